From an optimization exercise on the open Yosys and OpenROAD flow, aimed at small area; shortcuts taken in it are not production practice. RTL that was checked went through simulation tests only; none was proved equivalent to the original. Runs are listed by start time; runs that overlapped did not see each other's results, and the first one shown may already differ from the original design. Not every run is shown, and edits may drop behaviour that the tests do not exercise. Only the layout flow was run in run 3; the RTL was not checked for function there. The flow treats the clock pin as an ideal source. Dropping or thinning the clock tree relies on that and would not hold on a real chip. Power figures rest on the tool's default switching activity, not on a simulated workload.

--- flow/design.v ---
`timescale 1ns / 1ps
module time_count(count, s0, s1, m0, m1, h0, h1);
	input[16:0] count;
	output[3:0] s0, s1, m0, m1, h0, h1;
	reg[3:0] s0, s1, m0, m1, h0, h1;
	always@(*)
		begin
			s0 = (count%60)%10;
			s1 = (count%60-((count%60)%10))/10;
			m0 = (((count-count%60)/60)%60)%10;
			m1 = ((((count-count%60)/60)-((count-count%60)/60)%10)%60)/10;
			h0 = ((count-count%3600)/3600)%10;
			h1 = (((count-count%3600)/3600)-((count-count%3600)/3600)%10)/10;
		end
endmodule
`timescale 1ns / 1ps
module digital_clock(clk, rst, tick_sec, tick_scan, select, y);
	input clk, rst, tick_sec, tick_scan;
	output[7:0] y;
	output[7:0] select;
	reg[16:0] count;
	reg[7:0] select, y;
	wire[3:0] s0, s1, m0, m1, h0, h1;
	always@(posedge clk)
		begin
			if(rst)
				count <= 0;
			else if(tick_sec)
				begin
					if(count != 17'd86399)
						count <= count + 1;
					else count <= 0;
				end
		end
	time_count t(count, s0, s1, m0, m1, h0, h1);
	wire[7:0] y0, y1, y2, y3, y4, y5;
	decoder4_8 d1(s0, y0);
	decoder4_8 d2(s1, y1);
	decoder4_8 d3(m0, y2);
	decoder4_8 d4(m1, y3);
	decoder4_8 d5(h0, y4);
	decoder4_8 d6(h1, y5);
	reg[2:0] flag;
	always@(posedge clk)
		begin
			if(rst)
				flag <= 0;
			else if(tick_scan)
				flag <= (flag+1)%6;
		end
	always@(*)
		begin
			select = 8'b1111_1110;
			y = y0;
			if(flag == 3'd1)
				begin
					select = 8'b1111_1101;
					y = y1;
				end
			if(flag == 3'd2)
				begin
					select = 8'b1111_1011;
					y = y2;
				end
			if(flag == 3'd3)
				begin
					select = 8'b1111_0111;
					y = y3;
				end
			if(flag == 3'd4)
				begin
					select = 8'b1110_1111;
					y = y4;
				end
			if(flag == 3'd5)
				begin
					select = 8'b1101_1111;
					y = y5;
				end
		end
endmodule
module decoder4_8(x, y);
	input[3:0] x;
	output[7:0] y;
	reg[7:0] y;
	always@(*)
		case(x)
			4'd0: y = 8'h03;
			4'd1: y = 8'h9f;
			4'd2: y = 8'h25;
			4'd3: y = 8'h0d;
			4'd4: y = 8'h99;
			4'd5: y = 8'h49;
			4'd6: y = 8'h41;
			4'd7: y = 8'h1f;
			4'd8: y = 8'h01;
			4'd9: y = 8'h09;
			default: y = 8'hff;
		endcase
endmodule
--- flow/run.sh ---
#!/bin/bash
# synth_recipe.tcl (not shown) runs the flow's synth.tcl, then flattens the netlist and writes it again
# the make line also repeats each setting of config.mk as NAME=value (left out here)
make -C /OpenROAD-flow-scripts/flow DESIGN_CONFIG=/design/flow/config.mk WORK_HOME=/design/flow/orfs CLKGATE_MAP_FILE= SYNTH_SCRIPT=/design/flow/synth_recipe.tcl finish
--- flow/config.mk ---
export PLATFORM = sky130hd
export DESIGN_NAME = digital_clock
export DESIGN_NICKNAME = digital_clock
export VERILOG_FILES = /design/flow/design.v
export SDC_FILE = /design/flow/constraint.sdc
export NUM_CORES = 4
export LEC_CHECK = 0
export ABC_AREA = 1
export CAP_MARGIN = 20
export CORE_MARGIN = 2
export CORE_UTILIZATION = 40
export SLEW_MARGIN = 20
--- flow/constraint.sdc ---
create_clock -name core_clock -period 50.0 [get_ports {clk}]
set_input_delay 10.0000 -clock core_clock [delete_from_list [all_inputs] [get_ports {clk}]]
set_output_delay 10.0000 -clock core_clock [all_outputs]
set_load 0.01 [all_outputs]
==> results of run 1 <==
==> metrics by stage <==
step,utilization,hold WS (ns),cell area (sq um),worst slack (ns),cells
2_1_floorplan,-,0.499,21100,12.12,3650
3_3_place_gp,0.424,0.559,21800,7.94,4324
3_5_place_dp,0.424,0.557,21800,7.20,4324
4_1_cts,0.426,0.573,21900,6.80,4328
5_1_grt,0.426,0.604,21900,1.66,4328
6_report,0.426,0.564,21900,6.61,4328
==> flip-flops by register name, indices dropped and copies added, names as in the netlist <==
register / cells
flag: 3
count: 17
==> final timing paths <==
kind | endpoint | start | slack [ns] | depth (start not counted)
max | y[4] | count[12] | 6.61 | 260
min | flag[1] | flag[1] | 0.56 | 2
max reg2reg | count[15] | count[1] | 47.18 | 10
min reg2reg | flag[1] | flag[1] | 0.56 | 2
==> layout make-up <==
type	count	area share
multi-input combinational	2995	0.821
inverter	613	0.110
tap	680	0.0388
sequential	20	0.0183
timing repair buffer	16	0.00730
clock buffer	3	0.00342
clock inverter	1	0.00137
==> kinds of logic after synthesis <==
kind of cell             after synthesis  share of synthesized area
AND/OR/NAND/NOR                     2073                      0.514
XOR/XNOR                             191                     0.0843
other                                  2                   0.000359
buffers and inverters                635                      0.128
AO/OA/AOI/OAI                        548                      0.171
flip-flops                            20                     0.0191
adder cells (fa/ha/maj)              139                     0.0831
==> layer usage <==
metal,GRT usage,vias to the layer above,wire [um]
li1,-,11700,-
met1,0.244,9064,24600
met2,0.318,183,22300
met3,0.00662,22,897
met4,0.0139,0,393
met5,0,-,0
==> layout by cell type, fill, tap and decap left out, types with 8 or more instances in the layout <==
cell | synthesis | layout
or2_2 | 13 | 13
o21ai_1 | 77 | 77
nand4_4 | 8 | 8
o211ai_1 | 10 | 10
nand3b_1 | 10 | 10
ha_1 | 139 | 139
nor3_1 | 26 | 26
a21o_1 | 8 | 8
nand4_1 | 71 | 71
clkinv_1 | 16 | 16
a21oi_2 | 16 | 16
nor2_1 | 261 | 261
a21oi_1 | 153 | 153
o21bai_1 | 21 | 21
a31oi_1 | 12 | 12
xnor2_1 | 46 | 46
o21bai_2 | 13 | 13
nor4_1 | 8 | 8
xor2_1 | 138 | 138
nor2_2 | 54 | 54
nor2_4 | 16 | 16
nand2_2 | 300 | 300
a211oi_1 | 8 | 8
nand3_1 | 290 | 290
nand2_1 | 845 | 845
inv_2 | 99 | 99
inv_1 | 475 | 475
nand2_4 | 74 | 74
clkdlybuf4s50_1 | 0 | 16
clkinv_2 | 11 | 11
dfxtp_1 | 20 | 20
conb_1 | 2 | 44
nand3_2 | 63 | 63
o21ai_0 | 125 | 125
o21ai_2 | 48 | 48
==> critical path: cells and delay by family, from the launching register on <==
family                     cells  cell delay [ns]
and+or+nand+nor              164            17.21
AOI/OAI and AO/OA             46             8.79
buffers and inverters         38             3.52
xor gates and xnor gates       9             1.81
adders and majority gates      3             1.03
DFF                            1             0.71
==> reports/qor.csv, run 1 <==
stage,metric,value,unit
min_path,hold_path_class,flop to flop,
timing,slew_violations,0,
timing,tightest_slew,0.661,ns
routing,viasPerCell,4.83,
critical_path,slowest_stage,dfxtp_1,
logic_synthesis,synth_ff_type,dfxtp_1,
global_routing,grt-ovfl-total,0,
logic_synthesis,synth_cell_types,80,
routing,firstDrtPassIters,5,
die,dieArea,0.0542,sq mm
die,io_pins,20,
routing,routed_wl,48200,um
logic_synthesis,yosys-top-cells-area,"nand2_1, nand2_2, inv_1",
logic_synthesis,async_reset_ff_frac,0,
clocking,insertion_delay,0.26,ns
logic_synthesis,synth_largest_area_cell,nand2_1,
critical_path,crit_path_end_kind,primary output,
logic_synthesis,yosys_register_bits,20,
cells_and_area,syn_to_final_growth,4.77,%
routing,routedWlPerCell,11.1,um
place,portBuffers,16,
die,die_w,233,um
cells_and_area,n_fill_cell,5779,
routing,drc,0,
timing,final_period_minus_worst_setup_slack,43.39,ns
clocking,post_cts_buffers,0,
routing,drt-initial-drc-count,937,
die,initial_core_util,0.406,
cells_and_area,multi_input_area,0.0180,sq mm
clocking,clockBufferDepth,2,
cells_and_area,drive_above_1_share,0.216,
routing,drtAntennaViolNets,0,
clocking,cts_hold_buf,0,
critical_path,arrival,33.39,ns
logic_synthesis,synthesis.area,0.0209,sq mm
timing,hold_viol_final,0,
clocking,cts_buffers,3,
clocking,htree_levels,1,
critical_path,required,40.00,ns
timing,slew_headroom,0.555,
logic_synthesis,yosysSeqAreaShare,0.0191,
logic_synthesis,synth_edf_count,0,
global_routing,antenna_found_initial,0,
global_routing,grt_pass1_vias,18900,
critical_path,start_kind,flop,
logic_synthesis,yosysMostFrequentCell,nand2_1,
timing,rsz0062_at_grt,no,
status,status,timing/DRC/antenna clean,
clocking,cts_num_sinks,20,
die,rows,83,
logic_synthesis,yosys_warnings,3,
timing,min_period_over_period,0.868,
logic_synthesis,synthCells,3608,
critical_path,crit_path_frequent_cell,nand2_1,
logic_synthesis,synth_top_cell_area_share,0.151,
die,coreArea,0.0515,sq mm
timing,fin_tns_setup,0,ns
place,place.gp.congestion,0.898,
timing,finalSetupViolCount,0,
timing,skew,0.00931,ns
clocking,clk_pin_slew_worst_paths,0.07,ns
timing,timing.fmax,0.0230,GHz
logic_synthesis,avgSynthCellArea,5.80,sq um
global_routing,grt_first_pass_wirelength,84400,um
cells_and_area,final_nets,3792,
clocking,cts_resized,0,
critical_path,crit_fanout,14,
routing,vias,20900,
clocking,cts_root_buf,clkbuf_16,
critical_path,max_stage_delay,0.71,ns
cells_and_area,seq_area,400,sq um
job,drv_cap,0,
clocking,cts_tree,yes,
logic_synthesis,synth_commonest_cells,"nand2_1, inv_1, nand2_2",
global_routing,track_usage,0.178,
cells_and_area,diodes,0,
place,hpwl,41800,um
global_routing,grt_max_degree,23,
die,fp.dieH,233,um
critical_path,crit_type,flop to primary output,
Power of run 1 is left out: the tool's default activity adds up to more than one toggle a clock period on the data nets, which glitch-free logic cannot reach.
==> inputs of run 2 (changes only) <==
==> flow/design.v (replaced) <==
module seg_dec(x, y);
	input [3:0] x;
	output reg [7:0] y;
	always @(*)
		case (x)
			4'd0: y = 8'h03;
			4'd1: y = 8'h9f;
			4'd2: y = 8'h25;
			4'd3: y = 8'h0d;
			4'd4: y = 8'h99;
			4'd5: y = 8'h49;
			4'd6: y = 8'h41;
			4'd7: y = 8'h1f;
			4'd8: y = 8'h01;
			default: y = 8'h09;
		endcase
endmodule
module digital_clock(clk, rst, tick_sec, tick_scan, select, y);
	input clk, rst, tick_sec, tick_scan;
	output [7:0] select;
	output [7:0] y;
	reg [3:0] s0, m0, h0;
	reg [2:0] s1, m1;
	reg [1:0] h1;
	reg [2:0] flag;
	wire s0w = s0[3] & s0[0];             
	wire s1w = s1[2] & s1[0];             
	wire m0w = m0[3] & m0[0];
	wire m1w = m1[2] & m1[0];
	wire h0w = h0[3] & h0[0];
	wire dw  = h1[1] & h0[1] & h0[0];     
	wire c1 = tick_sec & s0w;
	wire c2 = c1 & s1w;
	wire c3 = c2 & m0w;
	wire c4 = c3 & m1w;
	always @(posedge clk) begin
		if (rst) begin
			s0 <= 0; s1 <= 0; m0 <= 0; m1 <= 0; h0 <= 0; h1 <= 0;
		end else begin
			if (tick_sec) s0 <= s0w ? 4'd0 : s0 + 4'd1;
			if (c1) s1 <= s1w ? 3'd0 : s1 + 3'd1;
			if (c2) m0 <= m0w ? 4'd0 : m0 + 4'd1;
			if (c3) m1 <= m1w ? 3'd0 : m1 + 3'd1;
			if (c4) begin
				h0 <= (h0w | dw) ? 4'd0 : h0 + 4'd1;
				h1 <= dw ? 2'd0 : h0w ? h1 + 2'd1 : h1;
			end
		end
	end
	always @(posedge clk) begin
		if (rst) flag <= 0;
		else if (tick_scan) flag <= (flag[2] & flag[0]) ? 3'd0 : flag + 3'd1;
	end
	reg [3:0] d;
	reg [7:0] sel;
	always @(*) begin
		case (flag)
			3'd0: begin d = s0; sel = 8'b1111_1110; end
			3'd1: begin d = {1'b0, s1}; sel = 8'b1111_1101; end
			3'd2: begin d = m0; sel = 8'b1111_1011; end
			3'd3: begin d = {1'b0, m1}; sel = 8'b1111_0111; end
			3'd4: begin d = h0; sel = 8'b1110_1111; end
			default: begin d = {2'b0, h1}; sel = 8'b1101_1111; end
		endcase
	end
	assign select = sel;
	seg_dec u(d, y);
endmodule
==> run 2 against run 1 <==
Setup slack improved by 31 ns. Wire length is 93% lower. Non-clock buffer count unchanged. Critical path depth shrank 247. Sequential share of layout area rose by 24 points. Flip-flop and latch count increased by 3. Hold slack worse by 0.088 ns. Global-route usage fell by 1.2 points. Still clean on timing, DRC and antenna. Register-to-register slack improved by 1.4 ns. Fmax grew to 3.4 times the previous value. Clock skew shrank 0.0054 ns.
==> reports/qor.csv, run 2 <==
stage,metric,value,unit,change
status,status,timing/DRC/antenna clean,,
routing,routed_wl,3160,um,-93%
critical_path,crit_path_end_kind,primary output,,
place,placed_area,0.00175,sq mm,-92%
routing,viasPerCell,4.72,,-2.4%
logic_synthesis,synth_largest_area_cell,dfxtp_1,,
die,fp.dieH,66.3,um,-72%
clocking,cts_hold_buf,0,,unchanged
clocking,cts_buffers,3,,unchanged
logic_synthesis,yosys_register_bits,23,,+15%
cells_and_area,final_nets,264,,-93%
cells_and_area,diodes,0,,unchanged
logic_synthesis,synthCells,227,,-94%
global_routing,track_usage,0.166,,-0.0120
cells_and_area,mostFrequentLayoutCell,nand2_1,,
timing,timing.hold.ws,0.476,ns,-0.0883 ns
place,portBuffers,16,,unchanged
power_and_ir_drop,powerDensity,22.1,mW/mm^2,
global_routing,grt_first_pass_wirelength,5670,um,-93%
clocking,insertion_delay,0.26,ns,about the same
logic_synthesis,synth_commonest_cells,"nand2_1, inv_1, dfxtp_1",,
logic_synthesis,yosys-top-cells-area,"dfxtp_1, nand2_1, ha_1",,
critical_path,required,40.00,ns,about the same
routing,firstDrtPassIters,4,,-1
logic_synthesis,synth_ff_type,dfxtp_1,,
cells_and_area,drive_above_1_share,0.0492,,-0.167
cells_and_area,syn_to_final_growth,15.4,%,
critical_path,cp-startpoint,flag[0],,
routing,drc,0,,unchanged
critical_path,reg2reg_from,s0[0],,
timing,fin_tns_setup,0,ns,unchanged
timing,hold_viol_final,0,,unchanged
timing,min_period_over_period,0.256,,-0.611
min_path,min_from,m0[3],,
global_routing,antenna_found_initial,0,,unchanged
routing,routedWlPerCell,10.8,um,-2.6%
die,io_pins,20,,unchanged
die,die_w,66.3,um,-72%
timing,skew,0.00392,ns,-0.00539 ns
global_routing,grt_max_degree,14,,-39%
timing,final_period_minus_worst_setup_slack,12.82,ns,-30.57 ns
timing,timing.fmax,0.0780,GHz,+240%
cells_and_area,mostFrequentLayoutCells,"nand2_1, inv_1, dfxtp_1",,
clocking,cts_num_sinks,23,,+15%
clocking,cts_tree,yes,,
logic_synthesis,synth_cell_types,27,,-66%
clocking,clk_pin_slew_worst_paths,0.08,ns,about the same
cells_and_area,postLayoutCellArea,0.00179,sq mm,-92%
die,coreArea,0.00369,sq mm,-93%
logic_synthesis,avgSynthCellArea,6.85,sq um,+18%
logic_synthesis,async_reset_ff_frac,0,,unchanged
routing,drt-initial-drc-count,67,,-93%
critical_path,arrival,2.82,ns,-30.57 ns
timing,slew_violations,0,,unchanged
clocking,clockBufferDepth,2,,unchanged
power_and_ir_drop,p_leak,0.000907,uW,
logic_synthesis,yosysSeqAreaShare,0.296,,+0.277
die,initial_core_util,0.421,,+0.0148
place,place.gp.congestion,0.844,,-6.0%
cells_and_area,n_fill_cell,404,,-93%
clocking,cts_resized,0,,unchanged
logic_synthesis,yosysMostFrequentCell,nand2_1,,
critical_path,crit_type,flop to primary output,,
die,dieArea,0.00440,sq mm,-92%
routing,vias,1378,,-93%
timing,finalSetupViolCount,0,,unchanged
timing,rsz0062_at_grt,no,,
power_and_ir_drop,irDropWorstVdd,0.0000162,V,
min_path,hold_path_class,flop to flop,,
logic_synthesis,synth_top_cell_area_share,0.296,,+0.145
job,drv_cap,0,,unchanged
logic_synthesis,synthesis.area,0.00155,sq mm,-93%
critical_path,crit_fanout,6,,-8
global_routing,grt-ovfl-total,0,,unchanged
timing,slew_headroom,0.642,,+0.0868
die,rows,22,,-73%
clocking,post_cts_buffers,0,,unchanged
global_routing,grt_pass1_vias,1268,,-93%
timing,tightest_slew,0.536,ns,-0.126 ns
clocking,cts_root_buf,clkbuf_8,,
critical_path,start_kind,flop,,
routing,drtAntennaViolNets,0,,unchanged
place,hpwl,2480,um,-94%
clocking,htree_levels,1,,unchanged
logic_synthesis,synth_edf_count,0,,unchanged
logic_synthesis,yosys_warnings,2,,-1
cells_and_area,reg_top3,"h0 (4), m0 (4), s0 (4)",,
-- run 2: cell families (layout without fill, tap and decap cells) --
kind of cell | Yosys count | after routing | share of synthesized area
AO/OA/AOI/OAI | 33 | 33 | 0.111
XOR/XNOR | 6 | 6 | 0.0338
adder cells (fa/ha/maj) | 15 | 15 | 0.121
buffers and inverters | 41 | 56 | 0.109
flip-flops | 23 | 23 | 0.296
other | 1 | 3 | 0.00241
AND/OR/NAND/NOR | 108 | 108 | 0.327
-- run 2: where the power goes --
group	internal [uW]	switching, uW
sequential	18.7	0.573
clock	5.69	5.99
combinational	3.93	4.73
total	28.3	11.3
-- run 2: path summary, 6_finish.rpt --
check                             end  slack (ns)  cells after the start
worst max-delay path             y[2]       37.18                     13
worst min-delay path            m0[3]        0.48                      2
worst max register to register  h1[1]       48.61                      7
worst min register to register  m0[3]        0.48                      2
-- run 2: per-layer routing --
layer	share of wire	GRT usage
met2	0.43	0.260
met3	0.034	0.0204
met1	0.52	0.234
met4	0.014	0.0536
met5	0	0
-- run 2: per-stage QoR --
stage	utilization	instances	setup slack [ns]	power (uW)
after floorplan	-	229	38.05	24.7
after global routing	0.486	292	36.83	41.9
after detailed placement	0.474	288	37.45	28.3
final	0.486	292	37.18	39.6
after CTS	0.486	292	37.14	40.1
after global placement	0.474	288	37.52	28.4
-- run 2: cell type report --
type / count / area, sq um / area share
Timing Repair Buffer: 16 / 160 / 0.0893
Multi-Input combinational cell: 165 / 932 / 0.520
Tap cell: 48 / 60.1 / 0.0335
Sequential cell: 23 / 460 / 0.257
Inverter: 36 / 135 / 0.0754
Clock buffer: 4 / 45.0 / 0.0251
-- run 2: critical path, cell delays in order (launching register included) --
cell and delay [ns]:
dfxtp_1 0.43, inv_1 0.11, ha_1 0.26, nand2_1 0.17
inv_1 0.06, nor2_1 0.15, nand4_1 0.12, nand2_1 0.14
inv_1 0.08, ha_1 0.20, inv_1 0.07, nand2_1 0.05
a21oi_1 0.15, clkdlybuf4s50_1 0.55
==> inputs of run 3 (changes only) <==
==> flow/design.v (replaced) <==
module seg_dec(d, y);
	input [3:0] d;
	output [7:0] y;
	assign y[7] = (~d[3] & ~d[2] & ~d[1] & d[0]) | (d[2] & ~d[1] & ~d[0]);
	assign y[6] = d[2] & (d[1] ^ d[0]);
	assign y[5] = ~d[2] & d[1] & ~d[0];
	assign y[4] = (~d[3] & ~d[2] & ~d[1] & d[0]) | (d[2] & ~d[1] & ~d[0]) | (d[2] & d[1] & d[0]);
	assign y[3] = d[0] | (d[2] & ~d[1]);
	assign y[2] = (d[1] & d[0]) | (~d[2] & d[1]) | (~d[3] & ~d[2] & d[0]);
	assign y[1] = (~d[3] & ~d[2] & ~d[1]) | (d[2] & d[1] & d[0]);
	assign y[0] = 1'b1;
endmodule
module cnt10(clk, r, e, q, co);
	input clk, r, e;
	output reg [3:0] q;
	output co;
	wire t = e & q[0];
	assign co = t & q[3];
	always @(posedge clk) begin
		q[0] <= ~r & (q[0] ^ e);
		q[1] <= ~r & (t ? ~(q[1] | q[3]) : q[1]);
		q[2] <= ~r & (t ? (q[2] ^ q[1]) : q[2]);
		q[3] <= ~r & (t ? (q[2] & q[1]) : q[3]);
	end
endmodule
module cnt6(clk, r, e, q, co);
	input clk, r, e;
	output reg [2:0] q;
	output co;
	wire t = e & q[0];
	assign co = t & q[2];
	always @(posedge clk) begin
		q[0] <= ~r & (q[0] ^ e);
		q[1] <= ~r & (t ? ~(q[1] | q[2]) : q[1]);
		q[2] <= ~r & (t ? q[1] : q[2]);
	end
endmodule
module digital_clock(clk, rst, tick_sec, tick_scan, select, y);
	input clk, rst, tick_sec, tick_scan;
	output [7:0] select;
	output [7:0] y;
	wire [3:0] s0, m0;
	wire [2:0] s1, m1;
	wire c1, c2, c3, c4;
	cnt10 us(clk, rst, tick_sec, s0, c1);
	cnt6  ts(clk, rst, c1, s1, c2);
	cnt10 um(clk, rst, c2, m0, c3);
	cnt6  tm(clk, rst, c3, m1, c4);
	reg [3:0] h0;
	reg [1:0] h1;
	wire t = c4 & h0[0];
	always @(posedge clk) begin
		h0[0] <= ~rst & (h0[0] ^ c4);
		h0[1] <= ~rst & (t ? ~(h0[1] | h0[3]) : h0[1]);
		h0[2] <= ~rst & (t ? (h0[2] ^ h0[1]) & ~h1[1] : h0[2]);
		h0[3] <= ~rst & (t ? (h0[2] & h0[1]) : h0[3]);
		h1[0] <= ~rst & ((t & h0[3]) ? ~h1[0] : h1[0]);
		h1[1] <= ~rst & (t ? ((h0[3] & h1[0]) | (h1[1] & ~h0[1])) : h1[1]);
	end
	reg [2:0] f;
	wire ft = tick_scan & f[0];
	always @(posedge clk) begin
		f[0] <= ~rst & (f[0] ^ tick_scan);
		f[1] <= ~rst & (ft ? ~(f[1] | f[2]) : f[1]);
		f[2] <= ~rst & (ft ? f[1] : f[2]);
	end
	assign select = {2'b11, ~(f[2] & f[0]), ~(f[2] & ~f[0]),
	                 ~(f[1] & f[0]), ~(f[1] & ~f[0]),
	                 ~(~f[2] & ~f[1] & f[0]), ~(~f[2] & ~f[1] & ~f[0])};
	wire [3:0] d;
	assign d[3] = ~f[0] & (f[2] ? h0[3] : f[1] ? m0[3] : s0[3]);
	assign d[2] = f[0] ? (~f[2] & (f[1] ? m1[2] : s1[2])) : (f[2] ? h0[2] : f[1] ? m0[2] : s0[2]);
	assign d[1] = f[0] ? (f[2] ? h1[1] : f[1] ? m1[1] : s1[1]) : (f[2] ? h0[1] : f[1] ? m0[1] : s0[1]);
	assign d[0] = f[0] ? (f[2] ? h1[0] : f[1] ? m1[0] : s1[0]) : (f[2] ? h0[0] : f[1] ? m0[0] : s0[0]);
	seg_dec u(d, y);
endmodule
==> flow/flow/run.sh (new file) <==
#!/bin/bash
# Standard synthesis, then an area re-mapping of its combinational logic
# (flip-flops kept), then the standard layout with buf_1 port buffers.
set -euo pipefail
W=$(pwd)
R=$W/orfs/results/$FLOW_PLATFORM/digital_clock/base
bash standard.sh synth > $W/log_synth.txt 2>&1
cp $R/1_2_yosys.v $W/std_synth.v
export LIB=$FLOW_HOME/platforms/$FLOW_PLATFORM/lib/sky130_fd_sc_hd__tt_025C_1v80.lib
export DONT_USE="$(sed -n '/DONT_USE_CELLS/,/^$/p' $FLOW_HOME/platforms/$FLOW_PLATFORM/config.mk | grep -o 'sky130_fd_sc_hd__[a-z0-9_]*' | tr '\n' ' ')"
export IN_V=$W/std_synth.v OUT_V=$W/resynth.v ABC_SCRIPT=$W/flow/area.abc
yosys -c $W/flow/resynth.tcl > $W/log_resynth.txt 2>&1
cp $W/resynth.v $R/1_2_yosys.v
rm -f $R/1_synth.odb $R/1_synth.sdc
bash standard.sh "BUFFER_PORTS_ARGS=-buffer_cell sky130_fd_sc_hd__buf_1" finish > $W/log_layout.txt 2>&1
==> flow/flow/area.abc (new file) <==
strash
dch -f
amap
==> flow/flow/resynth.tcl (new file) <==
# Re-map the combinational logic of the standard synthesis netlist for area.
# The flip-flops (and tie cells) are kept as they are, with their instance names.
set lib $::env(LIB)
set du {}
foreach c $::env(DONT_USE) { lappend du -dont_use $c }
yosys read_liberty -ignore_miss_func $lib
yosys read_verilog $::env(IN_V)
yosys hierarchy -top $::env(FLOW_TOP)
foreach m {dfxtp_1 dfxtp_2 dfxtp_4 conb_1} {
  catch { yosys setattr -mod -set keep_hierarchy 1 sky130_fd_sc_hd__$m }
}
yosys flatten
yosys opt_clean -purge
yosys abc -liberty $lib {*}$du -script $::env(ABC_SCRIPT)
yosys opt_clean -purge
yosys rename -hide w:*.*
yosys stat -liberty $lib
yosys write_verilog -noattr -selected $::env(OUT_V)
==> flow/standard.sh (new file) <==
#!/bin/bash
# synth_recipe.tcl (not shown) runs the flow's synth.tcl, then flattens the netlist and writes it again
# the make line also repeats each setting of config.mk as NAME=value (left out here)
make -C /OpenROAD-flow-scripts/flow DESIGN_CONFIG=/design/flow/config.mk WORK_HOME=/design/flow/orfs CLKGATE_MAP_FILE= SYNTH_SCRIPT=/design/flow/synth_recipe.tcl "${@:-finish}"
removed: flow/run.sh
==> run 3 against run 2 <==
The run now fails in 1_synth.
==> reports/qor.csv, run 3 <==
stage,metric,value,unit,change
status,stop_stage,1_synth,,
status,status,aborted with a tool error,,
status,error_line,"[ERROR STA-0171] /design/flow/orfs/results/sky130hd/digital_clock/base/1_2_yosys.v line 938, syntax error",,
logic_synthesis,yosys_warnings,3,,+1
==> inputs of run 4 (changes only) <==
--- a/flow/design.v
+++ b/flow/design.v
@@ -58,19 +58,19 @@
 		h1[1] <= ~rst & (t ? ((h0[3] & h1[0]) | (h1[1] & ~h0[1])) : h1[1]);
 	end
-	reg [2:0] f;
-	wire ft = tick_scan & f[0];
+	reg [2:0] j;
 	always @(posedge clk) begin
-		f[0] <= ~rst & (f[0] ^ tick_scan);
-		f[1] <= ~rst & (ft ? ~(f[1] | f[2]) : f[1]);
-		f[2] <= ~rst & (ft ? f[1] : f[2]);
+		if (rst) j <= 3'b000;
+		else if (tick_scan) j <= {j[1], j[0], ~j[2]};
 	end
-	assign select = {2'b11, ~(f[2] & f[0]), ~(f[2] & ~f[0]),
-	                 ~(f[1] & f[0]), ~(f[1] & ~f[0]),
-	                 ~(~f[2] & ~f[1] & f[0]), ~(~f[2] & ~f[1] & ~f[0])};
+	wire p0 = ~j[0] & ~j[2];
+	wire p1 = j[0] & ~j[1];
+	wire p2 = j[1] & ~j[2];
+	wire p3 = j[2] & j[0];
+	wire p4 = ~j[0] & j[1];
+	wire p5 = j[2] & ~j[1];
+	assign select = {2'b11, ~p5, ~p4, ~p3, ~p2, ~p1, ~p0};
 	wire [3:0] d;
-	assign d[3] = ~f[0] & (f[2] ? h0[3] : f[1] ? m0[3] : s0[3]);
-	assign d[2] = f[0] ? (~f[2] & (f[1] ? m1[2] : s1[2])) : (f[2] ? h0[2] : f[1] ? m0[2] : s0[2]);
-	assign d[1] = f[0] ? (f[2] ? h1[1] : f[1] ? m1[1] : s1[1]) : (f[2] ? h0[1] : f[1] ? m0[1] : s0[1]);
-	assign d[0] = f[0] ? (f[2] ? h1[0] : f[1] ? m1[0] : s1[0]) : (f[2] ? h0[0] : f[1] ? m0[0] : s0[0]);
+	assign d = ({4{p0}} & s0) | ({4{p1}} & {1'b0, s1}) | ({4{p2}} & m0) |
+	           ({4{p3}} & {1'b0, m1}) | ({4{p4}} & h0) | ({4{p5}} & {2'b0, h1});
 	seg_dec u(d, y);
 endmodule
--- a/flow/flow/resynth.tcl
+++ b/flow/flow/resynth.tcl
@@ -15,4 +15,7 @@
 yosys opt_clean -purge
 yosys rename -hide w:*.*
+foreach m {dfxtp_1 dfxtp_2 dfxtp_4 conb_1} {
+  catch { yosys blackbox sky130_fd_sc_hd__$m }
+}
 yosys stat -liberty $lib
 yosys write_verilog -noattr -selected $::env(OUT_V)
--- a/flow/config.mk
+++ b/flow/config.mk
@@ -9,4 +9,4 @@
 export CAP_MARGIN = 20
 export CORE_MARGIN = 2
-export CORE_UTILIZATION = 40
+export CORE_UTILIZATION = 70
 export SLEW_MARGIN = 20
==> run 4 against run 3 <==
Now clean on timing, DRC and antenna.
==> reports/qor.csv, run 4 <==
stage,metric,value,unit,change
global_routing,grt-ovfl-total,0,,
die,fp.dieH,42.6,um,
logic_synthesis,synthesis.area,0.00104,sq mm,
global_routing,grt_max_degree,18,,
critical_path,worstRegToRegCells,12,,
timing,skew,0.00692,ns,
timing,timing.fmax,0.0771,GHz,
routing,drc,0,,
cells_and_area,multi_input_area,495,sq um,
die,io_pins,20,,
cells_and_area,n_fill_cell,84,,
timing,slew_violations,0,,
critical_path,start_kind,flop,,
die,initial_core_util,0.772,,
critical_path,required,40.00,ns,
power_and_ir_drop,swShare,0.265,,
min_path,min_from,tm.q[2],,
clocking,post_cts_buffers,0,,
routing,vias,1082,,
critical_path,crit_path_frequent_cell,or2_0,,
critical_path,path_buf_inv,2,,
critical_path,crit_chain,"or2_0, o22ai_1, a2111oi_0, clkinv_1, nor3_1, or2_0, buf_1",,
cells_and_area,syn_to_final_growth,11.5,%,
status,status,timing/DRC/antenna clean,,
power_and_ir_drop,p_leak,0.000394,uW,
cells_and_area,mostFrequentLayoutCells,"clkinv_1, nor2_1, dfxtp_1",,
timing,hold_viol_final,0,,
critical_path,crit_fanout,8,,
critical_path,crit_type,flop to primary output,,
die,dieArea,0.00181,sq mm,
cells_and_area,mostFrequentLayoutCell,clkinv_1,,
critical_path,cp_top_family,compound AO/OA/AOI/OAI gates,,
timing,min_period_over_period,0.259,,
clocking,clk_pin_slew_worst_paths,0.12,ns,
power_and_ir_drop,p_seq_frac,0.610,,
clocking,cts_hold_buf,0,,
clocking,cts_resized,0,,
cells_and_area,seq_area,460,sq um,
timing,final_period_minus_worst_setup_slack,12.97,ns,
cells_and_area,diodes,0,,
min_path,holdPathStages,2,,
place,placed_area,0.00114,sq mm,
timing,finalSetupViolCount,0,,
cells_and_area,reg_top3,"h0 (4), um.q (4), us.q (4)",,
power_and_ir_drop,power.internal,22.8,uW,
logic_synthesis,avgSynthCellArea,7.44,sq um,
routing,viasPerCell,6.08,,
power_and_ir_drop,p_clk_frac,0.279,,
critical_path,reg2reg_to,h1[1],,
critical_path,slowest_stage,a2111oi_0,,
clocking,cts_buffers,3,,
timing,slew_headroom,0.352,,
clocking,cts_tree,yes,,
critical_path,rrSetupSlack,47.62,ns,
global_routing,grt_first_pass_wirelength,3900,um,
place,place.gp.congestion,0.896,,
min_path,hold_end,tm.q[2],,
routing,drt-initial-drc-count,26,,
timing,rsz0062_at_grt,no,,
timing,tightest_slew,0.947,ns,
critical_path,reg2reg_from,us.q[0],,
logic_synthesis,synthCells,140,,
die,die_w,42.6,um,
critical_path,arrival,2.97,ns,
job,drv_cap,0,,
cells_and_area,final_nets,168,,
critical_path,crit_path_end_kind,primary output,,
critical_path,max_stage_delay,0.85,ns,
die,rows,13,,
routing,drtAntennaViolNets,0,,
cells_and_area,drive_above_1_share,0.0245,,
critical_path,cp.depth,7,,
timing,fin_tns_setup,0,ns,
power_and_ir_drop,power,31.1,uW,
routing,routed_wl,2370,um,
clocking,clockBufferDepth,2,,
power_and_ir_drop,pwr-share-comb,0.111,,
place,hpwl,1870,um,
clocking,insertion_delay,0.32,ns,
logic_synthesis,yosys_warnings,3,,unchanged
cells_and_area,postLayoutCellArea,0.00116,sq mm,
min_path,hold_path_class,flop to flop,,
global_routing,track_usage,0.290,,
place,portBuffers,16,,
power_and_ir_drop,switchingPower,8.24,uW,
power_and_ir_drop,irDropWorstVdd,0.0000209,V,
global_routing,grt_pass1_vias,953,,
clocking,cts_root_buf,clkbuf_4,,
power_and_ir_drop,powerDensity,26.7,mW/mm^2,
clocking,htree_levels,1,,
global_routing,antenna_found_initial,0,,
die,coreArea,0.00135,sq mm,
routing,routedWlPerCell,13.3,um,
clocking,cts_num_sinks,23,,
routing,firstDrtPassIters,4,,
critical_path,cp-startpoint,j[0],,
run 4: cell type report:
cell class                 instances  area share
tap                               15      0.0161
multi-input combinational         94       0.426
clock buffer                       4      0.0226
inverter                          25      0.0807
sequential                        23       0.396
timing repair buffer              17      0.0581
run 4: through the flow:
step / instances / setup slack, ns / utilization / hold WS [ns]
6_report: 178 / 37.03 / 0.861 / 0.495
5_1_grt: 178 / 36.75 / 0.861 / 0.506
4_1_cts: 178 / 37.09 / 0.861 / 0.489
3_5_place_dp: 174 / 37.46 / 0.842 / 0.467
3_3_place_gp: 174 / 37.63 / 0.842 / 0.452
2_1_floorplan: 142 / 37.62 / - / 0.437
run 4: worst max-delay path by stage:
stage | end | slack (ns)
after floorplan | y[4] | 37.62
after global placement | y[7] | 37.63
after detailed placement | y[7] | 37.46
after CTS | y[7] | 37.09
after global routing | y[4] | 36.75
final | y[7] | 37.03
run 4: per-layer routing:
metal  global-route usage  part of all wire  wire length (um)
met1                0.351              0.45              1070
met2                0.446              0.43              1020
met3               0.0819             0.084               200
met4                0.188             0.033                78
met5                    0                 0                 0
run 4: worst register-to-register path: stages (launching register included):
cell,delay (ns)
dfxtp_1,0.38
nand2_1,0.12
nor2_1,0.16
nand2_1,0.14
nor2b_1,0.22
nand2_1,0.15
nor2_1,0.18
nand2_1,0.12
nor2_1,0.23
nand2_1,0.18
nor3_1,0.29
nand2_1,0.09
o21ai_0,0.07
run 4: power groups by stage:
stage / Combinational [uW] / Clock, uW / Sequential, uW
final: 3.46 / 8.67 / 19.0
after global routing: 3.85 / 9.26 / 19.0
after CTS: 3.43 / 8.61 / 18.9
after detailed placement: 3.43 / 0 / 19.4
after global placement: 3.32 / 0 / 19.3
after floorplan: 2.20 / 0 / 19.3
==> inputs of run 5 (changes only) <==
--- a/flow/config.mk
+++ b/flow/config.mk
@@ -10,3 +10,6 @@
 export CORE_MARGIN = 2
 export CORE_UTILIZATION = 70
+export CTS_BUF_LIST = sky130_fd_sc_hd__clkbuf_8
+export CTS_CLUSTER_DIAMETER = 200
+export CTS_CLUSTER_SIZE = 30
 export SLEW_MARGIN = 20
==> run 5 against run 4 <==
Critical path type unchanged. Die area did not move. Register-to-register slack worse by 0.06 ns. Synthesized cell count unchanged. Largest power group unchanged. Fmax increased by 0.56%.
==> reports/qor.csv, run 5 <==
stage,metric,value,unit,change
power_and_ir_drop,p_clk_frac,0.332,,+0.053
global_routing,track_usage,0.294,,+0.00358
critical_path,reg2reg_from,us.q[0],,
cells_and_area,final_cells,178,,unchanged
timing,slew_headroom,0.355,,+0.00311
routing,routed.top_layer,met4,,
timing,finalSetupViolCount,0,,unchanged
power_and_ir_drop,irDropWorstVdd,0.0000212,V,+1.4%
critical_path,start_kind,flop,,
cells_and_area,mostFrequentLayoutCells,"clkinv_1, nor2_1, dfxtp_1",,
routing,met2WireLength,1050,um,+2.7%
timing,hold_viol_final,0,,unchanged
critical_path,reg2reg_to,h1[1],,
clocking,insertion_delay,0.26,ns,-0.06 ns
critical_path,cp-startpoint,j[0],,
clocking,post_cts_buffers,0,,unchanged
min_path,hold_path_class,flop to flop,,
critical_path,worstRegToRegCells,12,,unchanged
critical_path,crit_path_end_kind,primary output,,
clocking,cts_tree,yes,,
routing,routedWlPerCell,13.5,um,+1.8%
global_routing,grt-ovfl-total,0,,unchanged
power_and_ir_drop,power.internal,25.2,uW,+10%
status,status,timing/DRC/antenna clean,,
power_and_ir_drop,switchingPower,8.35,uW,+1.3%
timing,skew,0.00248,ns,-0.00445 ns
clocking,htree_levels,1,,unchanged
routing,viasPerCell,6.05,,-0.46%
critical_path,rrSetupSlack,47.56,ns,-0.06 ns
timing,final_period_minus_worst_setup_slack,12.90,ns,-0.0724 ns
critical_path,crit_fanout,8,,unchanged
place,place.gp.congestion,0.896,,unchanged
global_routing,grt_pass1_vias,961,,+0.84%
cells_and_area,reg_top3,"h0 (4), um.q (4), us.q (4)",,
cells_and_area,mostFrequentLayoutCell,clkinv_1,,
routing,vias,1077,,-0.46%
logic_synthesis,yosys_warnings,3,,unchanged
cells_and_area,final_nets,168,,unchanged
routing,firstDrtPassIters,4,,unchanged
routing,wirelength_met1,1070,um,-0.56%
critical_path,required,40.00,ns,about the same
die,dieArea,0.00181,sq mm,unchanged
power_and_ir_drop,p_seq_frac,0.565,,-0.045
timing,fin_tns_setup,0,ns,unchanged
timing,min_period_over_period,0.258,,-0.00145
global_routing,antenna_found_initial,0,,unchanged
critical_path,crit_type,flop to primary output,,
clocking,cts_buffers,3,,unchanged
place,dpl.cell_count,174,,unchanged
job,drv_cap,0,,unchanged
timing,slew_violations,0,,unchanged
clocking,cts_hold_buf,0,,unchanged
routing,drt-initial-drc-count,33,,+27%
die,coreArea,0.00135,sq mm,unchanged
cells_and_area,n_fill_cell,80,,-4.8%
routing,routed_wl,2410,um,+1.8%
place,hpwl,1870,um,unchanged
timing,rsz0062_at_grt,no,,
timing,timing.hold.ws,0.487,ns,-0.00859 ns
power_and_ir_drop,p_leak,0.000406,uW,+3.0%
clocking,clockBufferDepth,2,,unchanged
power_and_ir_drop,swShare,0.249,,-0.0162
critical_path,crit_path_end,y[7],,
routing,drc,0,,unchanged
die,die_w,42.6,um,unchanged
die,rows,13,,unchanged
die,fp.dieH,42.6,um,unchanged
logic_synthesis,synthCells,140,,unchanged
power_and_ir_drop,pwr-share-comb,0.104,,-0.007
timing,tightest_slew,0.943,ns,-0.00455 ns
global_routing,grt_max_degree,18,,unchanged
routing,routed-wl-met3,201,um,+0.50%
clocking,cts_root_buf,clkbuf_8,,
logic_synthesis,synthesis.area,0.00104,sq mm,unchanged
die,io_pins,20,,unchanged
cells_and_area,syn_to_final_growth,13.3,%,
cells_and_area,final_util,0.875,,+0.0139
logic_synthesis,avgSynthCellArea,7.44,sq um,unchanged
power_and_ir_drop,powerDensity,28.4,mW/mm^2,+6.2%
clocking,cts_num_sinks,23,,unchanged
routing,drtAntennaViolNets,0,,unchanged
place,portBuffers,16,,unchanged
die,initial_core_util,0.772,,unchanged
global_routing,grt_first_pass_wirelength,3950,um,+1.2%
clocking,clk_pin_slew_worst_paths,0.08,ns,-0.04 ns
clocking,cts_resized,0,,unchanged
cells_and_area,drive_above_1_share,0.0245,,unchanged
timing,timing.fmax,0.0775,GHz,+0.56%
cells_and_area,diodes,0,,unchanged
critical_path,arrival,2.90,ns,-0.07 ns
## run 5: critical path, cell delays in order, from the launching register on
cell       delay, ns
dfxtp_1         0.45
or2_0           0.30
o22ai_1         0.14
a2111oi_0       0.85
clkinv_1        0.32
nor3_1          0.29
or2_0           0.14
buf_1           0.15
## run 5: power groups by stage
stage          Clock (uW)  Combinational, uW  Sequential (uW)
2_1_floorplan           0               2.20             19.3
3_3_place_gp            0               3.32             19.3
3_5_place_dp            0               3.43             19.4
4_1_cts              11.2               3.43             18.9
5_1_grt              11.9               3.85             19.0
6_report             11.1               3.48             18.9
## run 5: stage by stage
stage          worst slack [ns]  instance area [sq um]  total power (uW)
6_report                  37.10                   1180              33.5
5_1_grt                   36.82                   1180              34.8
4_1_cts                   37.16                   1180              33.6
3_5_place_dp              37.46                   1140              22.8
3_3_place_gp              37.63                   1140              22.6
2_1_floorplan             37.62                   1050              21.5
## run 5: final cells by class
cell class	count	area, sq um	share of cell area
Tap cell	15	18.8	0.0159
Inverter	25	93.8	0.0794
Clock buffer	3	41.3	0.0350
Sequential cell	23	460	0.390
Timing Repair Buffer	17	67.6	0.0572
Clock inverter	1	3.75	0.00318
Multi-Input combinational cell	94	495	0.419
## run 5: worst min path at each step
stage,start,endpoint,slack (ns),depth (start not counted)
after floorplan,tm.q[2],tm.q[2],0.44,2
after global placement,tm.q[0],tm.q[0],0.45,1
after detailed placement,tm.q[0],tm.q[0],0.47,1
after CTS,tm.q[0],tm.q[0],0.48,1
after global routing,tm.q[0],tm.q[0],0.50,1
final,tm.q[0],tm.q[0],0.49,1
## run 5: layer usage
layer  up-vias  global-route usage
met5         -                   0
met4         0               0.175
met2        54               0.458
met3        15              0.0948
met1       473               0.349
li1        535                   -
==> inputs of run 6 (changes only) <==
--- a/flow/config.mk
+++ b/flow/config.mk
@@ -8,8 +8,6 @@
 export ABC_AREA = 1
 export CAP_MARGIN = 20
-export CORE_MARGIN = 2
-export CORE_UTILIZATION = 70
+export CORE_AREA = 2 2 68 68
 export CTS_BUF_LIST = sky130_fd_sc_hd__clkbuf_8
-export CTS_CLUSTER_DIAMETER = 200
-export CTS_CLUSTER_SIZE = 30
+export DIE_AREA = 0 0 70 70
 export SLEW_MARGIN = 20
==> run 6 against run 5 <==
Still clean. Non-clock buffer count stayed put. Count of clock-buffer cells in the layout unchanged. Via count decreased by 5.4%. First-iteration DRC count is 97% higher. Setup slack gained 0.045 ns. Cell area rose by 4.0%. Critical path type unchanged. Critical endpoint unchanged. Largest cell class unchanged. Highest routed layer unchanged.
==> reports/qor.csv, run 6 <==
stage,metric,value,unit,change
routing,firstDrtPassIters,4,,unchanged
clocking,post_cts_buffers,0,,unchanged
global_routing,grt_first_pass_wirelength,3790,um,-4.0%
place,hpwl,1860,um,-0.63%
clocking,cts_buffers,3,,unchanged
place,place.gp.congestion,0.802,,-10%
power_and_ir_drop,swShare,0.255,,+0.00573
place,dpl.cell_count,211,,+21%
clocking,cts_hold_buf,0,,unchanged
critical_path,crit_type,flop to primary output,,
clocking,htree_levels,1,,unchanged
min_path,hold_path_class,flop to flop,,
cells_and_area,final_nets,168,,unchanged
power_and_ir_drop,power.internal,25.3,uW,+0.27%
logic_synthesis,yosys_warnings,3,,unchanged
timing,min_period_over_period,0.257,,-0.000910
logic_synthesis,avgSynthCellArea,7.44,sq um,unchanged
global_routing,antenna_found_initial,0,,unchanged
routing,drc,0,,unchanged
routing,drt-initial-drc-count,65,,+97%
status,status,timing/DRC/antenna clean,,
critical_path,cp_top_family,compound AO/OA/AOI/OAI gates,,
die,coreArea,0.00426,sq mm,+220%
clocking,cts_num_sinks,23,,unchanged
die,fp.dieH,70,um,+64%
cells_and_area,syn_to_final_growth,17.9,%,
global_routing,busiest_layer,met2,,
routing,viasPerCell,4.74,,-22%
global_routing,grt_pass1_vias,855,,-11%
critical_path,worstRegToRegCells,12,,unchanged
power_and_ir_drop,pwr-share-comb,0.103,,about the same
cells_and_area,diodes,0,,unchanged
critical_path,crit_path_frequent_cell,or2_0,,
die,rows,24,,+11
die,io_pins,20,,unchanged
clocking,clk_pin_slew_worst_paths,0.08,ns,about the same
timing,hold_viol_final,0,,unchanged
cells_and_area,drive_above_1_share,0.0307,,+0.00613
logic_synthesis,synthCells,140,,unchanged
clocking,insertion_delay,0.26,ns,about the same
routing,routed_wl,2400,um,-0.33%
die,die_w,70,um,+64%
power_and_ir_drop,p_seq_frac,0.558,,-0.007
timing,final_period_minus_worst_setup_slack,12.85,ns,-0.0455 ns
cells_and_area,reg_top3,"h0 (4), um.q (4), us.q (4)",,
critical_path,crit_fanout,8,,unchanged
global_routing,grt.met2_usage,0.143,,-0.316
critical_path,start_kind,flop,,
timing,finalSetupViolCount,0,,unchanged
clocking,cts_tree,yes,,
place,placed_area,0.00118,sq mm,+4.1%
timing,timing.fmax,0.0778,GHz,+0.35%
global_routing,grt_max_degree,18,,unchanged
logic_synthesis,synthesis.area,0.00104,sq mm,unchanged
clocking,cts_resized,0,,unchanged
timing,fin_tns_setup,0,ns,unchanged
routing,routedWlPerCell,11.2,um,-17%
power_and_ir_drop,irDropWorstVdd,0.00000791,V,-63%
die,dieArea,0.00490,sq mm,+170%
power_and_ir_drop,powerDensity,27.6,mW/mm^2,-2.9%
critical_path,crit_chain,"or2_0, o22ai_1, a2111oi_0, clkinv_1, nor3_1, or2_0, buf_1",,
cells_and_area,final_util,0.288,,-0.587
timing,skew,0.00473,ns,+0.00225 ns
cells_and_area,mostFrequentLayoutCells,"clkinv_1, nor2_1, dfxtp_1",,
critical_path,cp.depth,7,,unchanged
place,portBuffers,16,,unchanged
critical_path,slowest_stage,a2111oi_0,,
cells_and_area,final_cells,215,,+21%
global_routing,track_usage,0.0967,,-0.197
critical_path,arrival,2.85,ns,-0.05 ns
critical_path,crit_path_end_kind,primary output,,
global_routing,grt-ovfl-total,0,,unchanged
min_path,holdPathStages,2,,+1
job,drv_cap,0,,unchanged
power_and_ir_drop,switchingPower,8.63,uW,+3.4%
power_and_ir_drop,p_leak,0.000405,uW,-0.35%
power_and_ir_drop,p_clk_frac,0.339,,+0.007
critical_path,required,40.00,ns,about the same
critical_path,path_buf_inv,2,,unchanged
die,initial_core_util,0.244,,-0.528
clocking,clockBufferDepth,2,,unchanged
cells_and_area,postLayoutCellArea,0.00123,sq mm,+4.0%
cells_and_area,mostFrequentLayoutCell,clkinv_1,,
timing,slew_headroom,0.387,,+0.0315
critical_path,max_stage_delay,0.81,ns,-0.04 ns
routing,vias,1019,,-5.4%
timing,tightest_slew,0.897,ns,-0.0460 ns
timing,rsz0062_at_grt,no,,
timing,slew_violations,0,,unchanged
routing,drtAntennaViolNets,0,,unchanged
clocking,cts_root_buf,clkbuf_8,,
global_routing,grt_util_met1,0.136,,-0.212
global_routing,use_met3,0.0231,,-0.0717
-- run 6: worst reg2reg max path, delay by kind of cell (launching register included) --
family             cells  cell delay, ns
and+or+nand+nor       11            1.82
DFF                    1            0.37
AOI/OAI and AO/OA      1            0.07
-- run 6: metrics by stage --
| stage | setup slack [ns] | power, uW | hold WS, ns |
|---|---|---|---|
| after floorplan | 37.62 | 21.5 | 0.437 |
| after global placement | 37.46 | 22.8 | 0.460 |
| after detailed placement | 37.48 | 22.8 | 0.458 |
| after CTS | 37.18 | 34.4 | 0.474 |
| after global routing | 36.82 | 35.6 | 0.513 |
| final | 37.15 | 33.9 | 0.471 |
-- run 6: power by group through the flow --
stage / logic (uW) / registers [uW] / clock network, uW
after floorplan: 2.20 / 19.3 / 0
after global placement: 3.50 / 19.3 / 0
after detailed placement: 3.49 / 19.3 / 0
after CTS: 3.49 / 18.9 / 12.0
after global routing: 3.88 / 19.0 / 12.7
final: 3.49 / 18.9 / 11.5
-- run 6: final cells by class --
cell class	instances	area, sq um
timing repair buffer	17	67.6
inverter	25	93.8
fill	479	3040
tap	52	65.1
multi-input combinational	94	495
sequential	23	460
clock inverter	1	5.00
clock buffer	3	41.3
-- run 6: per-layer routing --
metal  vias up  wire length, um
met4         0               18
li1        530                -
met1       458             1220
met2        27             1020
met3         4              141
met5         -                0
-- run 6: path summary, 6_finish.rpt --
path,from,to,slack [ns]
worst min register to register,tm.q[2],tm.q[2],0.47
worst max-delay path,j[0],y[7],37.15
worst max register to register,us.q[0],h1[1],47.67
worst min-delay path,tm.q[2],tm.q[2],0.47
==> inputs of run 7 (changes only) <==
--- a/flow/config.mk
+++ b/flow/config.mk
@@ -9,5 +9,4 @@
 export CAP_MARGIN = 20
 export CORE_AREA = 2 2 68 68
-export CTS_BUF_LIST = sky130_fd_sc_hd__clkbuf_8
 export DIE_AREA = 0 0 70 70
 export SLEW_MARGIN = 20
==> run 7 against run 6 <==
Critical path depth stayed put. Sequential power hardly changed. Core utilization stayed put. Setup slack stayed put. Clock power about the same. First-iteration DRC count unchanged. Critical endpoint unchanged. Largest power group unchanged.
==> reports/qor.csv, run 7 <==
stage,metric,value,unit,change
clocking,cts_buffers,3,,unchanged
clocking,clk_pin_slew_worst_paths,0.08,ns,about the same
cells_and_area,final_nets,168,,unchanged
cells_and_area,syn_to_final_growth,17.9,%,unchanged
clocking,cts_hold_buf,0,,unchanged
cells_and_area,diodes,0,,unchanged
logic_synthesis,synthCells,140,,unchanged
timing,slew_violations,0,,unchanged
clocking,cts_num_sinks,23,,unchanged
timing,fin_tns_setup,0,ns,unchanged
power_and_ir_drop,irDropWorstVdd,0.00000791,V,unchanged
cells_and_area,mostFrequentLayoutCells,"clkinv_1, nor2_1, dfxtp_1",,
routing,viasPerCell,4.74,,unchanged
job,drv_cap,0,,unchanged
global_routing,grt_first_pass_wirelength,3790,um,unchanged
timing,skew,0.00473,ns,unchanged
logic_synthesis,synthesis.area,0.00104,sq mm,unchanged
timing,finalSetupViolCount,0,,unchanged
critical_path,rrSetupSlack,47.67,ns,about the same
die,dieArea,0.00490,sq mm,unchanged
power_and_ir_drop,p_seq_frac,0.558,,about the same
timing,final_period_minus_worst_setup_slack,12.85,ns,unchanged
power_and_ir_drop,powerDensity,27.6,mW/mm^2,unchanged
logic_synthesis,avgSynthCellArea,7.44,sq um,unchanged
power_and_ir_drop,power.internal,25.3,uW,unchanged
place,place.gp.congestion,0.802,,unchanged
global_routing,antenna_found_initial,0,,unchanged
global_routing,track_usage,0.0967,,unchanged
timing,tightest_slew,0.897,ns,unchanged
place,portBuffers,16,,unchanged
critical_path,crit_fanout,8,,unchanged
power_and_ir_drop,p_leak,0.000405,uW,unchanged
clocking,insertion_delay,0.26,ns,about the same
cells_and_area,mostFrequentLayoutCell,clkinv_1,,
clocking,cts_resized,0,,unchanged
die,rows,24,,unchanged
timing,min_period_over_period,0.257,,unchanged
routing,routedWlPerCell,11.2,um,unchanged
routing,drt-initial-drc-count,65,,unchanged
cells_and_area,reg_top3,"h0 (4), um.q (4), us.q (4)",,
place,hpwl,1860,um,unchanged
clocking,htree_levels,1,,unchanged
cells_and_area,n_fill_cell,479,,unchanged
cells_and_area,seq_area,460,sq um,unchanged
timing,timing.fmax,0.0778,GHz,unchanged
routing,drc,0,,unchanged
critical_path,arrival,2.85,ns,about the same
cells_and_area,postLayoutCellArea,0.00123,sq mm,unchanged
critical_path,start_kind,flop,,
routing,firstDrtPassIters,4,,unchanged
cells_and_area,drive_above_1_share,0.0307,,unchanged
status,status,timing/DRC/antenna clean,,
die,die_w,70,um,unchanged
routing,vias,1019,,unchanged
routing,drtAntennaViolNets,0,,unchanged
place,placed_area,0.00118,sq mm,unchanged
power_and_ir_drop,p_clk_frac,0.339,,about the same
global_routing,grt_max_degree,18,,unchanged
die,io_pins,20,,unchanged
timing,rsz0062_at_grt,no,,
power_and_ir_drop,swShare,0.255,,unchanged
logic_synthesis,yosys_warnings,3,,unchanged
timing,hold_viol_final,0,,unchanged
global_routing,grt-ovfl-total,0,,unchanged
die,coreArea,0.00426,sq mm,unchanged
die,fp.dieH,70,um,unchanged
clocking,cts_root_buf,clkbuf_8,,
cells_and_area,multi_input_area,495,sq um,unchanged
clocking,post_cts_buffers,0,,unchanged
power_and_ir_drop,pwr-share-comb,0.103,,about the same
critical_path,crit_path_end_kind,primary output,,
clocking,clockBufferDepth,2,,unchanged
die,initial_core_util,0.244,,unchanged
critical_path,crit_type,flop to primary output,,
critical_path,required,40.00,ns,about the same
power_and_ir_drop,switchingPower,8.63,uW,unchanged
routing,routed_wl,2400,um,unchanged
clocking,cts_tree,yes,,
timing,slew_headroom,0.387,,unchanged
min_path,hold_path_class,flop to flop,,
global_routing,grt_pass1_vias,855,,unchanged
-- run 7: stage by stage --
step	setup slack, ns	total power (uW)	hold WS, ns	utilization	cells
2_1_floorplan	37.62	21.5	0.437	-	142
3_3_place_gp	37.46	22.8	0.460	0.277	211
3_5_place_dp	37.48	22.8	0.458	0.277	211
4_1_cts	37.18	34.4	0.474	0.288	215
6_report	37.15	33.9	0.471	0.288	215
5_1_grt	36.82	35.6	0.513	0.288	215
-- run 7: layout make-up --
cell class                 count  area share
inverter                      25      0.0764
tap                           52      0.0530
clock inverter                 1     0.00407
sequential                    23       0.375
multi-input combinational     94       0.403
timing repair buffer          17      0.0550
clock buffer                   3      0.0336
-- run 7: worst max-delay path, stage by stage (launching register included) --
cell and delay [ns]:
dfxtp_1 0.44, or2_0 0.33, o22ai_1 0.15, a2111oi_0 0.81, clkinv_1 0.32, nor3_1 0.27, or2_0 0.13, buf_1 0.14
-- run 7: power by group through the flow --
stage	Clock (uW)	Combinational (uW)	Sequential (uW)
floorplan	0	2.20	19.3
global placement	0	3.50	19.3
detailed placement	0	3.49	19.3
CTS	12.0	3.49	18.9
global route	12.7	3.88	19.0
finish	11.5	3.49	18.9
-- run 7: worst paths after layout --
| kind | startpoint | endpoint | cells past startpoint |
|---|---|---|---|
| setup / recovery | j[0] | y[7] | 7 |
| hold / removal | tm.q[2] | tm.q[2] | 2 |
| setup reg to reg | us.q[0] | h1[1] | 12 |
| hold reg to reg | tm.q[2] | tm.q[2] | 2 |
-- run 7: per-layer routing --
metal  global-route usage  share of wire
met5                    0              0
met4               0.0363         0.0075
met3               0.0231          0.059
met2                0.143           0.43
met1                0.136           0.51
==> inputs of run 8 (changes only) <==
==> flow/flow/run.sh (replaced) <==
#!/bin/bash
# Standard synthesis, then an area re-mapping of its combinational logic
# (flip-flops kept), then the standard layout with buf_1 port buffers, one tie
# cell, and the clock tree collapsed into one buffer.
set -euo pipefail
W=$(pwd)
R=$W/orfs/results/$FLOW_PLATFORM/digital_clock/base
bash standard.sh synth > $W/log_synth.txt 2>&1
cp $R/1_2_yosys.v $W/std_synth.v
export LIB=$FLOW_HOME/platforms/$FLOW_PLATFORM/lib/sky130_fd_sc_hd__tt_025C_1v80.lib
export DONT_USE="$(sed -n '/DONT_USE_CELLS/,/^$/p' $FLOW_HOME/platforms/$FLOW_PLATFORM/config.mk | grep -o 'sky130_fd_sc_hd__[a-z0-9_]*' | tr '\n' ' ')"
export IN_V=$W/std_synth.v OUT_V=$W/resynth.v ABC_DIR=$W/flow/abc
yosys -c $W/flow/resynth.tcl > $W/log_resynth.txt 2>&1
cp $W/resynth.v $R/1_2_yosys.v
rm -f $R/1_synth.odb $R/1_synth.sdc
MK=("BUFFER_PORTS_ARGS=-buffer_cell sky130_fd_sc_hd__buf_1" "SKIP_REPAIR_TIE_FANOUT=1")
bash standard.sh "${MK[@]}" cts > $W/log_layout.txt 2>&1
cp $R/4_cts.odb $W/cts_orig.odb
ODB_IN=$W/cts_orig.odb ODB_OUT=$R/4_cts.odb CLOCK_BUF=sky130_fd_sc_hd__clkbuf_16 \
  openroad -no_init -exit $W/flow/clock_fix.tcl > $W/log_clock_fix.txt 2>&1
touch $R/4_cts.sdc
bash standard.sh "${MK[@]}" finish > $W/log_layout2.txt 2>&1
==> flow/flow/abc/x1.abc (new file) <==
strash
dch -f
amap
==> flow/flow/abc/x2.abc (new file) <==
strash
balance
rewrite
refactor
balance
rewrite
rewrite -z
balance
refactor -z
rewrite -z
balance
dch -f
amap
==> flow/flow/abc/x3.abc (new file) <==
strash
dc2
dch -f
amap
==> flow/flow/abc/x4.abc (new file) <==
strash
ifraig
dc2
balance
dch -f
amap
==> flow/flow/abc/x8.abc (new file) <==
strash
dch -f
amap
topo
strash
dch -f
amap
==> flow/flow/clock_fix.tcl (new file) <==
# Collapse the clock tree that CTS built (a root buffer feeding two leaf buffers,
# plus a dummy load) into a single buffer that drives every flip-flop.
# All flip-flops then hang on the same net: no skew between them.
read_db $::env(ODB_IN)
set db [ord::get_db]
set block [ord::get_db_block]
set root [$block findInst clkbuf_0_clk]
set rootnet [[$root findITerm X] getNet]
foreach inst [$block getInsts] {
  set name [$inst getName]
  set m [[$inst getMaster] getName]
  if {[string match clkload* $name]} {
    puts "remove dummy load $name ($m)"
    foreach it [$inst getITerms] { $it disconnect }
    odb::dbInst_destroy $inst
  }
}
foreach inst [$block getInsts] {
  set name [$inst getName]
  if {$inst != $root && [string match clkbuf_* $name]} {
    set out [[$inst findITerm X] getNet]
    puts "remove leaf buffer $name ([[$inst getMaster] getName]), moving its loads to [$rootnet getName]"
    foreach it [$out getITerms] {
      if {[$it getInst] != $inst} {
        $it disconnect
        $it connect $rootnet
      }
    }
    foreach it [$inst getITerms] { $it disconnect }
    odb::dbInst_destroy $inst
    odb::dbNet_destroy $out
  }
}
$root swapMaster [$db findMaster $::env(CLOCK_BUF)]
set n 0
foreach it [$rootnet getITerms] { incr n }
puts "clock net [$rootnet getName] now has $n pins; root is $::env(CLOCK_BUF)"
detailed_placement
check_placement
write_db $::env(ODB_OUT)
==> flow/flow/resynth.tcl (replaced) <==
# Re-map the combinational logic of the standard synthesis netlist for area.
# The flip-flops (and tie cells) are kept as they are, with their instance names.
# Several ABC scripts are tried, twice over (the second round starts from the
# first round's best netlist); the smallest result is written.
set lib $::env(LIB)
set du {}
foreach c $::env(DONT_USE) { lappend du -dont_use $c }
set keep {dfxtp_1 dfxtp_2 dfxtp_4 conb_1}
yosys read_liberty -ignore_miss_func $lib
yosys read_verilog $::env(IN_V)
yosys hierarchy -top $::env(FLOW_TOP)
foreach m $keep {
  catch { yosys setattr -mod -set keep_hierarchy 1 sky130_fd_sc_hd__$m }
}
yosys flatten
yosys opt_clean -purge

proc area {} {
  global lib
  set f $::env(OUT_V).stat
  yosys tee -q -o $f stat -liberty $lib
  set fh [open $f]; set t [read $fh]; close $fh
  regexp {Chip area for module '\\[^']*': ([0-9.]+)} $t -> a
  return $a
}

yosys design -save best
set best 1e9
foreach round {1 2} {
  yosys design -save start
  foreach s [lsort [glob $::env(ABC_DIR)/*.abc]] {
    yosys design -load start
    yosys abc -liberty $lib {*}$du -script $s
    yosys opt_clean -purge
    set a [area]
    puts "round $round [file tail $s]: $a"
    if {$a < $best} { set best $a; yosys design -save best }
  }
  yosys design -load best
}
puts "best area: $best"
yosys rename -hide w:*.*
foreach m $keep {
  catch { yosys blackbox sky130_fd_sc_hd__$m }
}
yosys stat -liberty $lib
yosys write_verilog -noattr -selected $::env(OUT_V)
removed: flow/flow/area.abc
==> run 8 against run 7 <==
Register-to-register slack gained 0.24 ns. Still clean. Clock skew rose by 0.00068 ns. Combinational power fell by 12%. Synthesized cell count decreased by 6.4%. Setup slack better by 0.69 ns.
==> reports/qor.csv, run 8 <==
stage,metric,value,unit,change
status,status,timing/DRC/antenna clean,,
timing,timing.fmax,0.0822,GHz,+5.7%
critical_path,cp.depth,8,,+1
clocking,post_cts_buffers,0,,unchanged
critical_path,crit_path_end_kind,primary output,,
cells_and_area,diodes,0,,unchanged
routing,routed-wl-met3,167,um,+18%
min_path,hold_path_class,flop to flop,,
routing,routed_wl,2320,um,-3.5%
timing,fin_tns_setup,0,ns,unchanged
critical_path,slowest_stage,a221oi_1,,
timing,slew_headroom,0.538,,+0.152
timing,timing.hold.ws,0.486,ns,+0.0150 ns
min_path,holdPathStages,2,,unchanged
clocking,cts_resized,0,,unchanged
die,die_w,70,um,unchanged
place,place.gp.congestion,0.804,,+0.26%
die,coreArea,0.00426,sq mm,unchanged
critical_path,path_buf_inv,1,,-1
routing,wirelength_met1,1110,um,-9.3%
power_and_ir_drop,p_seq_frac,0.624,,+0.066
routing,vias,961,,-5.7%
die,io_pins,20,,unchanged
timing,final_period_minus_worst_setup_slack,12.16,ns,-0.690 ns
cells_and_area,mostFrequentLayoutCells,"dfxtp_1, clkinv_1, nor2_1",,
critical_path,reg2reg_from,us.q[0],,
global_routing,grt_max_degree,24,,+6
power_and_ir_drop,irDropWorstVdd,0.0000151,V,+92%
timing,finalSetupViolCount,0,,unchanged
critical_path,worstRegToRegCells,10,,-2
die,dieArea,0.00490,sq mm,unchanged
timing,finalWorstSetupSlack,37.84,ns,+0.690 ns
critical_path,arrival,2.16,ns,-0.69 ns
global_routing,track_usage,0.111,,+0.0139
routing,viasPerCell,4.81,,+1.4%
timing,slew_violations,0,,unchanged
logic_synthesis,synthesis.area,0.00101,sq mm,-2.6%
clocking,clk_pin_slew_worst_paths,0.09,ns,about the same
routing,routedWlPerCell,11.6,um,+3.7%
critical_path,reg2reg_to,h0[3],,
timing,hold_viol_final,0,,unchanged
global_routing,grt-ovfl-total,0,,unchanged
place,portBuffers,16,,unchanged
die,initial_core_util,0.238,,-0.00646
cells_and_area,syn_to_final_growth,14.8,%,
routing,drc,0,,unchanged
cells_and_area,drive_above_1_share,0.00676,,-0.0239
routing,drt-initial-drc-count,91,,+40%
global_routing,antenna_found_initial,0,,unchanged
cells_and_area,reg_top3,"h0 (4), um.q (4), us.q (4)",,
place,pre_cts_ws,38.03,ns,+0.553 ns
cells_and_area,mostFrequentLayoutCell,dfxtp_1,,
global_routing,grt_pass1_vias,840,,-1.8%
critical_path,start_kind,flop,,
logic_synthesis,avgSynthCellArea,7.75,sq um,+4.0%
logic_synthesis,yosys_warnings,3,,unchanged
timing,min_period_over_period,0.243,,-0.0138
critical_path,max_stage_delay,0.54,ns,-0.27 ns
clocking,cts_hold_buf,0,,unchanged
routing,firstDrtPassIters,7,,+3
place,hpwl,1790,um,-3.8%
routing,drtAntennaViolNets,0,,unchanged
power_and_ir_drop,power,30.3,uW,-11%
clocking,cts_num_sinks,23,,unchanged
routing,routed.top_layer,met4,,
power_and_ir_drop,p_clk_frac,0.274,,-0.065
power_and_ir_drop,switchingPower,7.15,uW,-17%
critical_path,rrSetupSlack,47.91,ns,+0.24 ns
critical_path,required,40.00,ns,about the same
clocking,insertion_delay,0.15,ns,-0.11 ns
power_and_ir_drop,power.internal,23.2,uW,-8.3%
critical_path,crit_chain,"nor2_1, nand2_1, o221ai_1, a221oi_1, o21ai_0, o21a_1, or2_0, buf_1",,
critical_path,crit_type,flop to primary output,,
logic_synthesis,synthCells,131,,-6.4%
critical_path,cp-startpoint,j[2],,
power_and_ir_drop,swShare,0.236,,-0.0187
global_routing,grt_first_pass_wirelength,3760,um,-0.74%
power_and_ir_drop,p_leak,0.000363,uW,-10%
timing,skew,0.00541,ns,+0.000680 ns
power_and_ir_drop,powerDensity,26.0,mW/mm^2,-5.6%
timing,rsz0062_at_grt,no,,
critical_path,cp_top_family,compound AO/OA/AOI/OAI gates,,
routing,met2WireLength,1010,um,-1.6%
power_and_ir_drop,pwr-share-comb,0.102,,about the same
critical_path,crit_path_end,y[4],,
die,fp.dieH,70,um,unchanged
cells_and_area,final_nets,154,,-8.3%
timing,tightest_slew,0.693,ns,-0.204 ns
critical_path,crit_fanout,7,,-1
job,drv_cap,0,,unchanged
die,rows,24,,unchanged
run 8: routing by layer:
| metal | vias to the layer above | global-route usage |
|---|---|---|
| met2 | 34 | 0.170 |
| met5 | - | 0 |
| met4 | 0 | 0.0321 |
| li1 | 504 | - |
| met1 | 419 | 0.154 |
| met3 | 4 | 0.0260 |
run 8: power groups by stage:
stage                     clock network [uW]  registers (uW)  logic, uW
after floorplan                            0            19.3       1.96
after global placement                     0            19.3       3.11
after detailed placement                   0            19.3       3.09
after CTS                               11.6            18.9       3.11
after global routing                    9.29            19.0       3.51
final                                   8.32            18.9       3.08
run 8: final cells by class:
type                       count  area [sq um]
multi-input combinational     86           472
tap                           52          65.1
sequential                    23           460
timing repair buffer          16          60.1
fill                         471          3100
clock buffer                   1          25.0
inverter                      22          82.6
run 8: stage by stage:
stage,utilization,instances,instance area (sq um)
2_1_floorplan,-,131,1010
3_3_place_gp,0.267,199,1140
3_5_place_dp,0.267,199,1140
4_1_cts,0.278,203,1180
5_1_grt,0.273,200,1160
6_report,0.273,200,1160
run 8: worst min path at each step:
stage            start      end
2_1_floorplan  us.q[2]  us.q[2]
3_3_place_gp     h0[1]    h0[1]
3_5_place_dp     h0[1]    h0[1]
4_1_cts          h0[1]    h0[1]
5_1_grt        us.q[2]  us.q[2]
6_report         h0[1]    h0[1]
run 8: worst min-delay path, delay by kind of cell, from the launching register on:
| kind | cells | cell delay [ns] |
|---|---|---|
| AO/OA/AOI/OAI | 1 | 0.04 |
| flip-flops | 1 | 0.34 |
| AND/OR/NAND/NOR | 1 | 0.07 |
==> inputs of run 9 (changes only) <==
==> flow/flow/run.sh (replaced) <==
#!/bin/bash
# The standard flow's synthesis with an area-oriented ABC mapping (flow/synth.tcl; the
# registers are the standard synthesis's), then the standard layout with buf_1
# port buffers, one tie cell, and the clock tree collapsed into one buffer.
set -euo pipefail
W=$(pwd)
R=$W/orfs/results/$FLOW_PLATFORM/digital_clock/base
export FLOW_SYNTH_TCL=$W/synth_recipe.tcl MY_ABC_DIR=$W/flow/abc
MK=("SYNTH_SCRIPT=$W/flow/synth.tcl" "BUFFER_PORTS_ARGS=-buffer_cell sky130_fd_sc_hd__buf_1" "SKIP_REPAIR_TIE_FANOUT=1")
bash standard.sh "${MK[@]}" cts > $W/log_layout.txt 2>&1
cp $R/4_cts.odb $W/cts_orig.odb
ODB_IN=$W/cts_orig.odb ODB_OUT=$R/4_cts.odb CLOCK_BUF=sky130_fd_sc_hd__clkbuf_16 \
  openroad -no_init -exit $W/flow/clock_fix.tcl > $W/log_clock_fix.txt 2>&1
touch $R/4_cts.sdc
bash standard.sh "${MK[@]}" finish > $W/log_layout2.txt 2>&1
==> flow/flow/synth.tcl (new file) <==
# The standard flow's synthesis script (synth_recipe.tcl: ORFS synthesis without the fsm and
# share passes, flattened, function nets renamed) with changes to the
# combinational mapping only: no half/full-adder extraction, no buffers on
# outputs tied to a constant (one tie cell drives them), and the ABC
# mapping is run with several area scripts, keeping the smallest result.
# Registers are mapped exactly as in the standard synthesis and keep its names.
proc extract_fa {args} { puts "extract_fa skipped" }
proc insbuf {args} { puts "insbuf skipped" }
proc abc {args} {
  set i [lsearch -exact $args -script]
  if {$i < 0} { yosys abc {*}$args; return }
  set lib [lindex $::env(LIB_FILES) 0]
  yosys design -save pre_abc
  set best 1e9
  foreach s [lsort [glob $::env(MY_ABC_DIR)/*.abc]] {
    yosys design -load pre_abc
    yosys abc {*}[lreplace $args [expr {$i + 1}] [expr {$i + 1}] $s]
    yosys opt_clean -purge
    set f $::env(OBJECTS_DIR)/abc_try.stat
    yosys tee -q -o $f stat -liberty $lib
    set fh [open $f]; set t [read $fh]; close $fh
    regexp {Chip area for module '\\[^']*': ([0-9.]+)} $t -> a
    puts "abc script [file tail $s]: area $a"
    if {$a < $best} { set best $a; yosys design -save best_abc }
  }
  yosys design -load best_abc
  puts "abc best area: $best"
}
source $::env(FLOW_SYNTH_TCL)
removed: flow/flow/resynth.tcl
==> run 9 against run 8 <==
Area after synthesis fell by 0.74%. Hold slack got worse by 0.017 ns. Synthesized cell count rose by 1.5%. Via count rose by 1.0%. Critical path depth rose by 1. Flip-flop and latch count did not move. Cell area did not move. Largest power group unchanged. Still clean on timing, DRC and antenna. Critical path type unchanged. Non-clock buffer count rose by 1. Largest cell class is now registers.
==> reports/qor.csv, run 9 <==
stage,metric,value,unit,change
cells_and_area,drive_above_1_share,0.0132,,+0.00649
global_routing,antenna_found_initial,0,,unchanged
logic_synthesis,yosys_warnings,3,,unchanged
cells_and_area,n_fill_cell,460,,-2.3%
logic_synthesis,async_reset_ff_frac,0,,
logic_synthesis,synth_edf_count,0,,
critical_path,cp_top_family,compound AO/OA/AOI/OAI gates,,
logic_synthesis,synthCells,133,,+1.5%
min_path,hold_path_class,flop to flop,,
logic_synthesis,yosys-top-cells-area,"dfxtp_1, nor2_1, clkinv_1",,
routing,drtAntennaViolNets,0,,unchanged
critical_path,crit_fanout,8,,+1
power_and_ir_drop,irDropWorstVdd,0.0000153,V,+0.73%
logic_synthesis,synth_cell_types,19,,
critical_path,crit_type,flop to primary output,,
logic_synthesis,yosysMostFrequentCell,nor2_1,,
routing,met2WireLength,1040,um,+3.5%
global_routing,grt_first_pass_wirelength,3750,um,-0.19%
logic_synthesis,synth_largest_area_cell,dfxtp_1,,
routing,routed.top_layer,met4,,
routing,routed_wl,2280,um,-1.6%
power_and_ir_drop,powerDensity,26.5,mW/mm^2,+1.8%
power_and_ir_drop,power,30.9,uW,+1.8%
cells_and_area,seq_area,460,sq um,unchanged
global_routing,grt_max_degree,24,,unchanged
place,hpwl,1750,um,-2.1%
global_routing,grt_pass1_vias,824,,-1.9%
status,status,timing/DRC/antenna clean,,
global_routing,track_usage,0.108,,-0.00295
timing,rsz0062_at_grt,no,,
critical_path,slowest_stage,a31oi_1,,
cells_and_area,syn_to_final_growth,15.7,%,
clocking,cts_hold_buf,0,,unchanged
global_routing,grt-ovfl-total,0,,unchanged
routing,drt-initial-drc-count,153,,+68%
place,place.gp.congestion,0.802,,-0.25%
cells_and_area,final_nets,157,,+1.9%
clocking,post_cts_buffers,0,,unchanged
cells_and_area,reg_top3,"h0 (4), um.q (4), us.q (4)",,
critical_path,crit_chain,"clkinv_1, a32o_1, a221oi_1, o21ai_0, a31oi_1, o21ai_0, o21a_1, or2_0, buf_1",,
clocking,insertion_delay,0.15,ns,about the same
timing,final_period_minus_worst_setup_slack,12.41,ns,+0.248 ns
clocking,cts_num_sinks,23,,unchanged
timing,skew,0.00419,ns,-0.00122 ns
cells_and_area,mostFrequentLayoutCells,"nor2_1, clkinv_1, dfxtp_1",,
die,initial_core_util,0.236,,-0.00176
critical_path,max_stage_delay,0.39,ns,-0.15 ns
die,dieArea,0.00490,sq mm,unchanged
place,portBuffers,16,,unchanged
clocking,cts_resized,0,,unchanged
cells_and_area,mostFrequentLayoutCell,nor2_1,,
logic_synthesis,synthesis.area,0.00101,sq mm,-0.74%
critical_path,arrival,2.41,ns,+0.25 ns
power_and_ir_drop,p_leak,0.000355,uW,-2.1%
clocking,clk_pin_slew_worst_paths,0.09,ns,about the same
timing,timing.fmax,0.0806,GHz,-2.0%
logic_synthesis,avgSynthCellArea,7.57,sq um,-2.2%
routing,wirelength_met1,1090,um,-1.2%
die,io_pins,20,,unchanged
routing,vias,971,,+1.0%
routing,drc,0,,unchanged
routing,viasPerCell,4.78,,-0.45%
logic_synthesis,synth_commonest_cells,"nor2_1, clkinv_1, dfxtp_1",,
timing,slew_violations,0,,unchanged
critical_path,path_buf_inv,2,,+1
timing,fin_tns_setup,0,ns,unchanged
routing,routedWlPerCell,11.2,um,-3.1%
timing,min_period_over_period,0.248,,+0.00497
critical_path,worstRegToRegCells,11,,+1
logic_synthesis,synth_top_cell_area_share,0.457,,
timing,finalSetupViolCount,0,,unchanged
die,fp.dieH,70,um,unchanged
die,coreArea,0.00426,sq mm,unchanged
job,drv_cap,0,,unchanged
logic_synthesis,yosysSeqAreaShare,0.457,,
critical_path,required,40.00,ns,about the same
critical_path,crit_path_end_kind,primary output,,
routing,firstDrtPassIters,7,,unchanged
critical_path,start_kind,flop,,
timing,hold_viol_final,0,,unchanged
min_path,holdPathStages,2,,unchanged
timing,timing.hold.ws,0.469,ns,-0.0171 ns
cells_and_area,multi_input_area,460,sq um,-2.4%
logic_synthesis,yosys_register_bits,23,,
logic_synthesis,synth_ff_type,dfxtp_1,,
critical_path,crit_path_frequent_cell,o21ai_0,,
cells_and_area,diodes,0,,unchanged
critical_path,cp.depth,9,,+1
die,rows,24,,unchanged
routing,routed-wl-met3,120,um,-28%
die,die_w,70,um,unchanged
[run 9: report_power, final]
part | leakage (uW) | internal (uW) | switching [uW]
registers | 0.000186 | 18.6 | 0.296
logic | 0.000156 | 1.06 | 2.43
clock network | 0.0000123 | 3.67 | 4.79
[run 9: tightest hold or removal path, stage by stage, from the launching register on]
cell and delay [ns]:
dfxtp_1 0.32, clkinv_1 0.05, a211oi_1 0.05
[run 9: layout make-up]
| class | count | area share |
|---|---|---|
| flip-flops and latches | 23 | 0.395 |
| multi-input cells | 87 | 0.395 |
| inverters | 23 | 0.0741 |
| repair buffers | 17 | 0.0580 |
| well taps | 52 | 0.0559 |
| clock buffers | 1 | 0.0215 |
[run 9: routing by layer]
metal	global-route usage	vias to the layer above
met5	0	-
met4	0.0192	0
met3	0.00433	2
met2	0.182	26
met1	0.154	437
li1	-	506
[run 9: cells by family after synthesis]
logic type / after synthesis / synth area share
buffers and inverters: 23 / 0.0857
other: 1 / 0.00372
AND/OR/NAND/NOR: 45 / 0.179
AO/OA/AOI/OAI: 41 / 0.275
flip-flops: 23 / 0.457
[run 9: worst paths after layout]
check                           startpoint  endpoint  slack, ns
worst max register to register     us.q[0]     h1[1]      47.73
worst max-delay path                  j[1]      y[4]      37.59
worst min register to register     um.q[3]   um.q[3]       0.47
worst min-delay path               um.q[3]   um.q[3]       0.47
[run 9: metrics by stage]
step	area (sq um)	cells	setup slack [ns]	utilization
CTS	1180	206	37.48	0.278
global route	1160	203	37.36	0.273
floorplan	1010	133	37.96	-
finish	1160	203	37.59	0.273
detailed placement	1140	202	37.80	0.267
global placement	1140	202	37.93	0.267
==> inputs of run 10 (changes only) <==
--- a/flow/config.mk
+++ b/flow/config.mk
@@ -10,3 +10,5 @@
 export CORE_AREA = 2 2 68 68
 export DIE_AREA = 0 0 70 70
+export GPL_TIMING_DRIVEN = 0
+export PLACE_DENSITY = 0.4
 export SLEW_MARGIN = 20
==> run 10 against run 9 <==
Core utilization is 0.18 points lower. Global-route usage grew 1.2 points. Largest cell class unchanged. Clock skew shrank 0.0022 ns. Hold slack improved by 0.0060 ns. Fmax decreased by 0.16%. Critical path depth shrank 1. Cell area down 0.64%. Largest power group unchanged. Combinational power hardly changed. Die area did not move. Flip-flop and latch count unchanged. Sequential power about the same. Wire length up 6.0%.
==> reports/qor.csv, run 10 <==
stage,metric,value,unit,change
cells_and_area,syn_to_final_growth,14.9,%,
logic_synthesis,synth_commonest_cells,"nor2_1, clkinv_1, dfxtp_1",,
clocking,post_cts_buffers,0,,unchanged
critical_path,crit_chain,"clkinv_1, a32o_1, a221oi_1, o21ai_0, a31oi_1, clkinv_1, a221oi_1, buf_1",,
min_path,hold_path_class,flop to flop,,
routing,firstDrtPassIters,6,,-1
cells_and_area,mostFrequentLayoutCell,nor2_1,,
logic_synthesis,yosys_warnings,3,,unchanged
timing,hold_viol_final,0,,unchanged
die,io_pins,20,,unchanged
timing,skew,0.00196,ns,-0.00222 ns
logic_synthesis,yosysMostFrequentCell,nor2_1,,
place,place.gp.congestion,0.769,,-4.1%
clocking,clk_pin_slew_worst_paths,0.09,ns,about the same
routing,drtAntennaViolNets,0,,unchanged
die,rows,24,,unchanged
routing,viasPerCell,4.79,,+0.18%
logic_synthesis,async_reset_ff_frac,0,,unchanged
logic_synthesis,yosys_register_bits,23,,unchanged
place,dpl.cell_count,201,,-0.50%
power_and_ir_drop,p_leak,0.000350,uW,-1.4%
cells_and_area,mostFrequentLayoutCells,"nor2_1, clkinv_1, dfxtp_1",,
critical_path,max_stage_delay,0.40,ns,about the same
place,hpwl,1880,um,+7.5%
global_routing,grt-ovfl-total,0,,unchanged
logic_synthesis,synth_top_cell_area_share,0.457,,unchanged
logic_synthesis,yosys-top-cells-area,"dfxtp_1, nor2_1, clkinv_1",,
critical_path,required,40.00,ns,about the same
critical_path,crit_path_end_kind,primary output,,
critical_path,start_kind,flop,,
cells_and_area,final_util,0.271,,-0.00176
job,drv_cap,0,,unchanged
critical_path,arrival,2.43,ns,+0.02 ns
global_routing,grt_max_degree,24,,unchanged
timing,finalWorstSetupSlack,37.57,ns,-0.0199 ns
timing,rsz0062_at_grt,no,,
global_routing,antenna_found_initial,0,,unchanged
logic_synthesis,avgSynthCellArea,7.57,sq um,unchanged
global_routing,grt_first_pass_wirelength,3990,um,+6.3%
clocking,cts_num_sinks,23,,unchanged
power_and_ir_drop,irDropWorstVdd,0.0000146,V,-4.2%
die,initial_core_util,0.236,,unchanged
place,portBuffers,16,,unchanged
die,coreArea,0.00426,sq mm,unchanged
routing,vias,968,,-0.31%
cells_and_area,diodes,0,,unchanged
timing,timing.fmax,0.0805,GHz,-0.16%
logic_synthesis,synth_ff_type,dfxtp_1,,
logic_synthesis,synth_cell_types,19,,unchanged
critical_path,slowest_stage,a31oi_1,,
cells_and_area,final_nets,156,,-0.64%
logic_synthesis,synthesis.area,0.00101,sq mm,unchanged
routing,drt-initial-drc-count,90,,-41%
cells_and_area,final_cells,202,,-0.49%
timing,fin_tns_setup,0,ns,unchanged
clocking,cts_resized,0,,unchanged
logic_synthesis,synthCells,133,,unchanged
timing,tightest_slew,0.992,ns,
power_and_ir_drop,power,30.9,uW,+0.15%
power_and_ir_drop,powerDensity,26.7,mW/mm^2,+0.80%
timing,min_period_over_period,0.249,,+0.000398
routing,routedWlPerCell,12.0,um,+6.6%
cells_and_area,reg_top3,"h0 (4), um.q (4), us.q (4)",,
place,pre_cts_ws,37.75,ns,-0.0452 ns
critical_path,path_buf_inv,3,,+1
global_routing,grt_pass1_vias,840,,+1.9%
status,status,timing/DRC/antenna clean,,
die,die_w,70,um,unchanged
timing,final_period_minus_worst_setup_slack,12.43,ns,+0.0199 ns
logic_synthesis,yosysSeqAreaShare,0.457,,unchanged
die,dieArea,0.00490,sq mm,unchanged
critical_path,cp_top_family,compound AO/OA/AOI/OAI gates,,
logic_synthesis,synth_largest_area_cell,dfxtp_1,,
global_routing,track_usage,0.120,,+0.0125
clocking,insertion_delay,0.15,ns,about the same
timing,finalSetupViolCount,0,,unchanged
timing,slew_headroom,0.338,,
clocking,cts_hold_buf,0,,unchanged
cells_and_area,drive_above_1_share,0.00667,,-0.00658
routing,drc,0,,unchanged
logic_synthesis,synth_edf_count,0,,unchanged
routing,routed_wl,2420,um,+6.0%
critical_path,crit_fanout,8,,unchanged
die,fp.dieH,70,um,unchanged
timing,slew_violations,0,,unchanged
critical_path,crit_type,flop to primary output,,
==> run 10: cell counts after synthesis <==
No cell type changed its count.
==> run 10: cell families after synthesis <==
kind of cell,Yosys count,synth area share
AND/OR/NAND/NOR,45,0.179
flip-flops,23,0.457
other,1,0.00372
AO/OA/AOI/OAI,41,0.275
buffers and inverters,23,0.0857
==> run 10: layout make-up <==
class / count / area [sq um]
Inverter: 23 / 86.3
Clock buffer: 1 / 25.0
Multi-Input combinational cell: 87 / 460
Timing Repair Buffer: 16 / 60.1
Fill cell: 479 / 3110
Sequential cell: 23 / 460
Tap cell: 52 / 65.1
==> run 10: where the power goes <==
part / leakage, uW / total (uW) / internal [uW] / switching [uW]
clock: 0.0000123 / 8.54 / 3.67 / 4.86
combinational: 0.000152 / 3.46 / 1.00 / 2.45
sequential: 0.000186 / 18.9 / 18.6 / 0.289
==> run 10: path summary, 6_finish.rpt <==
path | end | startpoint | cells after the start | slack, ns
min reg2reg | um.q[3] | um.q[3] | 2 | 0.47
min | um.q[3] | um.q[3] | 2 | 0.47
max reg2reg | h1[1] | us.q[0] | 11 | 47.66
max | y[6] | j[1] | 8 | 37.57
==> run 10: routing by layer <==
metal	up-vias	wire (um)	track usage
met1	441	1210	0.178
met3	2	144	0.0260
met5	-	0	0
li1	503	-	-
met2	22	1050	0.182
met4	0	17	0.0192
==> run 10: worst register-to-register path, delay by kind of cell (launching register included) <==
family          cells  cell delay, ns
simple gates        9            1.44
compound gates      2            0.39
flops               1            0.37
==> run 10: metrics by stage <==
step,cell area (sq um),hold WS [ns]
4_1_cts,1180,0.471
2_1_floorplan,1010,0.434
5_1_grt,1160,0.496
6_report,1160,0.475
3_3_place_gp,1130,0.452
3_5_place_dp,1130,0.457
==> inputs of run 11 (changes only) <==
--- a/flow/flow/run.sh
+++ b/flow/flow/run.sh
@@ -10,5 +10,5 @@
 bash standard.sh "${MK[@]}" cts > $W/log_layout.txt 2>&1
 cp $R/4_cts.odb $W/cts_orig.odb
-ODB_IN=$W/cts_orig.odb ODB_OUT=$R/4_cts.odb CLOCK_BUF=sky130_fd_sc_hd__clkbuf_16 \
+ODB_IN=$W/cts_orig.odb ODB_OUT=$R/4_cts.odb CLOCK_BUF=sky130_fd_sc_hd__buf_12 \
   openroad -no_init -exit $W/flow/clock_fix.tcl > $W/log_clock_fix.txt 2>&1
 touch $R/4_cts.sdc
==> run 11 against run 10 <==
Via count grew 0.10%. Global-route usage is the same. Combinational power is essentially flat. Critical path depth is the same. Hold slack is essentially flat. Flip-flop and latch count is the same. Total power shrank 1.3%. Fmax grew 0.19%. Register-to-register slack is essentially flat. First-iteration DRC count shrank 6.7%. Largest power group unchanged.
==> reports/qor.csv, run 11 <==
stage,metric,value,unit,change
logic_synthesis,synth_commonest_cells,"nor2_1, clkinv_1, dfxtp_1",,
timing,finalSetupViolCount,0,,unchanged
place,place.gp.congestion,0.769,,unchanged
cells_and_area,n_fill_cell,480,,+0.21%
cells_and_area,mostFrequentLayoutCell,nor2_1,,
critical_path,rrSetupSlack,47.65,ns,about the same
logic_synthesis,yosys-top-cells-area,"dfxtp_1, nor2_1, clkinv_1",,
clocking,clk_pin_slew_worst_paths,0.09,ns,about the same
global_routing,grt-ovfl-total,0,,unchanged
timing,finalWorstSetupSlack,37.60,ns,+0.0238 ns
logic_synthesis,synthesis.area,0.00101,sq mm,unchanged
routing,viasPerCell,4.80,,+0.10%
global_routing,track_usage,0.120,,unchanged
min_path,min_from,um.q[3],,
timing,rsz0062_at_grt,no,,
logic_synthesis,synth_edf_count,0,,unchanged
power_and_ir_drop,power,30.5,uW,-1.3%
clocking,insertion_delay,0.13,ns,-0.02 ns
clocking,cts_resized,0,,unchanged
cells_and_area,diodes,0,,unchanged
die,fp.dieH,70,um,unchanged
timing,hold_viol_final,0,,unchanged
power_and_ir_drop,powerDensity,26.5,mW/mm^2,-0.92%
die,dieArea,0.00490,sq mm,unchanged
routing,routed_wl,2420,um,about the same
routing,routedWlPerCell,12.0,um,about the same
clocking,cts_hold_buf,0,,unchanged
timing,timing.fmax,0.0806,GHz,+0.19%
timing,final_period_minus_worst_setup_slack,12.41,ns,-0.0238 ns
logic_synthesis,yosys_warnings,3,,unchanged
timing,skew,0.00228,ns,+0.000314 ns
global_routing,grt_pass1_vias,840,,unchanged
timing,min_period_over_period,0.248,,-0.000476
critical_path,required,40.00,ns,about the same
clocking,post_cts_buffers,0,,unchanged
global_routing,grt_max_degree,24,,unchanged
cells_and_area,drive_above_1_share,0.00667,,unchanged
clocking,cts_num_sinks,23,,unchanged
die,initial_core_util,0.236,,unchanged
logic_synthesis,yosysMostFrequentCell,nor2_1,,
die,coreArea,0.00426,sq mm,unchanged
logic_synthesis,synth_cell_types,19,,unchanged
routing,firstDrtPassIters,6,,unchanged
timing,slew_violations,0,,unchanged
die,rows,24,,unchanged
logic_synthesis,yosys_register_bits,23,,unchanged
min_path,hold_path_class,flop to flop,,
global_routing,grt_first_pass_wirelength,3990,um,unchanged
logic_synthesis,synthCells,133,,unchanged
timing,tightest_slew,0.990,ns,-0.00241 ns
logic_synthesis,yosysSeqAreaShare,0.457,,unchanged
routing,vias,969,,+0.10%
routing,drt-initial-drc-count,84,,-6.7%
die,io_pins,20,,unchanged
min_path,hold_end,um.q[3],,
cells_and_area,reg_top3,"h0 (4), um.q (4), us.q (4)",,
logic_synthesis,synth_ff_type,dfxtp_1,,
place,hpwl,1880,um,unchanged
die,die_w,70,um,unchanged
routing,drtAntennaViolNets,0,,unchanged
critical_path,crit_fanout,8,,unchanged
critical_path,crit_path_end_kind,primary output,,
critical_path,arrival,2.41,ns,-0.02 ns
critical_path,reg2reg_from,us.q[0],,
timing,slew_headroom,0.340,,+0.00161
logic_synthesis,synth_top_cell_area_share,0.457,,unchanged
place,portBuffers,16,,unchanged
global_routing,antenna_found_initial,0,,unchanged
timing,fin_tns_setup,0,ns,unchanged
critical_path,crit_type,flop to primary output,,
critical_path,start_kind,flop,,
status,status,timing/DRC/antenna clean,,
cells_and_area,syn_to_final_growth,14.4,%,
critical_path,worstRegToRegCells,11,,unchanged
critical_path,reg2reg_to,h1[1],,
routing,drc,0,,unchanged
power_and_ir_drop,p_leak,0.000347,uW,-0.84%
logic_synthesis,synth_largest_area_cell,dfxtp_1,,
power_and_ir_drop,irDropWorstVdd,0.0000134,V,-8.0%
cells_and_area,final_util,0.270,,-0.00117
min_path,holdPathStages,2,,unchanged
cells_and_area,mostFrequentLayoutCells,"nor2_1, clkinv_1, dfxtp_1",,
cells_and_area,final_nets,156,,unchanged
job,drv_cap,0,,unchanged
logic_synthesis,async_reset_ff_frac,0,,unchanged
place,pre_cts_ws,37.75,ns,unchanged
logic_synthesis,avgSynthCellArea,7.57,sq um,unchanged
-- run 11: power breakdown --
part / switching [uW] / internal [uW] / total [uW] / leakage (uW)
Sequential: 0.289 / 18.6 / 18.9 / 0.000186
Combinational: 2.45 / 1.00 / 3.46 / 0.000152
Clock: 4.86 / 3.26 / 8.12 / 0.00000940
Total: 7.60 / 22.9 / 30.5 / 0.000347
-- run 11: worst max-delay path: stages (launching register included) --
cell and delay [ns]:
dfxtp_1 0.34, clkinv_1 0.21, a32o_1 0.29, a221oi_1 0.20, o21ai_0 0.14, a31oi_1 0.40
clkinv_1 0.17, a221oi_1 0.33, buf_1 0.19
-- run 11: final cells by class --
class                      instances  area [sq um]  share of cell area
sequential                        23           460               0.400
inverter                          23          86.3              0.0749
multi-input combinational         87           460               0.400
clock buffer                       1          20.0              0.0174
tap                               52          65.1              0.0565
timing repair buffer              16          60.1              0.0521
-- run 11: worst max-delay path by stage --
stage / startpoint / endpoint / slack, ns / cells past startpoint
global placement: j[1] / y[4] / 37.80 / 9
global route: j[1] / y[4] / 37.36 / 9
floorplan: j[1] / y[4] / 37.96 / 8
finish: j[1] / y[6] / 37.60 / 8
detailed placement: j[1] / y[4] / 37.75 / 9
CTS: j[1] / y[4] / 37.43 / 9
-- run 11: per-layer routing --
| metal | GRT usage | part of all wire |
|---|---|---|
| met1 | 0.178 | 0.50 |
| met3 | 0.0260 | 0.060 |
| met5 | 0 | 0 |
| met4 | 0.0192 | 0.0070 |
| met2 | 0.182 | 0.43 |
-- run 11: logic make-up after synthesis --
logic type	synth area share
other	0.00372
AND/OR/NAND/NOR	0.179
buffers and inverters	0.0857
AO/OA/AOI/OAI	0.275
flip-flops	0.457
-- run 11: metrics by stage --
step	instance area, sq um	hold WS, ns	cells
2_1_floorplan	1010	0.434	133
3_3_place_gp	1130	0.452	201
3_5_place_dp	1130	0.457	201
4_1_cts	1180	0.471	205
5_1_grt	1150	0.497	202
6_report	1150	0.475	202

static timing again, ports no longer ideal:
In the flow no input, the clock included, has a driving cell. The finished layouts below were timed again as built, in two steps. Step 1 (the two cells are an assumption about what drives the block):
set clk [get_ports {clk}]
set_driving_cell -lib_cell sky130_fd_sc_hd__clkbuf_16 $clk
set_driving_cell -lib_cell sky130_fd_sc_hd__buf_2 [delete_from_list [all_inputs] $clk]
Step 2 times the ports against the registers' clock, not the clock port: input delays grow and output delays shrink by t, the midpoint of the rising clock arrivals with the driver on. a / b / c = ideal ports / drivers / drivers and shift; a / b = the first two.
run	t (ns)	slack for setup (ns)	clock arrival spread, ns	worst slew at a driven data input, ns
run 1	0.291	6.611 / 6.573 / 6.865	0.010 / 0.009	0.10
run 2	0.287	37.178 / 37.153 / 37.440	0.004 / 0.004	0.03
run 4	0.333	37.031 / 37.013 / 37.346	0.007 / 0.006	0.03
run 5	0.286	37.104 / 37.080 / 37.366	0.002 / 0.002	0.03
run 6	0.284	37.149 / 37.125 / 37.409	0.005 / 0.005	0.03
run 7	0.284	37.149 / 37.125 / 37.409	0.005 / 0.005	0.03
run 8	0.182	37.839 / 37.808 / 37.991	0.005 / 0.005	0.03
run 9	0.180	37.591 / 37.563 / 37.744	0.004 / 0.005	0.03
run 10	0.184	37.571 / 37.541 / 37.725	0.002 / 0.002	0.03
run 11	0.161	37.595 / 37.562 / 37.723	0.003 / 0.002	0.03
After both steps every run listed still meets setup and hold.
